This is an optimization exercise on Yosys and OpenROAD, whose aim is small area, not a production implementation.
In this exercise RTL edits were held to simulation tests only and were not proved equivalent to the original.
Runs are listed by start time; runs that overlapped did not see each other's results, and the first one shown may already differ from the original design.
The series may have gaps, and a smaller design here may also do less where the tests do not look.
The clock port is modelled as an ideal driver; clocking choices that lean on that would not hold on a real chip.
No activity file was given, so power comes from the tool's default toggle rates.

## run.sh

```bash
#!/bin/bash
# synth_recipe.tcl (not shown) runs the flow's synth.tcl, then flattens the netlist and writes it again
# the make line also repeats each setting of config.mk as NAME=value (left out here)
make -C /OpenROAD-flow-scripts/flow DESIGN_CONFIG=/design/flow/config.mk WORK_HOME=/design/flow/orfs CLKGATE_MAP_FILE= SYNTH_SCRIPT=/design/flow/synth_recipe.tcl finish
```

## config.mk

```make
export PLATFORM = sky130hd
export DESIGN_NAME = fpga_storm_iv_demo
export DESIGN_NICKNAME = fpga_storm_iv_demo
export VERILOG_FILES = /design/flow/design.v
export SDC_FILE = /design/flow/constraint.sdc
export NUM_CORES = 4
export LEC_CHECK = 0
export CAP_MARGIN = 20
export CORE_MARGIN = 2
export CORE_UTILIZATION = 40
export SLEW_MARGIN = 20
```

## constraint.sdc

```tcl
create_clock -name core_clock -period 10.0 [get_ports {clk}]
set_input_delay 2.0000 -clock core_clock [delete_from_list [all_inputs] [get_ports {clk}]]
set_output_delay 2.0000 -clock core_clock [all_outputs]
set_load 0.01 [all_outputs]
```

## design.v

```verilog
module fpga_storm_iv_demo(
    input wire clk,            
    input wire rst_n,          
    input wire [3:0] keys,     
    input wire [3:0] dips,     
    output reg [7:0] leds,     
    output reg [3:0] seg_sel,  
    output reg [7:0] seg_data, 
    output reg beep            
);
    parameter ZERO=8'b11000000; parameter ONE=8'b11111001; parameter TWO=8'b10100100;
    parameter THREE=8'b10110000; parameter FOUR=8'b10011001; parameter FIVE=8'b10010010;
    parameter SIX=8'b10000010; parameter SEVEN=8'b11111000; parameter EIGHT=8'b10000000;
    parameter NINE=8'b10010000; parameter OFF=8'b11111111;
    localparam ONE_SEC_LAST = 49_999;   
    localparam DEBOUNCE     = 500;      
    localparam BEEP_LEN     = 5_000;    
    localparam TONE_HALF    = 12;       
    reg [3:0] digit0;  
    reg [3:0] digit1;  
    reg [3:0] digit2;  
    reg [3:0] digit3;  
    reg [15:0] one_sec_timer;
    reg [3:0] last_keys;
    reg [9:0] debounce_timer;
    reg request_beep; 
    always @(posedge clk) begin
        request_beep <= 0;
        if (!rst_n) begin
            digit0 <= 0; digit1 <= 0; digit2 <= 0; digit3 <= 0;
            one_sec_timer <= 0;
        end 
        else if (one_sec_timer == ONE_SEC_LAST) begin
            one_sec_timer <= 0;
            if (dips == 4'b1111) begin
                if (digit0 == 9) begin
                    digit0 <= 0;
                    if (digit1 == 9) begin
                        digit1 <= 0;
                        if (digit2 == 9) begin
                            digit2 <= 0;
                            if (digit3 == 9) digit3 <= 0;
                            else digit3 <= digit3 + 1;
                        end else digit2 <= digit2 + 1;
                    end else digit1 <= digit1 + 1;
                end else digit0 <= digit0 + 1;
            end
            else begin
                if (!dips[0]) digit0 <= (digit0 == 9) ? 0 : digit0 + 1;
                if (!dips[1]) digit1 <= (digit1 == 9) ? 0 : digit1 + 1;
                if (!dips[2]) digit2 <= (digit2 == 9) ? 0 : digit2 + 1;
                if (!dips[3]) digit3 <= (digit3 == 9) ? 0 : digit3 + 1;
            end
        end else begin
            one_sec_timer <= one_sec_timer + 1;
        end
        if (!rst_n) begin
            leds <= 8'b00001111;
            last_keys <= 4'b1111;
            debounce_timer <= 0;
            request_beep <= 0;
        end else if (debounce_timer > 0) begin
            debounce_timer <= debounce_timer - 1;
            last_keys <= keys;
        end else begin
            if (last_keys != keys) begin
                if ((last_keys[0] && !keys[0]) || (last_keys[1] && !keys[1]) || 
                    (last_keys[2] && !keys[2]) || (last_keys[3] && !keys[3])) 
                begin
                    request_beep <= 1;
                    debounce_timer <= DEBOUNCE;
                    if (!keys[0]) leds[0] <= ~leds[0];
                    if (!keys[1]) leds[1] <= ~leds[1];
                    if (!keys[2]) leds[2] <= ~leds[2];
                    if (!keys[3]) leds[3] <= ~leds[3];
                end
            end
            last_keys <= keys;
        end
    end
    reg [2:0] beep_state; 
    reg [14:0] beep_timer;
    reg [7:0] tone_counter;
    always @(posedge clk) begin
        if (!rst_n) begin
            beep_state <= 0;
            beep <= 0;
            beep_timer <= 0;
            tone_counter <= 0;
        end else
        case (beep_state)
            0: begin  
                beep <= 0;
                beep_timer <= 0;
                if (request_beep) beep_state <= 1;
            end
            1: begin  
                beep_timer <= beep_timer + 1;
                tone_counter <= tone_counter + 1;
                if (tone_counter > TONE_HALF) begin  
                    tone_counter <= 0;
                    beep <= ~beep;
                end
                if (beep_timer > BEEP_LEN) begin  
                    beep_state <= 0; 
                    beep <= 0;
                end
            end
        endcase
    end
    reg [1:0] scan_idx;
    reg [7:0] scan_timer;
    reg [3:0] digit_to_show;
    always @(posedge clk) begin
        if (!rst_n) begin
            scan_timer <= 0;
            scan_idx <= 0;
        end else begin
            scan_timer <= scan_timer + 1;
            if (scan_timer == 0) scan_idx <= scan_idx + 1;
        end
    end
    always @(*) begin
        case (scan_idx)
            0: digit_to_show = digit0;
            1: digit_to_show = digit1;
            2: digit_to_show = digit2;
            3: digit_to_show = digit3;
        endcase
        case (scan_idx)
            0: seg_sel = 4'b1110; 
            1: seg_sel = 4'b1101; 
            2: seg_sel = 4'b1011; 
            3: seg_sel = 4'b0111; 
        endcase
        case (digit_to_show)
            0: seg_data = ZERO; 1: seg_data = ONE; 2: seg_data = TWO;
            3: seg_data = THREE; 4: seg_data = FOUR; 5: seg_data = FIVE;
            6: seg_data = SIX; 7: seg_data = SEVEN; 8: seg_data = EIGHT;
            9: seg_data = NINE; default: seg_data = OFF;
        endcase
    end
endmodule
```

==> results.txt, run 1 <==
most crowded layer after global routing met2; clock buffer count from CTS 9; number of buffer and inverter instances along the worst setup path 3; maximum fanout along the worst path 6; power density over the cells 194 nW/µm²; slew at the pin closest to its max-slew limit 961 ps; power share of the clock group roughly a third; final cycle utilization of the critical path between 50% and 60%; cells along the critical path inv_1 -> ha_1 -> a222oi_1 -> mux2i_1 -> inv_1 -> ha_1 -> nor2_1 -> o21ai_0 -> o21a_1 -> clkdlybuf4s50_1; total vias in the final route 3307; total routing usage reported by global routing 14.6%; average detailed-routed wire length per instance 11.8 µm; Resized Gates After CTS 0; routability congestion estimate 0.840; count of synthesis-stage warnings from yosys 1; met1 track utilization from global routing ~18%; number of max-slew violations in the final report 0; XOR/XNOR share of the synthesized area 9.13%; ant diodes 0; signal arrival time at the worst endpoint 3000 ps; total routed wirelength 7700 µm; hold violation count in the final report 0; net count of the finished layout 542; post-placement worst setup slack 5370 ps; FMAX 200 MHz; FFs w/ async S/R, synth 0%; Hold Buf Count CTS 0; multiplexer share of the synthesized area 2.67%; count of different cell masters after synthesis 51; clock root cell sky130_fd_sc_hd__clkbuf_8; width of the die 107 µm; path class of the lowest-slack min-delay path register to register; initial detailed-routing violation count 129; PnR worst setup slack roughly 5000 ps; clock tree from TritonCTS yes; cell with the largest stage delay on the worst path sky130_fd_sc_hd__clkdlybuf4s50_1; layout cells sized above 1 under 10%; initial core utilization roughly 40%; setup repair after global routing missed its margin no; total area of multi-input combinational cells 2310 µm²; portion of total power attributed to sequential cells 43.2%; most used flip-flop cell after synthesis sky130_fd_sc_hd__dfxtp_1; depth of the CTS H-tree 3; fin util around 47%; Max Cap Viol 0; setup TNS after final layout 0 ps; Leakage around 1.8 nW; core region area 10300 µm²; antenna violations before repair 0; post-detailed-route via-to-cell ratio 5.07; die area about 11000 µm²; GR Overflow Total 0; post-synthesis simple-gate area fraction 26.3%; Critical Path End Type output port; maximum clock skew at final layout 7.35 ps; internal cell power 0.000659 W; CP peak stage delay 530 ps; Adder-Cell Fraction of Synth Area 6.22%; post-synthesis sequential area ratio 40.8%; CTS Buffer Depth 2; number of standard cells after synthesis 487; met3 track demand over resource 4.38%; via count of the first global-routing pass 3120; run status timing/DRC/antenna clean; pin count of the biggest net entering global routing 33; Final min period 5000 ps; row count 37; EDFF count, synth 0; switching share of power just under 30%; y dimension of the die ~110 µm; delay-heaviest family, CP buffers and inverters; average instance area after synthesis 8.67 µm²; final setup violation count 0; Combinational Power Share ~24%; final antenna-violating net count 0; Area growth syn-to-layout 14.3%; clock latency at the later pin of the worst-skew pair 360 ps; TritonCTS sink count 86; HPWL after DPL approximately 5400 µm; area occupied by registers 1720 µm²; setup bufs post-CTS 0; share of the synthesized area in compound gates (AO/OA/AOI/OAI) between 10% and 20%; Worst Setup Start Kind register; clock-pin transition on the worst setup and hold timing paths 80 ps; first-pass GRT wire length 13600 µm; Remaining DRCs 0; number of fillers in the final layout around 1000; number of ports placed on the die boundary 31; headroom to the max-slew limit ~36%; register bit count reported by yosys 86; Critical Path RT 8000 ps; dominant combinational cell family by area after synthesis simple AND/OR/NAND/NOR gates; Port Buf Inserts 25; net switching power 0.000276 W; number of iterations in the first detailed-routing pass 6; Cell Area, Synth approximately 4200 µm²; Max rail drop VDD 0.0000871 V; GRT met2 Usage 24.1%; category of the most critical setup path register to output port
-- metal layers --
layer  wire length (µm)  part of all wire (%)
met5                  0                     0
met4                106                   1.4
met3                272                   3.5
met2               3560                    46
met1               3760                    49
-- cell families (layout without fill, tap and decap cells) --
kind of cell | after synthesis | after routing
xor gates and xnor gates | 44 | 44
adders and majority gates | 21 | 21
DFF | 86 | 86
and+or+nand+nor | 214 | 214
AOI/OAI and AO/OA | 63 | 63
buffers and inverters | 46 | 72
muxes | 11 | 11
other | 2 | 5
-- final cells by class --
type	instances	area share, %
inverter	30	2.33
sequential	86	35.7
clock buffer	10	2.85
tap	136	3.52
timing repair buffer	26	5.34
clock inverter	6	2.41
multi-input combinational	358	47.9
-- synthesized netlist by cell type, types with 2 or more instances --
library cell / number / area, µm²
sky130_fd_sc_hd__nand3_1: 26 / 130
sky130_fd_sc_hd__nand3b_1: 5 / 37.5
sky130_fd_sc_hd__conb_1: 2 / 7.51
sky130_fd_sc_hd__nor2_1: 65 / 244
sky130_fd_sc_hd__and3_1: 16 / 100
sky130_fd_sc_hd__o311a_1: 2 / 20.0
sky130_fd_sc_hd__ha_1: 21 / 263
sky130_fd_sc_hd__or3_1: 11 / 68.8
sky130_fd_sc_hd__nor3_1: 15 / 75.1
sky130_fd_sc_hd__nor4b_2: 2 / 30.0
sky130_fd_sc_hd__clkbuf_1: 9 / 33.8
sky130_fd_sc_hd__dfxtp_1: 86 / 1720
sky130_fd_sc_hd__a31o_2: 2 / 17.5
sky130_fd_sc_hd__nor2b_1: 6 / 37.5
sky130_fd_sc_hd__nand4bb_1: 3 / 33.8
sky130_fd_sc_hd__a21oi_1: 21 / 105
sky130_fd_sc_hd__a31oi_1: 5 / 31.3
sky130_fd_sc_hd__xnor2_1: 19 / 166
sky130_fd_sc_hd__and2_1: 4 / 25.0
sky130_fd_sc_hd__mux2_2: 2 / 22.5
sky130_fd_sc_hd__nand2b_1: 3 / 18.8
sky130_fd_sc_hd__a222oi_1: 4 / 40.0
sky130_fd_sc_hd__o21a_1: 4 / 30.0
sky130_fd_sc_hd__buf_4: 5 / 37.5
sky130_fd_sc_hd__mux2i_1: 9 / 90.1
sky130_fd_sc_hd__o21ai_0: 17 / 85.1
sky130_fd_sc_hd__nand2_1: 37 / 139
sky130_fd_sc_hd__nand4_1: 11 / 68.8
sky130_fd_sc_hd__xor2_1: 25 / 219
sky130_fd_sc_hd__inv_1: 29 / 109
-- flip-flops by register name, indices dropped and copies added (netlist names), 8 cells and up --
name	cells
debounce_timer	10
beep_timer	15
one_sec_timer	16
scan_timer	8
tone_counter	8
-- power by group through the flow --
stage | combinational, W | sequential, W | clock (W)
2_1_floorplan | 0.000163 | 0.000406 | 0
3_3_place_gp | 0.000223 | 0.000411 | 0
3_5_place_dp | 0.000229 | 0.000412 | 0
4_1_cts | 0.000230 | 0.000404 | 0.000316
5_1_grt | 0.000258 | 0.000410 | 0.000327
6_report | 0.000228 | 0.000404 | 0.000303
-- per-stage QoR --
step	power, W	cells	hold WS [ps]	instance area (µm²)
global route	0.000995	652	483	4830
global placement	0.000634	636	426	4570
CTS	0.000950	652	451	4830
finish	0.000935	652	448	4830
detailed placement	0.000642	636	435	4570
floorplan	0.000569	490	413	4230
-- placed cells by master (no fill, tap or decap), types with 3 or more instances in the layout --
cell type	synthesis	layout
sky130_fd_sc_hd__o21a_1	4	4
sky130_fd_sc_hd__nor2b_1	6	6
sky130_fd_sc_hd__nand4_1	11	11
sky130_fd_sc_hd__or3_1	11	11
sky130_fd_sc_hd__a21oi_1	21	21
sky130_fd_sc_hd__nor3_1	15	15
sky130_fd_sc_hd__xnor2_1	19	19
sky130_fd_sc_hd__bufinv_16	0	3
sky130_fd_sc_hd__ha_1	21	21
sky130_fd_sc_hd__a31oi_1	5	5
sky130_fd_sc_hd__nor2_1	65	65
sky130_fd_sc_hd__mux2i_1	9	9
sky130_fd_sc_hd__clkbuf_8	0	10
sky130_fd_sc_hd__nand3b_1	5	5
sky130_fd_sc_hd__nand4bb_1	3	3
sky130_fd_sc_hd__a222oi_1	4	4
sky130_fd_sc_hd__and3_1	16	16
sky130_fd_sc_hd__dfxtp_1	86	86
sky130_fd_sc_hd__clkdlybuf4s50_1	0	25
sky130_fd_sc_hd__nand2_1	37	37
sky130_fd_sc_hd__o21ai_0	17	17
sky130_fd_sc_hd__inv_1	29	29
sky130_fd_sc_hd__nand2b_1	3	3
sky130_fd_sc_hd__conb_1	2	5
sky130_fd_sc_hd__xor2_1	25	25
sky130_fd_sc_hd__nand3_1	26	26
sky130_fd_sc_hd__and2_1	4	4
-- path summary, 6_finish.rpt --
| check | from | to | slack, ps | depth (start not counted) |
|---|---|---|---|---|
| setup / recovery | scan_idx[1] | seg_data[3] | 5000 | 10 |
| hold / removal | one_sec_timer[0] | one_sec_timer[0] | 450 | 1 |
| setup reg to reg | one_sec_timer[0] | digit2[2] | 7760 | 6 |
| hold reg to reg | one_sec_timer[0] | one_sec_timer[0] | 450 | 1 |
==> run 2, diff against run 1 <==
==> design.v (replaced) <==
module fpga_storm_iv_demo(
    input wire clk,
    input wire rst_n,
    input wire [3:0] keys,
    input wire [3:0] dips,
    output wire [7:0] leds,
    output wire [3:0] seg_sel,
    output wire [7:0] seg_data,
    output wire beep
);
    localparam [15:0] T_C = 16'h5555;
    localparam [15:0] T_FIRST = 16'h18cb;    
    localparam [15:0] T_LAST = 16'h8c65;     
    localparam [15:0] T_DET = 16'h7fbf;      
    reg  [15:0] t_q;
    wire [15:0] t_s = t_q ^ T_C;
    wire tick = ((t_s & T_DET) == (T_LAST & T_DET));
    wire [15:0] t_n = rst_n ? {t_s[14:0], t_s[2] ^ t_s[15] ^ tick} : T_FIRST;
    always @(posedge clk) t_q <= t_n ^ T_C;
    reg [3:0] digit0, digit1, digit2, digit3;
    wire all_off = &dips;
    wire nine0 = digit0[3] & digit0[0];
    wire nine1 = digit1[3] & digit1[0];
    wire nine2 = digit2[3] & digit2[0];
    wire inc0 = tick & (all_off | ~dips[0]);
    wire inc1 = tick & (all_off ? nine0 : ~dips[1]);
    wire inc2 = tick & (all_off ? (nine0 & nine1) : ~dips[2]);
    wire inc3 = tick & (all_off ? (nine0 & nine1 & nine2) : ~dips[3]);
    function [3:0] bcd_inc(input [3:0] d);    
        bcd_inc = {d[3] ? ~d[0] : (d[2] & d[1] & d[0]),
                   d[2] ^ (d[1] & d[0]),
                   (d[1] ^ d[0]) & ~d[3],
                   ~d[0]};
    endfunction
    always @(posedge clk) begin
        if (!rst_n) begin
            digit0 <= 4'd0; digit1 <= 4'd0; digit2 <= 4'd0; digit3 <= 4'd0;
        end else begin
            if (inc0) digit0 <= bcd_inc(digit0);
            if (inc1) digit1 <= bcd_inc(digit1);
            if (inc2) digit2 <= bcd_inc(digit2);
            if (inc3) digit3 <= bcd_inc(digit3);
        end
    end
    reg  [3:0] last_keys_n;           
    reg  [3:0] led_q;
    reg        request_beep;
    localparam [8:0] D_C = 9'h155;
    localparam [8:0] D_FIRST = 9'h08c;    
    reg  [8:0] d_q;
    wire [8:0] d_s = d_q ^ D_C;
    wire d_z8 = ~|d_s[7:0];
    wire deb_zero = d_z8 & ~d_s[8];
    wire press = |(~last_keys_n & ~keys);
    wire kev = rst_n & deb_zero & press;
    wire [8:0] d_step = {d_s[7:0], (d_s[3] ^ d_s[8]) & ~d_z8};
    wire [8:0] d_n = ({9{rst_n}} & d_step) | ({9{kev}} & D_FIRST);
    always @(posedge clk) begin
        d_q <= d_n ^ D_C;
        last_keys_n <= rst_n ? ~keys : 4'b0000;
        led_q <= rst_n ? (led_q ^ ({4{kev}} & ~keys)) : 4'b1111;
        request_beep <= kev;
    end
    assign leds = {4'b0000, led_q};
    localparam [12:0] B_C = 13'h1555;
    localparam [12:0] B_FIRST = 13'h0710;   
    reg  [12:0] b_q;
    wire [12:0] b_s = b_q ^ B_C;
    wire b_z12 = ~|b_s[11:0];
    wire active = ~(b_z12 & ~b_s[12]);
    wire load = request_beep & ~active;
    wire [12:0] b_step = {b_s[11:0], (b_s[2] ^ b_s[12]) & ~b_z12};
    wire [12:0] b_n = {13{rst_n}} & (b_step | ({13{load}} & B_FIRST));
    reg  [3:0] tone;
    reg        beep_q;
    wire tone_wrap = (tone == 4'd13);
    always @(posedge clk) begin
        b_q <= b_n ^ B_C;
        if (!rst_n) tone <= 4'd0;
        else if (active) tone <= tone_wrap ? 4'd0 : tone + 4'd1;
        beep_q <= rst_n & active & (beep_q ^ tone_wrap);
    end
    assign beep = beep_q & active;
    localparam [7:0] S_C = 8'h55;
    localparam [7:0] S_E = 8'h80;    
    reg  [7:0] s_q;
    wire [7:0] s_s = s_q ^ S_C;
    wire s_z7 = ~|s_s[6:0];
    wire scan_step = s_z7 & (s_s[7] == S_E[7]);
    wire [7:0] s_n = rst_n ? {s_s[6:0], s_s[0] ^ s_s[1] ^ s_s[6] ^ s_s[7] ^ s_z7} : S_E;
    reg  [1:0] scan_idx;
    always @(posedge clk) begin
        s_q <= s_n ^ S_C;
        if (!rst_n) scan_idx <= 2'd0;
        else if (scan_step) scan_idx <= scan_idx + 2'd1;
    end
    assign seg_sel = ~(4'b0001 << scan_idx);
    wire [3:0] dd = scan_idx[1] ? (scan_idx[0] ? digit3 : digit2)
                                : (scan_idx[0] ? digit1 : digit0);
    assign seg_data[7] = 1'b1;
    assign seg_data[0] = (~dd[0] & ~dd[1] & dd[2]) | (dd[0] & ~dd[1] & ~dd[2] & ~dd[3]);
    assign seg_data[1] = (dd[0] & ~dd[1] & dd[2]) | (~dd[0] & dd[1] & dd[2]);
    assign seg_data[2] = (~dd[0] & dd[1] & ~dd[2]);
    assign seg_data[3] = (~dd[0] & ~dd[1] & dd[2]) | (dd[0] & dd[1] & dd[2]) | (dd[0] & ~dd[1] & ~dd[2] & ~dd[3]);
    assign seg_data[4] = (dd[0]) | (~dd[1] & dd[2]);
    assign seg_data[5] = (dd[1] & ~dd[2]) | (dd[0] & dd[1]) | (dd[0] & ~dd[2] & ~dd[3]);
    assign seg_data[6] = (~dd[1] & ~dd[2] & ~dd[3]) | (dd[0] & dd[1] & dd[2]);
endmodule
--- a/config.mk
+++ b/config.mk
@@ -7,2 +7,3 @@
 export LEC_CHECK = 0
+export ABC_AREA = 1
 export CAP_MARGIN = 20
==> results.txt, run 2 <==
run status timing/DRC/antenna clean; clock tree from TritonCTS yes; Final min period 4310 ps; FFs w/ async S/R, synth 0%; library cell appearing most often on the critical path sky130_fd_sc_hd__nand2_1; top area cells in the synthesized netlist sky130_fd_sc_hd__dfxtp_1 45%, sky130_fd_sc_hd__nand2_1 12%, sky130_fd_sc_hd__nor2_1 6.8%; Max rail drop VDD around 0.00010 V; power density over the cells 200 nW/µm²; power share of the clock group 27.7%; CTS Buffer Depth 2; Resized Gates After CTS 0; total routing usage reported by global routing 14.2%; headroom to the max-slew limit 47.4%; die area 9480 µm²; Combinational Power Share 24.8%; count of synthesis-stage warnings from yosys 1; core region area 8590 µm²; setup TNS after final layout 0 ps; most common cell after layout, fill and taps aside sky130_fd_sc_hd__nand2_1; number of max-slew violations in the final report 0; row count 34; cell with the largest stage delay on the worst path sky130_fd_sc_hd__dfxtp_1; clock buffer count from CTS 9; initial detailed-routing violation count 93; Cell Area, Synth between 3000 and 4000 µm²; layout cells sized above 1 7.72%; delay-heaviest family, CP buffers and inverters; ant diodes 0; count of different cell masters after synthesis 35; Worst Setup Start Kind register; GR Overflow Total 0; final antenna-violating net count 0; pin count of the biggest net entering global routing 43; most used flip-flop cell after synthesis sky130_fd_sc_hd__dfxtp_1; setup repair after global routing missed its margin no; Yosys top cell by area sky130_fd_sc_hd__dfxtp_1; maximum clock skew at final layout 10.7 ps; Critical Path RT 8000 ps; hold violation count in the final report 0; Area growth syn-to-layout 14.4%; Max Cap Viol 0; Placed Cells incl. Taps 597; Reg-to-Reg Start t_q[5]; Critical Path End Type output port; destination of the worst hold path t_q[7]; final setup violation count 0; net switching power 0.000271 W; y dimension of the die about 97 µm; category of the most critical setup path register to output port; slew at the pin closest to its max-slew limit 788 ps; width of the die 97.4 µm; number of iterations in the first detailed-routing pass 5; internal cell power 0.000525 W; path class of the lowest-slack min-delay path register to register; average detailed-routed wire length per instance 10.5 µm; average instance area after synthesis 7.34 µm²; initial core utilization roughly two fifths; switching share of power 34.1%; HP Start t_q[6]; post-detailed-route via-to-cell ratio 4.74; final std cells w/o fill 613; top flop regs t_q: 16 flops, b_q: 13 flops, d_q: 9 flops; TritonCTS sink count 78; clock latency at the later pin of the worst-skew pair 350 ps; first-pass GRT wire length 11300 µm; HPWL after DPL 4640 µm; FMAX 232 MHz; cells along the critical path inv_1 -> nand2_1 -> nand3_1 -> nand2_2 -> nand2_1 -> inv_1 -> nand2_1 -> nand3_1 -> clkdlybuf4s50_1; setup bufs post-CTS 0; post-synthesis sequential area ratio 44.8%; register bank with the most flops t_q; portion of total power attributed to sequential cells 47.5%; commonest cells in the netlist 110 x sky130_fd_sc_hd__nand2_1, 78 x sky130_fd_sc_hd__dfxtp_1, 63 x sky130_fd_sc_hd__nor2_1; Hold Buf Count CTS 0; total routed wirelength 6430 µm; clock root cell sky130_fd_sc_hd__clkbuf_8; routability congestion estimate 0.867; number of ports placed on the die boundary 31; most common cell in the netlist sky130_fd_sc_hd__nand2_1; number of standard cells after synthesis 475; Remaining DRCs 0; maximum fanout along the worst path 18; commonest cells after routing, fill and taps aside 110 x sky130_fd_sc_hd__nand2_1, 78 x sky130_fd_sc_hd__dfxtp_1, 63 x sky130_fd_sc_hd__nor2_1; Leakage 1.74 nW; post-placement worst setup slack 6050 ps; antenna violations before repair 0; depth of the CTS H-tree 3; cell depth of the worst flop-to-flop path 7; max FFs per register 16; Port Buf Inserts 25; Synth top area share 44.8%; signal arrival time at the worst endpoint 2310 ps; EDFF count, synth 0; final cycle utilization of the critical path 43.1%; PnR worst setup slack 5690 ps; number of buffer and inverter instances along the worst setup path 3; net count of the finished layout ~520; capture instance of the worst register-to-register path digit0[3]; total vias in the final route 2904; clock-pin transition on the worst setup and hold timing paths about 80 ps; WHS Path Cells 1; via count of the first global-routing pass ~2600; CP peak stage delay 620 ps; register bit count reported by yosys 78; Worst R2R Setup Slack ~8600 ps
-- run 2: how the worst max path moves through the flow --
stage,from,endpoint,slack (ps),cells past startpoint
floorplan,scan_idx[0],seg_data[1],6820,7
global placement,scan_idx[0],seg_data[3],6120,9
detailed placement,scan_idx[0],seg_data[3],6050,9
CTS,scan_idx[0],seg_data[3],5670,9
global route,scan_idx[0],seg_data[3],5450,9
finish,scan_idx[0],seg_data[3],5690,9
-- run 2: metrics by stage --
| stage | hold WS (ps) | area, µm² | util, % | total power, W |
|---|---|---|---|---|
| final | 373 | 3990 | 46.4 | 0.000797 |
| after global routing | 398 | 3990 | 46.4 | 0.000856 |
| after CTS | 376 | 3990 | 46.4 | 0.000810 |
| after detailed placement | 355 | 3800 | 44.3 | 0.000585 |
| after global placement | 354 | 3800 | 44.3 | 0.000582 |
| after floorplan | 352 | 3500 | - | 0.000524 |
-- run 2: cell families (layout without fill, tap and decap cells) --
logic type	Yosys count	after routing	synth area share, %
flip-flops	78	78	44.8
adder cells (fa/ha/maj)	8	8	2.87
buffers and inverters	78	105	9.29
XOR/XNOR	10	10	2.51
AND/OR/NAND/NOR	245	245	31.9
AO/OA/AOI/OAI	54	54	8.47
other	2	5	0.215
-- run 2: routing by layer --
metal / global-route usage (%) / wire length, µm / up-vias
li1: - / - / 1546
met1: 17.6 / 3100 / 1295
met2: 24.2 / 2980 / 49
met3: 2.95 / 233 / 14
met4: 5.66 / 109 / 0
met5: 0 / 0 / -
-- run 2: area by class of cell --
class	count	area, µm²
clock buffer	9	124
inverter	63	236
sequential	78	1560
timing repair buffer	26	258
clock inverter	7	62.6
tap	108	135
multi-input combinational	322	1610
fill	882	4600
-- run 2: power groups by stage --
stage	sequential (W)	clock (W)	combinational, W
final	0.000379	0.000220	0.000197
after floorplan	0.000378	0	0.000146
after CTS	0.000379	0.000231	0.000200
after detailed placement	0.000386	0	0.000199
after global placement	0.000384	0	0.000197
after global routing	0.000385	0.000244	0.000228
==> run 3, diff against run 2 <==
--- a/config.mk
+++ b/config.mk
@@ -7,3 +7,2 @@
 export LEC_CHECK = 0
-export ABC_AREA = 1
 export CAP_MARGIN = 20
==> results.txt, run 3 <==
Hold Buf Count CTS 0; signal arrival time at the worst endpoint 2750 ps; Critical Path RT 8000 ps; count of different cell masters after synthesis 44; ant diodes 0; antenna violations before repair 0; depth of the CTS H-tree 3; max FFs per register 16; most used flip-flop cell after synthesis sky130_fd_sc_hd__dfxtp_1; layout cells sized above 1 6.36%; Leakage 1.45 nW; EDFF count, synth 0; Cell Area, Synth roughly 3100 µm²; clock latency at the later pin of the worst-skew pair approximately 350 ps; maximum fanout along the worst path 7; Remaining DRCs 0; y dimension of the die 91.5 µm; register bit count reported by yosys 78; number of standard cells after synthesis ~320; Yosys top cell by area sky130_fd_sc_hd__dfxtp_1; Port Buf Inserts 25; most common cell after layout, fill and taps aside sky130_fd_sc_hd__dfxtp_1; setup TNS after final layout 0 ps; average detailed-routed wire length per instance around 13 µm; Final min period 4750 ps; initial detailed-routing violation count 89; headroom to the max-slew limit between 50% and 60%; clock-pin transition on the worst setup and hold timing paths 90 ps; number of max-slew violations in the final report 0; CTS Buffer Depth 2; cell with the largest stage delay on the worst path sky130_fd_sc_hd__mux4_2; number of iterations in the first detailed-routing pass 5; maximum clock skew at final layout approximately 13 ps; TritonCTS sink count 78; clock tree from TritonCTS yes; category of the most critical setup path register to output port; Placed Cells incl. Taps between 400 and 500; average instance area after synthesis 9.63 µm²; pin count of the biggest net entering global routing 54; top flop regs t_q: 16 flops, b_q: 13 flops, d_q: 9 flops; post-synthesis sequential area ratio 51.0%; total routing usage reported by global routing 14.9%; clock root cell sky130_fd_sc_hd__clkbuf_8; power density over the cells 207 nW/µm²; net count of the finished layout 359; commonest cells in the netlist 78 x sky130_fd_sc_hd__dfxtp_1, 39 x sky130_fd_sc_hd__nand2_1, 30 x sky130_fd_sc_hd__nor2_1; Critical Path End Type output port; core region area 7330 µm²; initial core utilization 41.8%; Resized Gates After CTS 0; number of buffer and inverter instances along the worst setup path 1; final antenna-violating net count 0; total power about 0.00073 W; GR Overflow Total 0; HPWL after DPL 3860 µm; FMAX 210 MHz; commonest cells after routing, fill and taps aside 78 x sky130_fd_sc_hd__dfxtp_1, 39 x sky130_fd_sc_hd__nand2_1, 30 x sky130_fd_sc_hd__nor2_1; CP peak stage delay 620 ps; run status timing/DRC/antenna clean; Max Cap Viol 0; final cycle utilization of the critical path 47.5%; number of ports placed on the die boundary 31; post-detailed-route via-to-cell ratio 4.99; delay-heaviest family, CP multiplexers; worst slack on hold paths 377 ps; top area cells in the synthesized netlist sky130_fd_sc_hd__dfxtp_1 51%, sky130_fd_sc_hd__nand2_1 4.8%, sky130_fd_sc_hd__mux2i_1 4.2%; final setup violation count 0; Area growth syn-to-layout 15.8%; setup repair after global routing missed its margin no; total routed wirelength approximately 5700 µm; FFs w/ async S/R, synth 0%; Synth top area share 51.0%; die area between 8000 and 9000 µm²; clock buffer count from CTS 9; cells along the critical path mux4_2 -> or3b_1 -> a21oi_2 -> nand2b_1 -> clkdlybuf4s50_1; number of fillers in the final layout 709; register bank with the most flops t_q; slew at the pin closest to its max-slew limit roughly 640 ps; count of synthesis-stage warnings from yosys 1; first-pass GRT wire length 10100 µm; setup bufs post-CTS 0; hold violation count in the final report 0; total vias in the final route 2219; most common cell in the netlist sky130_fd_sc_hd__dfxtp_1; final std cells w/o fill between 400 and 500; width of the die 91.5 µm; routability congestion estimate between 0.8 and 0.9; Max rail drop VDD 0.000115 V; via count of the first global-routing pass ~2200; row count 31; Worst Setup Start Kind register; path class of the lowest-slack min-delay path register to register
## run 3: power by group
group | internal [W] | switching (W)
registers | 0.000350 | 0.0000295
logic | 0.0000697 | 0.0000730
clock network | 0.0000981 | 0.000115
total | 0.000518 | 0.000217
## run 3: final timing paths
| kind | start | endpoint | slack [ps] | cells past startpoint |
|---|---|---|---|---|
| max | scan_idx[0] | seg_data[3] | 5250 | 5 |
| min | t_q[6] | t_q[7] | 380 | 1 |
| max reg2reg | t_q[1] | digit3[2] | 7920 | 4 |
| min reg2reg | t_q[6] | t_q[7] | 380 | 1 |
## run 3: metrics by stage
step,cell area (µm²),setup WS [ps],util [%]
floorplan,3070,6180,-
global placement,3370,5690,45.9
detailed placement,3370,5620,45.9
CTS,3550,5230,48.4
global route,3550,5090,48.4
finish,3550,5250,48.4
## run 3: cell families after synthesis
group	count (synthesis)	synth area share (%)
AND/OR/NAND/NOR	130	22.1
AO/OA/AOI/OAI	41	8.01
flip-flops	78	51.0
other	2	0.245
buffers and inverters	31	4.66
multiplexers	17	7.56
XOR/XNOR	11	3.15
adder cells (fa/ha/maj)	8	3.27
## run 3: per-layer routing
layer	share of wire, %	global-route usage, %
met1	50	19.4
met2	45	23.8
met3	4.2	3.73
met4	1.5	5.30
met5	0	0
## run 3: final cells by class
type / count / area (µm²) / share of cell area [%]
Clock buffer: 10 / 138 / 3.88
Multi-Input combinational cell: 212 / 1370 / 38.6
Tap cell: 99 / 124 / 3.49
Timing Repair Buffer: 26 / 258 / 7.27
Clock inverter: 6 / 43.8 / 1.23
Inverter: 14 / 52.6 / 1.48
Sequential cell: 78 / 1560 / 44.0
==> run 4, diff against run 3 <==
==> flow/run.sh (new file) <==
#!/bin/bash
# Own layout flow: the standard ORFS flow (standard.sh) with these changes:
#  - synthesis: ABC's area-oriented mapping (flow/synth_area.tcl), no adder extraction
#  - port buffers: sky130_fd_sc_hd__buf_1 instead of the default pick
#  - clock tree: larger sink clusters, no dummy loads
# Each tool's full output goes to the ORFS logs (orfs/logs/...) and make's to flow_make.log.
set -euo pipefail
W=$(pwd)
bash standard.sh \
  SYNTH_SCRIPT="$W/flow/synth_area.tcl" \
  ADDER_MAP_FILE= \
  BUFFER_PORTS_ARGS="-buffer_cell sky130_fd_sc_hd__buf_1" \
  CTS_ARGS="-sink_clustering_enable -repair_clock_nets -dont_use_dummy_load -sink_clustering_size 30 -sink_clustering_max_diameter 100" \
  finish > "$W/flow_make.log" 2>&1
==> flow/synth_area.tcl (new file) <==
# Standard synthesis (synth_recipe.tcl, sourced below) with one change: ABC maps the
# logic with its default area-oriented script instead of the delay-driven one with a
# 10 ps target. Registers are mapped before ABC runs, so they are the standard ones.
proc abc {args} {
  set keep {}
  set skip 0
  foreach a $args {
    if {$skip} { incr skip -1; continue }
    if {$a eq "-script" || $a eq "-D" || $a eq "-constr"} { set skip 1; continue }
    lappend keep $a
  }
  yosys abc {*}$keep
}
source [file join [file dirname [file dirname [file normalize [info script]]]] synth_recipe.tcl]
==> standard.sh (new file) <==
#!/bin/bash
# synth_recipe.tcl (not shown) runs the flow's synth.tcl, then flattens the netlist and writes it again
# the make line also repeats each setting of config.mk as NAME=value (left out here)
make -C /OpenROAD-flow-scripts/flow DESIGN_CONFIG=/design/flow/config.mk WORK_HOME=/design/flow/orfs CLKGATE_MAP_FILE= SYNTH_SCRIPT=/design/flow/synth_recipe.tcl "${@:-finish}"
removed: run.sh
==> results.txt, run 4 <==
average instance area after synthesis 9.56 µm²; Remaining DRCs 0; HPWL after DPL 3360 µm; Critical Path RT 8000 ps; run status timing/DRC/antenna clean; clock root cell sky130_fd_sc_hd__clkbuf_8; most common cell in the netlist sky130_fd_sc_hd__dfxtp_1; GR Overflow Total 0; initial detailed-routing violation count roughly 120; delay-heaviest family, CP simple AND/OR/NAND/NOR gates; depth of the CTS H-tree 3; die area 7660 µm²; slew at the pin closest to its max-slew limit between 400 and 500 ps; portion of total power attributed to sequential cells a little under three fifths; cells along the critical path and3b_1 -> or4_1 -> a21o_1 -> a21boi_0 -> nand2b_1 -> buf_1; count of synthesis-stage warnings from yosys 1; top area cells in the synthesized netlist sky130_fd_sc_hd__dfxtp_1 56%, sky130_fd_sc_hd__nand2_1 4.8%, sky130_fd_sc_hd__nor2_1 4.8%; FFs w/ async S/R, synth 0%; Hold Buf Count CTS 0; EDFF count, synth 0; maximum fanout along the worst path 14; Area growth syn-to-layout 12.0%; clock tree from TritonCTS yes; clock-pin transition on the worst setup and hold timing paths 70 ps; antenna violations before repair 0; initial core utilization 41.3%; pin count of the biggest net entering global routing 44; total routing usage reported by global routing between 10% and 20%; number of max-slew violations in the final report 0; headroom to the max-slew limit 66.9%; power share of the clock group 25.7%; Combinational Power Share between 10% and 20%; layout cells sized above 1 4.59%; category of the most critical setup path register to output port; power density over the cells 216 nW/µm²; commonest cells in the netlist 78 x sky130_fd_sc_hd__dfxtp_1, 36 x sky130_fd_sc_hd__nand2_1, 36 x sky130_fd_sc_hd__nor2_1; Final min period 4300 ps; worst slack on hold paths around 360 ps; setup repair after global routing missed its margin no; switching share of power about 29%; total routed wirelength 5010 µm; hold violation count in the final report 0; final cycle utilization of the critical path between 40% and 50%; y dimension of the die 87.5 µm; number of iterations in the first detailed-routing pass 4; CP peak stage delay 590 ps; row count 30; core region area 6760 µm²; clock latency at the later pin of the worst-skew pair ~330 ps; total area of multi-input combinational cells 1180 µm²; post-synthesis sequential area ratio 55.9%; clock buffer count from CTS 9; top flop regs t_q: 16 flops, b_q: 13 flops, d_q: 9 flops; Yosys top cell by area sky130_fd_sc_hd__dfxtp_1; most used flip-flop cell after synthesis sky130_fd_sc_hd__dfxtp_1; final setup violation count 0; setup TNS after final layout 0 ps; area occupied by registers between 1500 and 2000 µm²; CTS Buffer Depth 2; setup bufs post-CTS 0; number of ports placed on the die boundary 31; count of different cell masters after synthesis 42; net count of the finished layout 339; via count of the first global-routing pass 1868; Synth top area share 55.9%; Max Cap Viol 0; Max rail drop VDD 0.000124 V; TritonCTS sink count 78; maximum clock skew at final layout between 10 and 15 ps; number of fillers in the final layout roughly 640; max FFs per register 16; number of buffer and inverter instances along the worst setup path 1; width of the die 87.5 µm; Resized Gates After CTS 0; routability congestion estimate 0.722; Port Buf Inserts 25; number of standard cells after synthesis 292; signal arrival time at the worst endpoint 2300 ps; register bank with the most flops t_q; most common cell after layout, fill and taps aside sky130_fd_sc_hd__dfxtp_1; post-detailed-route via-to-cell ratio 5.15; ant diodes 0; FMAX roughly 230 MHz; average detailed-routed wire length per instance 12.3 µm; total vias in the final route between 2000 and 2500; net switching power 0.000195 W; Cell Area, Synth 2790 µm²; first-pass GRT wire length 8540 µm; path class of the lowest-slack min-delay path register to register; Leakage 1.19 nW; internal cell power 0.000480 W; Critical Path End Type output port; register bit count reported by yosys 78; final antenna-violating net count 0; commonest cells after routing, fill and taps aside 78 x sky130_fd_sc_hd__dfxtp_1, 36 x sky130_fd_sc_hd__nor2_1, 36 x sky130_fd_sc_hd__nand2_1; Worst Setup Start Kind register; cell with the largest stage delay on the worst path sky130_fd_sc_hd__dfxtp_1
-- run 4: power by group through the flow --
| stage | Clock, W | Combinational, W | Sequential (W) |
|---|---|---|---|
| after floorplan | 0 | 0.0000906 | 0.000382 |
| after global placement | 0 | 0.000118 | 0.000388 |
| after detailed placement | 0 | 0.000121 | 0.000388 |
| after CTS | 0.000179 | 0.000121 | 0.000382 |
| after global routing | 0.000194 | 0.000138 | 0.000388 |
| final | 0.000173 | 0.000121 | 0.000382 |
-- run 4: cells by family after synthesis --
logic type,after synthesis,synth area share [%]
and+or+nand+nor,145,27.3
DFF,78,55.9
AOI/OAI and AO/OA,48,10.6
buffers and inverters,10,2.02
xor gates and xnor gates,7,2.20
muxes,2,1.61
other,2,0.269
-- run 4: final cells by class --
class                   count  area share (%)
flip-flops and latches     78            49.9
inverters                   5           0.600
well taps                  80            3.20
clock buffers               9            3.96
multi-input cells         207            37.9
repair buffers             28            4.40
-- run 4: final timing paths --
| check | startpoint | end | slack, ps | cells after the start |
|---|---|---|---|---|
| max | scan_idx[0] | seg_data[3] | 5700 | 6 |
| max reg2reg | t_q[3] | digit0[0] | 8080 | 6 |
| min | t_q[6] | t_q[7] | 360 | 1 |
| min reg2reg | t_q[6] | t_q[7] | 360 | 1 |
-- run 4: worst register-to-register path, cell delays in order (launching register included) --
cell	delay, ps
sky130_fd_sc_hd__dfxtp_1	310
sky130_fd_sc_hd__or4b_1	510
sky130_fd_sc_hd__nor4_1	230
sky130_fd_sc_hd__buf_4	230
sky130_fd_sc_hd__and2_0	240
sky130_fd_sc_hd__nor2_1	60
sky130_fd_sc_hd__a311oi_1	250
-- run 4: routing by layer --
layer | wire (µm) | share of wire (%) | GRT usage, % | vias to the layer above
li1 | - | - | - | 1101
met1 | 2680 | 53 | 19.7 | 950
met2 | 2070 | 41 | 21.2 | 37
met3 | 166 | 3.3 | 3.39 | 10
met4 | 102 | 2.0 | 7.55 | 0
met5 | 0 | 0 | 0 | -
-- run 4: stage by stage --
stage	total power, W	utilization (%)	area, µm²	setup slack (ps)	std cells
after floorplan	0.000472	-	2800	6110	295
after global placement	0.000506	44.0	2980	5910	397
after detailed placement	0.000509	44.0	2980	5890	397
after CTS	0.000682	45.9	3100	5660	406
after global routing	0.000720	46.3	3130	5520	407
final	0.000675	46.3	3130	5700	407
==> run 5, diff against run 4 <==
--- a/flow/run.sh
+++ b/flow/run.sh
@@ -4,3 +4,3 @@
 #  - port buffers: sky130_fd_sc_hd__buf_1 instead of the default pick
-#  - clock tree: larger sink clusters, no dummy loads
+#  - clock tree: clkbuf_4 buffers, no dummy loads
 # Each tool's full output goes to the ORFS logs (orfs/logs/...) and make's to flow_make.log.
@@ -12,3 +12,3 @@
   BUFFER_PORTS_ARGS="-buffer_cell sky130_fd_sc_hd__buf_1" \
-  CTS_ARGS="-sink_clustering_enable -repair_clock_nets -dont_use_dummy_load -sink_clustering_size 30 -sink_clustering_max_diameter 100" \
+  CTS_ARGS="-sink_clustering_enable -repair_clock_nets -dont_use_dummy_load -buf_list sky130_fd_sc_hd__clkbuf_4 -root_buf sky130_fd_sc_hd__clkbuf_4" \
   finish > "$W/flow_make.log" 2>&1
==> flow/abc_area.abc (new file) <==
strash; &get -n; &fraig -x; &put; scorr; dc2; dretime; strash; &get -n; &syn2; &dch -f; &nf -R 1000; &put
==> flow/synth_area.tcl (replaced) <==
# Standard synthesis (synth_recipe.tcl, sourced below) with one change: ABC maps the
# logic with an area-oriented script (flow/abc_area.abc) instead of the delay-driven
# one with a 10 ps target. Registers are mapped before ABC runs, so they are the
# standard ones, with the same names and cells.
proc abc {args} {
  set keep {}
  set skip 0
  foreach a $args {
    if {$skip} { incr skip -1; continue }
    if {$a eq "-script" || $a eq "-D" || $a eq "-constr"} { set skip 1; continue }
    lappend keep $a
  }
  yosys abc {*}$keep -script [file join $::own_flow_dir abc_area.abc]
}
set ::own_flow_dir [file dirname [file normalize [info script]]]
source [file join [file dirname $::own_flow_dir] synth_recipe.tcl]
==> results.txt, run 5 <==
die area around 7300 µm²; routability congestion estimate 0.766; number of iterations in the first detailed-routing pass 4; capture instance of the worst register-to-register path digit3[1]; XOR/XNOR share of the synthesized area 1.97%; number of ports placed on the die boundary 31; most common cell in the netlist sky130_fd_sc_hd__dfxtp_1; signal arrival time at the worst endpoint 2090 ps; delay-heaviest family, CP simple AND/OR/NAND/NOR gates; initial core utilization 41.8%; maximum clock skew at final layout 33.2 ps; count of synthesis-stage warnings from yosys 1; count of different cell masters after synthesis 35; cell with the largest stage delay on the worst path sky130_fd_sc_hd__dfxtp_1; Adder-Cell Fraction of Synth Area 0%; first-pass GRT wire length 8340 µm; top flop regs t_q: 16 flops, b_q: 13 flops, d_q: 9 flops; post-synthesis simple-gate area fraction 21.5%; antenna violations before repair 0; average instance area after synthesis between 9 and 10 µm²; GR Overflow Total 0; Hold Buf Count CTS 0; initial detailed-routing violation count 79; Synth top area share 58.5%; setup repair after global routing missed its margin no; power share of the clock group between 15 and 20%; TritonCTS sink count 78; net switching power 0.000246 W; core region area 6390 µm²; commonest cells in the netlist 78 x sky130_fd_sc_hd__dfxtp_1, 38 x sky130_fd_sc_hd__nor2_1, 31 x sky130_fd_sc_hd__nand2_1; Max rail drop VDD roughly 0.00013 V; FFs w/ async S/R, synth 0%; total routing usage reported by global routing 14.5%; number of standard cells after synthesis 283; HPWL after DPL 3430 µm; multiplexer share of the synthesized area 0.375%; number of buffer and inverter instances along the worst setup path 1; path class of the lowest-slack min-delay path register to register; fin util 45.7%; category of the most critical setup path register to output port; EDFF count, synth 0; dominant combinational cell family by area after synthesis simple AND/OR/NAND/NOR gates; via count of the first global-routing pass 1818; Critical Path End Type output port; most used flip-flop cell after synthesis sky130_fd_sc_hd__dfxtp_1; setup TNS after final layout 0 ps; power density over the cells around 250 nW/µm²; Area growth syn-to-layout 9.23%; hold violation count in the final report 0; run status timing/DRC/antenna clean; total routed wirelength 4880 µm; area occupied by registers between 1500 and 2000 µm²; destination of the worst hold path t_q[7]; pin count of the biggest net entering global routing 37; Leakage 1.08 nW; CP peak stage delay 420 ps; clock latency at the later pin of the worst-skew pair 400 ps; portion of total power attributed to sequential cells roughly 52%; Critical Path RT 8000 ps; Reg-to-Reg Start t_q[0]; total area of multi-input combinational cells 1060 µm²; Remaining DRCs 0; clock buffer count from CTS 9; Final min period 4090 ps; width of the die 85.7 µm; commonest cells after routing, fill and taps aside 78 x sky130_fd_sc_hd__dfxtp_1, 38 x sky130_fd_sc_hd__nor2_1, 31 x sky130_fd_sc_hd__nand2_1; maximum fanout along the worst path 7; ant diodes 0; Max Cap Viol 0; Combinational Power Share just over 30%; clock tree from TritonCTS yes; number of fillers in the final layout 635; HP Start t_q[6]; post-synthesis sequential area ratio ~60%; layout cells sized above 1 3.47%; final std cells w/o fill 394; final cycle utilization of the critical path between 40% and 50%; cell depth of the worst flop-to-flop path 6; switching share of power 34.1%; post-detailed-route via-to-cell ratio 5.22; Yosys top cell by area sky130_fd_sc_hd__dfxtp_1; register bank with the most flops t_q; setup bufs post-CTS 0; internal cell power 0.000475 W; clock root cell sky130_fd_sc_hd__clkbuf_4; depth of the CTS H-tree 3; Placed Cells incl. Taps 385; Port Buf Inserts 25; max FFs per register 16; FMAX 245 MHz; cells along the critical path or2_0 -> o22ai_1 -> nor2_1 -> nand2_1 -> o21ai_0 -> buf_1; final antenna-violating net count 0; average detailed-routed wire length per instance ~12 µm; number of logic stages on the critical path including buffering 6; register bit count reported by yosys a little under 80; most common cell after layout, fill and taps aside sky130_fd_sc_hd__dfxtp_1; Resized Gates After CTS 0; clock-pin transition on the worst setup and hold timing paths 110 ps; Worst R2R Setup Slack 7900 ps; number of max-slew violations in the final report 0; final setup violation count 0; WHS Path Cells 1; total power roughly 0.00072 W; y dimension of the die 85.7 µm; top area cells in the synthesized netlist sky130_fd_sc_hd__dfxtp_1 58%, sky130_fd_sc_hd__nor2_1 5.3%, sky130_fd_sc_hd__nand2_1 4.4%; Cell Area, Synth 2670 µm²; row count 29; net count of the finished layout 329; total vias in the final route 2058; CTS Buffer Depth 2; Worst Setup Start Kind register; share of the synthesized area in compound gates (AO/OA/AOI/OAI) 15.3%
## run 5: cell count changes after synthesis, sizes merged, moves of 4 or more
cell     previous run  this run
o22ai               2         6
and4                7         1
a2111oi             0         4
nor2b               6         0
nor3                7        11
nand2              36        31
a211oi              1         5
xor2                5         1
a21oi              15        20
## run 5: metrics by stage
step | worst slack, ps | hold slack, ps | instance area, µm²
6_report | 5910 | 386 | 2920
3_5_place_dp | 6230 | 365 | 2850
4_1_cts | 5880 | 384 | 2920
5_1_grt | 5580 | 388 | 2920
2_1_floorplan | 6490 | 350 | 2680
3_3_place_gp | 6360 | 359 | 2850
## run 5: worst max-delay path by stage
stage	from	end	slack [ps]
6_report	scan_idx[0]	seg_data[1]	5910
5_1_grt	scan_idx[0]	seg_data[6]	5580
3_5_place_dp	dips[2]	digit3[1]	6230
3_3_place_gp	b_q[5]	beep	6360
4_1_cts	scan_idx[0]	seg_data[3]	5880
2_1_floorplan	scan_idx[0]	seg_data[1]	6490
## run 5: final cells by class
cell class                      count  share of cell area, %
Tap cell                           77                   3.30
Sequential cell                    78                   53.5
Inverter                            5                  0.644
Clock buffer                        9                   2.32
Multi-Input combinational cell    198                   36.5
Timing Repair Buffer               27                   3.73
## run 5: kinds of logic (layout without fill, tap and decap cells)
family | Yosys count | after routing
AND/OR/NAND/NOR | 121 | 121
flip-flops | 78 | 78
AO/OA/AOI/OAI | 65 | 65
buffers and inverters | 10 | 41
XOR/XNOR | 6 | 6
other | 2 | 5
multiplexers | 1 | 1
## run 5: power groups by stage
stage	clock network (W)	logic (W)	registers [W]
finish	0.000126	0.000219	0.000375
global route	0.000145	0.000252	0.000381
global placement	0	0.000220	0.000382
CTS	0.000135	0.000221	0.000376
detailed placement	0	0.000220	0.000382
floorplan	0	0.000164	0.000377
## run 5: per-layer routing
metal  GRT usage [%]  part of all wire [%]
met1            18.9                    51
met3            6.16                   4.3
met2            21.5                    43
met5               0                     0
met4            5.19                  0.90
==> run 6, diff against run 5 <==
--- a/config.mk
+++ b/config.mk
@@ -9,3 +9,3 @@
 export CORE_MARGIN = 2
-export CORE_UTILIZATION = 40
+export CORE_UTILIZATION = 60
 export SLEW_MARGIN = 20
==> results.txt, run 6 <==
top area cells in the synthesized netlist sky130_fd_sc_hd__dfxtp_1 58%, sky130_fd_sc_hd__nor2_1 5.3%, sky130_fd_sc_hd__nand2_1 4.4%; total routing usage reported by global routing between 20% and 30%; via count of the first global-routing pass around 1800; most common cell in the netlist sky130_fd_sc_hd__dfxtp_1; total area of multi-input combinational cells 1060 µm²; number of iterations in the first detailed-routing pass 4; capture instance of the worst register-to-register path tone[3]; post-synthesis sequential area ratio approximately 58%; Worst R2R Setup Slack 7910 ps; average detailed-routed wire length per instance between 10 and 15 µm; most common cell after layout, fill and taps aside sky130_fd_sc_hd__dfxtp_1; max FFs per register 16; setup TNS after final layout 0 ps; CTS Buffer Depth 2; setup repair after global routing missed its margin no; row count 24; routability congestion estimate between 0.7 and 0.8; maximum clock skew at final layout 24.6 ps; most used flip-flop cell after synthesis sky130_fd_sc_hd__dfxtp_1; FFs w/ async S/R, synth 0%; met1 wire length 2490 µm; Critical Path End Type output port; headroom to the max-slew limit 63.0%; Critical Path RT 8000 ps; width of the die ~71 µm; HPWL after DPL 3300 µm; depth of the CTS H-tree 3; final antenna-violating net count 0; initial core utilization 61.7%; total routed wirelength 4790 µm; number of ports placed on the die boundary 31; FMAX between 200 and 250 MHz; crit path launch b_q[5]; ant diodes 0; Area growth syn-to-layout 8.06%; Reg-to-Reg Start b_q[5]; TritonCTS sink count 78; area occupied by registers roughly 1600 µm²; cell depth of the worst flop-to-flop path 6; commonest cells after routing, fill and taps aside 78 x sky130_fd_sc_hd__dfxtp_1, 38 x sky130_fd_sc_hd__nor2_1, 31 x sky130_fd_sc_hd__nand2_1; number of fillers in the final layout 366; count of synthesis-stage warnings from yosys 1; EDFF count, synth 0; antenna violations before repair 0; net count of the finished layout 329; clock-pin transition on the worst setup and hold timing paths 100 ps; capturing instance or port of the critical path beep; post-detailed-route via-to-cell ratio 5.55; routed length on met2 1990 µm; Max Cap Viol 0; Max rail drop VDD roughly 0.00017 V; post-placement worst setup slack 6210 ps; slew at the pin closest to its max-slew limit 552 ps; power density over the cells 252 nW/µm²; count of different cell masters after synthesis 35; commonest cells in the netlist 78 x sky130_fd_sc_hd__dfxtp_1, 38 x sky130_fd_sc_hd__nor2_1, 31 x sky130_fd_sc_hd__nand2_1; layout cells sized above 1 3.47%; max layer used met4; Worst Setup Start Kind register; number of max-slew violations in the final report 0; total vias in the final route 2048; Remaining DRCs 0; maximum fanout along the worst path 4; die area 5000 µm²; Synth top area share 58.5%; average instance area after synthesis 9.43 µm²; signal arrival time at the worst endpoint 2100 ps; category of the most critical setup path register to output port; setup bufs post-CTS 0; initial detailed-routing violation count 197; met3 WL 202 µm; Cell Area, Synth between 2000 and 3000 µm²; run status timing/DRC/antenna clean; Leakage 1.08 nW; path class of the lowest-slack min-delay path register to register; Resized Gates After CTS 0; Yosys top cell by area sky130_fd_sc_hd__dfxtp_1; first-pass GRT wire length 8270 µm; Port Buf Inserts 25; clock root cell sky130_fd_sc_hd__clkbuf_4; clock latency at the later pin of the worst-skew pair around 400 ps; GR Overflow Total 0; core region area 4320 µm²; final setup violation count 0; register bit count reported by yosys 78; pin count of the biggest net entering global routing 37; register bank with the most flops t_q; clock buffer count from CTS 9; hold violation count in the final report 0; Hold Buf Count CTS 0; clock tree from TritonCTS yes; final cycle utilization of the critical path 41.0%; PnR worst setup slack 5900 ps; Final min period between 4000 and 5000 ps; y dimension of the die between 70 and 80 µm; top flop regs t_q: 16 flops, b_q: 13 flops, d_q: 9 flops; number of standard cells after synthesis between 200 and 300
run 6: cell counts in the layout (fill, tap and decap cells not counted):
No cell type changed its count.
run 6: per-layer routing:
layer	global-route usage, %	up-vias
met1	30.4	925
met5	0	-
met2	29.3	36
li1	-	1074
met4	10.7	0
met3	4.42	13
run 6: area by class of cell:
cell class | instances | share of cell area, %
clock buffers | 9 | 2.34
inverters | 5 | 0.650
multi-input cells | 198 | 36.9
flip-flops and latches | 78 | 54.1
well taps | 52 | 2.25
repair buffers | 27 | 3.77
run 6: kinds of logic (layout without fill, tap and decap cells):
kind of cell | after synthesis | in the layout | share of synthesized area, %
compound gates | 65 | 65 | 15.3
xor+xnor | 6 | 6 | 1.97
buf+inv | 10 | 41 | 2.11
flops | 78 | 78 | 58.5
mux | 1 | 1 | 0.375
other cells | 2 | 5 | 0.281
simple gates | 121 | 121 | 21.5
run 6: critical path, stage by stage (launching register included):
cell                      delay (ps)
sky130_fd_sc_hd__dfxtp_1         320
sky130_fd_sc_hd__or4b_1          510
sky130_fd_sc_hd__nor4_1          410
sky130_fd_sc_hd__nand2_1         180
sky130_fd_sc_hd__and2_0          180
sky130_fd_sc_hd__buf_1           120
run 6: where the power goes:
part | internal (W) | total, W | switching (W)
logic | 0.0000836 | 0.000222 | 0.000139
registers | 0.000349 | 0.000375 | 0.0000259
clock network | 0.0000419 | 0.000130 | 0.0000881
run 6: how the worst min path moves through the flow:
stage | cells past startpoint | endpoint | from | slack [ps]
floorplan | 1 | t_q[7] | t_q[6] | 350
global placement | 1 | t_q[7] | t_q[6] | 360
detailed placement | 1 | t_q[7] | t_q[6] | 360
CTS | 1 | t_q[7] | t_q[6] | 390
global route | 1 | t_q[7] | t_q[6] | 400
finish | 1 | t_q[7] | t_q[6] | 380
run 6: stage by stage:
step                instance area [µm²]  instances  hold WS [ps]  total power, W  utilization (%)
global route                       2890        369           396        0.000780             66.7
finish                             2890        369           381        0.000727             66.7
CTS                                2890        369           387        0.000731             66.7
global placement                   2820        360           360        0.000600             65.2
detailed placement                 2820        360           360        0.000603             65.2
floorplan                          2680        286           350        0.000541                -
==> run 7, diff against run 6 <==
--- a/design.v
+++ b/design.v
@@ -10,11 +10,22 @@
 );
-    localparam [15:0] T_C = 16'h5555;
-    localparam [15:0] T_FIRST = 16'h18cb;    
-    localparam [15:0] T_LAST = 16'h8c65;     
-    localparam [15:0] T_DET = 16'h7fbf;      
-    reg  [15:0] t_q;
-    wire [15:0] t_s = t_q ^ T_C;
-    wire tick = ((t_s & T_DET) == (T_LAST & T_DET));
-    wire [15:0] t_n = rst_n ? {t_s[14:0], t_s[2] ^ t_s[15] ^ tick} : T_FIRST;
-    always @(posedge clk) t_q <= t_n ^ T_C;
+    localparam [3:0] A_C = 4'h5;
+    reg  [3:0] a_q;                       
+    wire [3:0] a_s = a_q ^ A_C;
+    wire a_z3 = ~|a_s[2:0];
+    wire a_wrap = a_z3 & ~a_s[3];         
+    wire a_last = a_z3 & a_s[3];          
+    wire [3:0] a_n = {4{rst_n}} & {a_s[2:0], a_s[0] ^ a_s[3] ^ a_z3};
+    localparam [11:0] C_C = 12'h555;
+    localparam [11:0] C_FIRST = 12'h235;    
+    localparam [11:0] C_LAST = 12'h11a;     
+    localparam [11:0] C_DET = 12'hfbf;      
+    reg  [11:0] c_q;
+    wire [11:0] c_s = c_q ^ C_C;
+    wire c_last = ((c_s & C_DET) == (C_LAST & C_DET));
+    wire [11:0] c_n = rst_n ? {c_s[10:0], c_s[0] ^ c_s[11] ^ c_last} : C_FIRST;
+    wire tick = a_last & c_last;          
+    always @(posedge clk) begin
+        a_q <= a_n ^ A_C;
+        c_q <= c_n ^ C_C;
+    end
     reg [3:0] digit0, digit1, digit2, digit3;
@@ -83,14 +94,12 @@
     assign beep = beep_q & active;
-    localparam [7:0] S_C = 8'h55;
-    localparam [7:0] S_E = 8'h80;    
-    reg  [7:0] s_q;
-    wire [7:0] s_s = s_q ^ S_C;
-    wire s_z7 = ~|s_s[6:0];
-    wire scan_step = s_z7 & (s_s[7] == S_E[7]);
-    wire [7:0] s_n = rst_n ? {s_s[6:0], s_s[0] ^ s_s[1] ^ s_s[6] ^ s_s[7] ^ s_z7} : S_E;
+    localparam [3:0] V_C = 4'h5;
+    reg  [3:0] v_q;
+    wire [3:0] v_s = v_q ^ V_C;
+    wire v_z3 = ~|v_s[2:0];
+    wire [3:0] v_n = {4{rst_n}} & (a_wrap ? {v_s[2:0], v_s[0] ^ v_s[3] ^ v_z3} : v_s);
     reg  [1:0] scan_idx;
     always @(posedge clk) begin
-        s_q <= s_n ^ S_C;
+        v_q <= v_n ^ V_C;
         if (!rst_n) scan_idx <= 2'd0;
-        else if (scan_step) scan_idx <= scan_idx + 2'd1;
+        else if (a_wrap & v_z3 & ~v_s[3]) scan_idx <= scan_idx + 2'd1;
     end
--- a/config.mk
+++ b/config.mk
@@ -9,3 +9,3 @@
 export CORE_MARGIN = 2
-export CORE_UTILIZATION = 60
+export CORE_UTILIZATION = 55
 export SLEW_MARGIN = 20
==> results.txt, run 7 <==
run status timing/DRC/antenna clean; commonest cells after routing, fill and taps aside 74 x sky130_fd_sc_hd__dfxtp_1, 46 x sky130_fd_sc_hd__nor2_1, 40 x sky130_fd_sc_hd__nand2_1; total routed wirelength 4790 µm; Remaining DRCs 0; most common cell after layout, fill and taps aside sky130_fd_sc_hd__dfxtp_1; most used flip-flop cell after synthesis sky130_fd_sc_hd__dfxtp_1; layout cells sized above 1 ~3.3%; top flop regs b_q: 13 flops, c_q: 12 flops, d_q: 9 flops; net count of the finished layout 346; path class of the lowest-slack min-delay path register to register; initial core utilization 56.8%; clock latency at the later pin of the worst-skew pair 380 ps; initial detailed-routing violation count 83; commonest cells in the netlist 74 x sky130_fd_sc_hd__dfxtp_1, 46 x sky130_fd_sc_hd__nor2_1, 40 x sky130_fd_sc_hd__nand2_1; most common cell in the netlist sky130_fd_sc_hd__dfxtp_1; depth of the CTS H-tree 3; total power about 0.0006 W; max FFs per register 13; Critical Path RT 8000 ps; number of max-slew violations in the final report 0; total routing usage reported by global routing 20.4%; count of synthesis-stage warnings from yosys 1; power density over the cells approximately 210 nW/µm²; CTS Buffer Depth 2; final setup violation count 0; CP peak stage delay 450 ps; clock tree from TritonCTS yes; number of iterations in the first detailed-routing pass 4; headroom to the max-slew limit 56.2%; Worst Setup Start Kind register; pin count of the biggest net entering global routing 40; setup repair after global routing missed its margin no; delay-heaviest family, CP simple AND/OR/NAND/NOR gates; EDFF count, synth 0; signal arrival time at the worst endpoint 2120 ps; number of standard cells after synthesis 301; final antenna-violating net count 0; average detailed-routed wire length per instance roughly 12 µm; slew at the pin closest to its max-slew limit 657 ps; first-pass GRT wire length 8400 µm; clock-pin transition on the worst setup and hold timing paths 100 ps; cell with the largest stage delay on the worst path sky130_fd_sc_hd__dfxtp_1; row count 25; Synth top area share 55.6%; Max rail drop VDD 0.000141 V; hold violation count in the final report 0; Yosys top cell by area sky130_fd_sc_hd__dfxtp_1; antenna violations before repair 0; number of fillers in the final layout 447; GR Overflow Total 0; Leakage between 1 and 1.5 nW; clock buffer count from CTS 9; maximum fanout along the worst path 8; Resized Gates After CTS 0; width of the die 73.6 µm; total vias in the final route about 2100; Area growth syn-to-layout 7.88%; Port Buf Inserts 25; clock root cell sky130_fd_sc_hd__clkbuf_4; maximum clock skew at final layout 36.4 ps; register bit count reported by yosys 74; Hold Buf Count CTS 0; FMAX 243 MHz; post-synthesis sequential area ratio a little under three fifths; die area ~5400 µm²; category of the most critical setup path register to output port; average instance area after synthesis 8.86 µm²; TritonCTS sink count 74; y dimension of the die 73.6 µm; number of buffer and inverter instances along the worst setup path 1; Critical Path End Type output port; number of ports placed on the die boundary 31; Max Cap Viol 0; HPWL after DPL 3290 µm; setup bufs post-CTS 0; area occupied by registers 1480 µm²; count of different cell masters after synthesis 36; top area cells in the synthesized netlist sky130_fd_sc_hd__dfxtp_1 56%, sky130_fd_sc_hd__nor2_1 6.5%, sky130_fd_sc_hd__nand2_1 5.6%; via count of the first global-routing pass approximately 1900; total area of multi-input combinational cells 1130 µm²; final cycle utilization of the critical path 41.2%; cells along the critical path or2_0 -> o22ai_1 -> nor2_1 -> nand2_1 -> a31oi_1 -> buf_1; FFs w/ async S/R, synth 0%; Cell Area, Synth 2670 µm²; ant diodes 0; setup TNS after final layout 0 ps; routability congestion estimate roughly 0.88; post-detailed-route via-to-cell ratio approximately 5.4; register bank with the most flops b_q; Final min period 4120 ps; core region area 4690 µm²
[run 7: cell count changes after synthesis, sizes merged, moves of 3 or more]
cell | before | now
a2111oi | 4 | 0
dfxtp | 78 | 74
nand2 | 31 | 40
nand2b | 2 | 5
nand4b | 1 | 5
nor2 | 38 | 46
nor4b | 3 | 0
xnor2 | 5 | 1
xor2 | 1 | 4
[run 7: stage by stage]
step | setup slack [ps] | cells | cell area, µm² | hold slack, ps | util, %
final | 5880 | 388 | 2880 | 381 | 61.3
after global placement | 6060 | 379 | 2810 | 366 | 59.9
after floorplan | 6470 | 304 | 2680 | 358 | -
after detailed placement | 5960 | 379 | 2810 | 374 | 59.9
after CTS | 5840 | 388 | 2880 | 385 | 61.3
after global routing | 5630 | 388 | 2880 | 388 | 61.3
[run 7: layout make-up]
class                           instances  area share [%]
Inverter                                7           0.913
Sequential cell                        74            51.5
Timing Repair Buffer                   26            3.52
Tap cell                               54            2.35
Clock buffer                            9            2.35
Multi-Input combinational cell        218            39.4
[run 7: worst reg2reg max path, delay by kind of cell (launching register included)]
kind | cells | cell delay [ps]
AND/OR/NAND/NOR | 7 | 1710
flip-flops | 1 | 330
AO/OA/AOI/OAI | 1 | 210
XOR/XNOR | 1 | 150
[run 7: layer usage]
metal | track usage, % | up-vias | share of wire [%]
met3 | 6.31 | 5 | 2.9
met4 | 8.48 | 0 | 0.94
met1 | 27.2 | 959 | 51
met2 | 30.7 | 29 | 45
met5 | 0 | - | 0
li1 | - | 1115 | -
[run 7: worst paths after layout]
path                       to         from  cells after the start  slack (ps)
setup / recovery  seg_data[3]  scan_idx[0]                      6        5880
hold / removal         c_q[7]       c_q[6]                      1         380
setup reg to reg    digit3[2]       c_q[4]                      9        7490
hold reg to reg        c_q[7]       c_q[6]                      1         380
[run 7: cell families (layout without fill, tap and decap cells)]
family | Yosys count | in the layout | share of synthesized area [%]
AOI/OAI and AO/OA | 59 | 59 | 13.1
xor gates and xnor gates | 5 | 5 | 1.64
buffers and inverters | 12 | 42 | 2.39
DFF | 74 | 74 | 55.6
muxes | 1 | 1 | 0.375
other | 2 | 5 | 0.282
and+or+nand+nor | 148 | 148 | 26.7
[run 7: power breakdown]
group / switching (W) / total, W / internal, W / leakage (nW)
combinational: 0.0000762 / 0.000122 / 0.0000454 / 0.422
sequential: 0.0000211 / 0.000350 / 0.000329 / 0.606
clock: 0.0000811 / 0.000123 / 0.0000419 / 0.0414
==> run 8, diff against run 7 <==
--- a/flow/run.sh
+++ b/flow/run.sh
@@ -2,3 +2,4 @@
 # Own layout flow: the standard ORFS flow (standard.sh) with these changes:
-#  - synthesis: ABC's area-oriented mapping (flow/synth_area.tcl), no adder extraction
+#  - synthesis: area-oriented ABC mapping, best of several scripts (flow/synth_area.tcl),
+#    no adder extraction
 #  - port buffers: sky130_fd_sc_hd__buf_1 instead of the default pick
==> flow/abc_area_s0.abc (new file) <==
strash; &get -n; &fraig -x; &put; scorr; dc2; dretime; strash; &get -n; &dch -f; &nf; &put
==> flow/abc_area_s1.abc (new file) <==
strash; &get -n; &fraig -x; &put; scorr; dc2; dretime; strash; &get -n; &dch -f; &nf -R 1000; &put
==> flow/abc_area_s11.abc (new file) <==
strash; &get -n; &fraig -x; &put; scorr; dc2; dretime; strash; &get -n; &dc2; &dch -f; &nf -R 10000 -p; &put
==> flow/abc_area_s12.abc (new file) <==
strash; &get -n; &fraig -x; &put; scorr; dc2; dretime; strash; &get -n; &dch -f; &nf -R 1000; &put; strash; &get -n; &dch -f; &nf -R 1000; &put
==> flow/abc_area_s13.abc (new file) <==
strash; &get -n; &fraig -x; &put; scorr; dc2; dretime; strash; &get -n; &syn2; &dc2; &dch -f; &nf -R 10000 -p; &put
==> flow/abc_area_s14.abc (new file) <==
strash; &get -n; &fraig -x; &put; scorr; dc2; dretime; strash; &get -n; &synch2; &dch -f; &nf -R 1000; &put
==> flow/abc_area_s15.abc (new file) <==
strash; &get -n; &fraig -x; &put; scorr; dc2; dretime; strash; &get -n; &dc2; &syn2; &dch -f; &nf -R 1000 -p; &put
==> flow/abc_area_s16.abc (new file) <==
strash; dc2; dc2; &get -n; &dch -f; &nf -R 1000 -p; &put
==> flow/abc_area_s17.abc (new file) <==
strash; &get -n; &fraig -x; &put; scorr; dc2; dretime; strash; &get -n; &b; &dch -f; &nf -R 1000 -p; &put
==> flow/abc_area_s3.abc (new file) <==
strash; &get -n; &fraig -x; &put; scorr; dc2; dretime; strash; dch -f; amap; topo
==> flow/abc_area_s8.abc (new file) <==
strash; &get -n; &fraig -x; &put; scorr; dc2; dretime; strash; &get -n; &syn2; &dch -f; &nf -R 1000; &put
==> flow/abc_area_s9.abc (new file) <==
strash; &get -n; &fraig -x; &put; scorr; dc2; dretime; strash; dc2; dc2; &get -n; &dch -f; &nf -R 1000; &put
==> flow/synth_area.tcl (replaced) <==
# Standard synthesis (synth_recipe.tcl, sourced below) with one change in the
# technology mapping: instead of ABC's delay-driven script with a 10 ps target,
# ABC runs each area-oriented script flow/abc_area*.abc on the same logic and the
# smallest result is kept. Registers are mapped before ABC runs, so they are the
# standard ones, with the same names and cells.
set ::own_flow_dir [file dirname [file normalize [info script]]]
proc own_abc_area {} {
  set f [file join $::env(OBJECTS_DIR) own_abc_stat.txt]
  yosys tee -q -o $f stat {*}$::own_lib_args
  set fp [open $f r]; set txt [read $fp]; close $fp
  regexp {Chip area for module [^:]*:\s*([0-9.]+)} $txt -> area
  return $area
}
proc abc {args} {
  set keep {}
  set skip 0
  foreach a $args {
    if {$skip} { incr skip -1; continue }
    if {$a eq "-script" || $a eq "-D" || $a eq "-constr"} { set skip 1; continue }
    lappend keep $a
  }
  set ::own_lib_args {}
  foreach lib $::env(LIB_FILES) { lappend ::own_lib_args -liberty $lib }
  set scripts [lsort [glob [file join $::own_flow_dir abc_area*.abc]]]
  yosys design -save own_pre_abc
  set best ""
  foreach s $scripts {
    yosys design -load own_pre_abc
    yosys abc {*}$keep -script $s
    yosys opt_clean
    set area [own_abc_area]
    puts "own flow: ABC script [file tail $s]: area $area"
    if {$best eq "" || $area < $best_area} { set best $s; set best_area $area }
  }
  yosys design -load own_pre_abc
  yosys abc {*}$keep -script $best
  puts "own flow: kept ABC script [file tail $best] (area $best_area)"
}
source [file join [file dirname $::own_flow_dir] synth_recipe.tcl]
removed: flow/abc_area.abc
==> results.txt, run 8 <==
clock tree from TritonCTS yes; commonest cells after routing, fill and taps aside 74 x sky130_fd_sc_hd__dfxtp_1, 49 x sky130_fd_sc_hd__nor2_1, 43 x sky130_fd_sc_hd__nand2_1; setup TNS after final layout 0 ps; post-detailed-route via-to-cell ratio 5.43; max layer used met4; cell depth of the worst flop-to-flop path 11; antenna violations before repair 0; capture instance of the worst register-to-register path digit2[3]; setup bufs post-CTS 0; FFs w/ async S/R, synth 0%; most common cell in the netlist sky130_fd_sc_hd__dfxtp_1; most used flip-flop cell after synthesis sky130_fd_sc_hd__dfxtp_1; register bit count reported by yosys 74; depth of the CTS H-tree 3; initial core utilization a little under three fifths; Resized Gates After CTS 0; pin count of the biggest net entering global routing 43; Area growth syn-to-layout 7.98%; path class of the lowest-slack min-delay path register to register; CTS Buffer Depth 2; delay-heaviest family, CP simple AND/OR/NAND/NOR gates; average detailed-routed wire length per instance 12.0 µm; final cycle utilization of the critical path 43.1%; Cell Area, Synth about 2600 µm²; final setup violation count 0; Leakage 1.09 nW; layout cells sized above 1 under 10%; TritonCTS sink count 74; register bank with the most flops b_q; ant diodes 0; via count of the first global-routing pass 1837; average instance area after synthesis roughly 9 µm²; maximum clock skew at final layout between 20 and 25 ps; GR Overflow Total 0; commonest cells in the netlist 74 x sky130_fd_sc_hd__dfxtp_1, 49 x sky130_fd_sc_hd__nor2_1, 43 x sky130_fd_sc_hd__nand2_1; signal arrival time at the worst endpoint 2310 ps; Final min period roughly 4300 ps; most common cell after layout, fill and taps aside sky130_fd_sc_hd__dfxtp_1; Worst Setup Start Kind register; number of logic stages on the critical path including buffering 9; total vias in the final route 2105; setup repair after global routing missed its margin no; Max rail drop VDD 0.000131 V; number of ports placed on the die boundary 31; final antenna-violating net count 0; met1 wire length 2360 µm; count of different cell masters after synthesis 33; cells along the critical path or2_0 -> nor2_1 -> nor2_1 -> o21ai_0 -> o21ai_0 -> or2_0 -> a21oi_1 -> nand2b_1 -> buf_1; post-synthesis sequential area ratio 56.2%; run status timing/DRC/antenna clean; Reg-to-Reg Start c_q[4]; Critical Path End Type output port; total routing usage reported by global routing 19.3%; Remaining DRCs 0; cell with the largest stage delay on the worst path sky130_fd_sc_hd__dfxtp_1; max FFs per register 13; number of iterations in the first detailed-routing pass 5; power density over the cells 208 nW/µm²; routability congestion estimate 0.753; Max Cap Viol 0; core region area between 4000 and 5000 µm²; row count 25; die area 5360 µm²; Hold Buf Count CTS 0; met3 WL around 160 µm; number of buffer and inverter instances along the worst setup path 1; top area cells in the synthesized netlist sky130_fd_sc_hd__dfxtp_1 56%, sky130_fd_sc_hd__nor2_1 7.0%, sky130_fd_sc_hd__nand2_1 6.1%; clock buffer count from CTS 9; crit path launch scan_idx[0]; Critical Path RT around 8000 ps; clock root cell sky130_fd_sc_hd__clkbuf_4; routed length on met2 about 2100 µm; Synth top area share 56.2%; top flop regs b_q: 13 flops, c_q: 12 flops, d_q: 9 flops; initial detailed-routing violation count approximately 150; PnR worst setup slack 5690 ps; first-pass GRT wire length 7950 µm; FMAX 232 MHz; width of the die 73.2 µm; number of max-slew violations in the final report 0; category of the most critical setup path register to output port; clock-pin transition on the worst setup and hold timing paths about 100 ps; Port Buf Inserts 25; count of synthesis-stage warnings from yosys 1; net count of the finished layout 346; capturing instance or port of the critical path seg_data[3]; EDFF count, synth 0; CP peak stage delay 350 ps; hold violation count in the final report 0; slew at the pin closest to its max-slew limit between 900 and 1000 ps; HPWL after DPL 3150 µm; total routed wirelength 4660 µm; number of standard cells after synthesis approximately 300; clock latency at the later pin of the worst-skew pair 400 ps; post-placement worst setup slack 6090 ps; Worst R2R Setup Slack 7080 ps; headroom to the max-slew limit between 30 and 40%; maximum fanout along the worst path 7; y dimension of the die 73.2 µm; Yosys top cell by area sky130_fd_sc_hd__dfxtp_1
[run 8: cell count changes after synthesis, sizes merged, moves of 3 or more]
cell / delta
nor3: -8
o21ai: +6
nand4b: -4
a21oi: -3
clkinv: -3
nand2: +3
nand4: +3
nor2: +3
nor4b: +3
or2: +3
[run 8: report_power, final]
part           internal (W)  switching (W)
logic             0.0000431      0.0000730
clock network     0.0000419      0.0000838
registers          0.000329      0.0000219
total              0.000414       0.000179
[run 8: final cells by class]
type / instances / area [µm²]
inverters: 4 / 15.0
multi-input cells: 221 / 1110
clock buffers: 9 / 67.6
flip-flops and latches: 74 / 1480
repair buffers: 26 / 101
fillers: 446 / 1820
well taps: 54 / 67.6
[run 8: worst min path at each step]
stage                      start      to  slack (ps)  cells after the start
after floorplan           a_q[1]  a_q[2]         360                      1
after global placement    a_q[1]  a_q[2]         370                      1
after detailed placement  a_q[1]  a_q[2]         370                      1
after CTS                 c_q[7]  c_q[8]         390                      1
after global routing      c_q[6]  c_q[7]         410                      1
final                     c_q[7]  c_q[8]         380                      1
[run 8: cell families after synthesis]
family                 after synthesis  synth area share, %
flip-flops                          74                 56.2
other                                2                0.285
AO/OA/AOI/OAI                       60                 12.9
AND/OR/NAND/NOR                    152                 27.3
buffers and inverters                9                 2.00
XOR/XNOR                             4                 1.33
[run 8: routing by layer]
| metal | GRT usage [%] | vias to the layer above |
|---|---|---|
| li1 | - | 1105 |
| met1 | 25.3 | 951 |
| met2 | 29.1 | 41 |
| met3 | 5.80 | 8 |
| met4 | 9.26 | 0 |
| met5 | 0 | - |
[run 8: through the flow]
| step | hold WS [ps] | power, W | utilization (%) | std cells | cell area [µm²] |
|---|---|---|---|---|---|
| global route | 413 | 0.000633 | 61.0 | 388 | 2840 |
| detailed placement | 372 | 0.000474 | 59.6 | 379 | 2780 |
| finish | 378 | 0.000593 | 61.0 | 388 | 2840 |
| floorplan | 358 | 0.000440 | - | 304 | 2650 |
| global placement | 370 | 0.000471 | 59.6 | 379 | 2780 |
| CTS | 389 | 0.000598 | 61.0 | 388 | 2840 |
==> run 9, diff against run 8 <==
--- a/design.v
+++ b/design.v
@@ -45,2 +45,5 @@
     endfunction
+    function [3:0] bcd_tog(input [3:0] d);    
+        bcd_tog = {d[0] & (d[3] | (d[1] & d[2])), d[0] & d[1], d[0] & ~d[3], 1'b1};
+    endfunction
     always @(posedge clk) begin
@@ -57,3 +60,2 @@
     reg  [3:0] led_q;
-    reg        request_beep;
     localparam [8:0] D_C = 9'h155;
@@ -63,2 +65,3 @@
     wire d_z8 = ~|d_s[7:0];
+    wire request_beep = (d_s == D_FIRST);    
     wire deb_zero = d_z8 & ~d_s[8];
@@ -72,3 +75,2 @@
         led_q <= rst_n ? (led_q ^ ({4{kev}} & ~keys)) : 4'b1111;
-        request_beep <= kev;
     end
@@ -84,12 +86,18 @@
     wire [12:0] b_n = {13{rst_n}} & (b_step | ({13{load}} & B_FIRST));
-    reg  [3:0] tone;
+    reg  [2:0] tone7;
+    reg        tone2;
     reg        beep_q;
-    wire tone_wrap = (tone == 4'd13);
+    wire tone_wrap = tone2 & (tone7 == 3'b100);
     always @(posedge clk) begin
         b_q <= b_n ^ B_C;
-        if (!rst_n) tone <= 4'd0;
-        else if (active) tone <= tone_wrap ? 4'd0 : tone + 4'd1;
-        beep_q <= rst_n & active & (beep_q ^ tone_wrap);
+        if (!rst_n) begin
+            tone7 <= 3'b001;
+            tone2 <= 1'b0;
+        end else if (active) begin
+            tone7 <= {tone7[1:0], tone7[2] ^ tone7[1]};
+            tone2 <= ~tone2;
+        end
+        beep_q <= rst_n & active & ~(b_z12 & b_s[12]) & (beep_q ^ tone_wrap);    
     end
-    assign beep = beep_q & active;
+    assign beep = beep_q;
     localparam [3:0] V_C = 4'h5;
--- a/flow/run.sh
+++ b/flow/run.sh
@@ -5,3 +5,4 @@
 #  - port buffers: sky130_fd_sc_hd__buf_1 instead of the default pick
-#  - clock tree: clkbuf_4 buffers, no dummy loads
+#  - clock tree: clkbuf_4 buffers, no dummy loads; buffers whose clock pins see
+#    too much slew are swapped for clkbuf_8 (flow/post_cts.tcl)
 # Each tool's full output goes to the ORFS logs (orfs/logs/...) and make's to flow_make.log.
@@ -13,2 +14,3 @@
   BUFFER_PORTS_ARGS="-buffer_cell sky130_fd_sc_hd__buf_1" \
+  POST_CTS_TCL="$W/flow/post_cts.tcl" \
   CTS_ARGS="-sink_clustering_enable -repair_clock_nets -dont_use_dummy_load -buf_list sky130_fd_sc_hd__clkbuf_4 -root_buf sky130_fd_sc_hd__clkbuf_4" \
==> flow/post_cts.tcl (new file) <==
estimate_parasitics -placement
set own_big [[ord::get_db] findMaster sky130_fd_sc_hd__clkbuf_8]
set own_swapped 0
foreach inst [[ord::get_db_block] getInsts] {
  if {[[$inst getMaster] getName] ne "sky130_fd_sc_hd__clkbuf_4"} { continue }
  set out [$inst findITerm X]
  set net [$out getNet]
  if {$net eq "NULL"} { continue }
  set worst 0
  foreach it [$net getITerms] {
    if {![$it isInputSignal]} { continue }
    set pin [get_pins -quiet [[$it getInst] getName]/[[$it getMTerm] getName]]
    if {$pin eq ""} { continue }
    set s [get_property $pin slew_max]
    if {$s > $worst} { set worst $s }
  }
  if {$worst > 0.095} {
    puts "own flow: [$inst getName] clock sink slew $worst ns: clkbuf_8"
    $inst swapMaster $own_big
    incr own_swapped
  }
}
if {$own_swapped} {
  detailed_placement
  estimate_parasitics -placement
}
==> results.txt, run 9 <==
clock tree from TritonCTS yes; FMAX 231 MHz; top flop regs b_q: 13 flops, c_q: 12 flops, d_q: 9 flops; most common cell in the netlist sky130_fd_sc_hd__dfxtp_1; ant diodes 0; CP peak stage delay 530 ps; maximum fanout along the worst path 12; pin count of the biggest net entering global routing 41; Synth top area share 56.5%; Critical Path End Type output port; commonest cells after routing, fill and taps aside 73 x sky130_fd_sc_hd__dfxtp_1, 31 x sky130_fd_sc_hd__o21ai_0, 30 x sky130_fd_sc_hd__nor2_1; cells along the critical path nor2_1 -> a222oi_1 -> nand2_1 -> nor2_1 -> nand2_1 -> a21boi_0 -> nand2b_1 -> buf_1; top area cells in the synthesized netlist sky130_fd_sc_hd__dfxtp_1 56%, sky130_fd_sc_hd__o21ai_0 6.0%, sky130_fd_sc_hd__a21oi_1 5.2%; average instance area after synthesis 9.24 µm²; number of standard cells after synthesis 280; setup repair after global routing missed its margin no; Reg-to-Reg Start c_q[0]; number of iterations in the first detailed-routing pass 5; post-detailed-route via-to-cell ratio 5.70; total routing usage reported by global routing 19.6%; final setup violation count 0; clock-pin transition on the worst setup and hold timing paths 90 ps; register bank with the most flops b_q; Layout Cell Area excl Fill roughly 2800 µm²; number of ports placed on the die boundary 31; cell with the largest stage delay on the worst path sky130_fd_sc_hd__dfxtp_1; count of different cell masters after synthesis 35; WHS Path Cells 1; Max Cap Viol 0; number of max-slew violations in the final report 0; FFs w/ async S/R, synth 0%; run status timing/DRC/antenna clean; Cell Area, Synth 2590 µm²; first-pass GRT wire length 8000 µm; hold violation count in the final report 0; routability congestion estimate 0.813; number of buffer and inverter instances along the worst setup path 1; dpl cell area roughly 2700 µm²; power density over the cells 191 nW/µm²; headroom to the max-slew limit 36.9%; delay-heaviest family, CP simple AND/OR/NAND/NOR gates; worst slack on hold paths about 380 ps; Final min period 4340 ps; total area of multi-input combinational cells 1070 µm²; setup TNS after final layout 0 ps; TritonCTS sink count 73; Worst R2R Setup Slack 7360 ps; Critical Path RT around 8000 ps; most used flip-flop cell after synthesis sky130_fd_sc_hd__dfxtp_1; HP Start a_q[1]; Yosys top cell by area sky130_fd_sc_hd__dfxtp_1; Worst Setup Start Kind register; cell depth of the worst flop-to-flop path 9; layout cells sized above 1 under 10%; EDFF count, synth 0; core region area 4440 µm²; Max rail drop VDD 0.000132 V; total routed wirelength 4690 µm; signal arrival time at the worst endpoint 2340 ps; register bit count reported by yosys 73; capture instance of the worst register-to-register path digit2[3]; fin util 63.5%; width of the die 72.6 µm; area occupied by registers about 1500 µm²; Leakage 1.10 nW; average detailed-routed wire length per instance 12.9 µm; number of fillers in the final layout 413; total vias in the final route 2079; destination of the worst hold path a_q[2]; clock latency at the later pin of the worst-skew pair 340 ps; maximum clock skew at final layout 26.2 ps; count of synthesis-stage warnings from yosys 1; final cycle utilization of the critical path 43.4%; commonest cells in the netlist 73 x sky130_fd_sc_hd__dfxtp_1, 31 x sky130_fd_sc_hd__o21ai_0, 30 x sky130_fd_sc_hd__nor2_1; category of the most critical setup path register to output port; HPWL after DPL 3100 µm; most common cell after layout, fill and taps aside sky130_fd_sc_hd__dfxtp_1; path class of the lowest-slack min-delay path register to register; Port Buf Inserts 25; Remaining DRCs 0; GR Overflow Total 0; net count of the finished layout 325; slew at the pin closest to its max-slew limit between 900 and 1000 ps; row count 24; via count of the first global-routing pass 1810; initial detailed-routing violation count 150; final antenna-violating net count 0; y dimension of the die 72.6 µm; max FFs per register 13; Area growth syn-to-layout 8.99%; post-synthesis sequential area ratio 56.5%; initial core utilization 58.2%; die area around 5300 µm²; antenna violations before repair 0
[run 9: changes by cell type in the layout (fill, tap and decap cells not counted), sizes merged, moves of 4 or more]
cell     delta
a2111oi     +4
nor2       -19
a21oi      +10
nand2      -17
o21ai       +6
nand3       -4
o22ai       -6
clkinv      +5
[run 9: worst max-delay path by stage]
stage / startpoint / endpoint / slack [ps] / cells past startpoint
floorplan: scan_idx[0] / seg_data[3] / 6200 / 7
global placement: rst_n / d_q[0] / 5970 / 4
detailed placement: rst_n / d_q[0] / 5960 / 4
global route: scan_idx[0] / seg_data[3] / 5320 / 8
finish: scan_idx[0] / seg_data[3] / 5660 / 8
[run 9: power by group]
part,total [W],internal (W),switching (W)
logic,0.0000607,0.0000228,0.0000379
registers,0.000333,0.000315,0.0000181
clock network,0.000145,0.0000593,0.0000860
[run 9: cell families (layout without fill, tap and decap cells)]
group / count (synthesis) / in the layout / synth area share [%]
AOI/OAI and AO/OA: 83 / 83 / 19.0
buffers and inverters: 14 / 44 / 2.76
and+or+nand+nor: 104 / 104 / 20.2
xor gates and xnor gates: 4 / 4 / 1.35
DFF: 73 / 73 / 56.5
other: 2 / 5 / 0.290
[run 9: final cells by class]
type / instances / area share (%)
multi-input cells: 196 / 37.8
flip-flops and latches: 73 / 51.8
clock buffers: 9 / 3.28
inverters: 9 / 1.20
well taps: 52 / 2.31
repair buffers: 26 / 3.59
[run 9: per-stage QoR]
| step | cells | setup slack [ps] | total power, W |
|---|---|---|---|
| finish | 365 | 5660 | 0.000539 |
| global route | 365 | 5320 | 0.000569 |
| detailed placement | 356 | 5960 | 0.000400 |
| floorplan | 283 | 6200 | 0.000381 |
| global placement | 356 | 5970 | 0.000399 |
[run 9: per-layer routing]
layer	share of wire [%]	track usage, %	wire length [µm]	vias to the layer above
li1	-	-	-	1068
met1	49	26.4	2310	958
met2	45	28.9	2100	48
met3	4.9	7.46	232	5
met4	1.1	7.41	51	0
met5	0	0	0	-
==> run 10, diff against run 9 <==
--- a/flow/run.sh
+++ b/flow/run.sh
@@ -13,2 +13,4 @@
   ADDER_MAP_FILE= \
+  SYNTH_INSBUF=0 \
+  SKIP_REPAIR_TIE_FANOUT=1 \
   BUFFER_PORTS_ARGS="-buffer_cell sky130_fd_sc_hd__buf_1" \
==> results.txt, run 10 <==
routability congestion estimate 0.759; setup TNS after final layout 0 ps; area occupied by registers between 1000 and 1500 µm²; number of buffer and inverter instances along the worst setup path 2; setup repair after global routing missed its margin no; most used flip-flop cell after synthesis sky130_fd_sc_hd__dfxtp_1; number of standard cells after synthesis 275; delay-heaviest family, CP compound AO/OA/AOI/OAI gates; portion of total power attributed to sequential cells 60.8%; HPWL after DPL 3130 µm; Max rail drop VDD 0.000143 V; Port Buf Inserts 25; row count 24; pin count of the biggest net entering global routing 41; number of fillers in the final layout 416; cells along the critical path nor2_1 -> a222oi_1 -> clkinv_1 -> a31oi_1 -> nand2_1 -> a21boi_0 -> nand2b_1 -> buf_1; clock tree from TritonCTS yes; maximum fanout along the worst path 12; Leakage 1.09 nW; dpl cell area approximately 2700 µm²; Remaining DRCs 0; post-synthesis sequential area ratio 57.3%; top flop regs b_q: 13 flops, c_q: 12 flops, d_q: 9 flops; core region area 4410 µm²; hold violation count in the final report 0; headroom to the max-slew limit 36.5%; layout cells sized above 1 approximately 3.2%; final cycle utilization of the critical path 43.3%; via count of the first global-routing pass 1853; power density over the cells 194 nW/µm²; switching share of power 26.0%; net count of the finished layout 322; Yosys top cell by area sky130_fd_sc_hd__dfxtp_1; average detailed-routed wire length per instance 13.1 µm; width of the die 72.1 µm; die area 5200 µm²; commonest cells in the netlist 73 x sky130_fd_sc_hd__dfxtp_1, 31 x sky130_fd_sc_hd__o21ai_0, 30 x sky130_fd_sc_hd__nor2_1; total area of multi-input combinational cells 1050 µm²; post-detailed-route via-to-cell ratio 5.66; Combinational Power Share 11.0%; number of iterations in the first detailed-routing pass 4; signal arrival time at the worst endpoint 2330 ps; net switching power 0.000143 W; count of synthesis-stage warnings from yosys 1; first-pass GRT wire length slightly above 8000 µm; Max Cap Viol 0; Final min period between 4000 and 5000 ps; CP peak stage delay 510 ps; max FFs per register 13; number of ports placed on the die boundary 31; y dimension of the die 72.1 µm; run status timing/DRC/antenna clean; clock-pin transition on the worst setup and hold timing paths 60 ps; clock latency at the later pin of the worst-skew pair 340 ps; path class of the lowest-slack min-delay path register to register; antenna violations before repair 0; category of the most critical setup path register to output port; TritonCTS sink count between 70 and 80; FFs w/ async S/R, synth 0%; Layout Cell Area excl Fill 2820 µm²; Cell Area, Synth 2550 µm²; GR Overflow Total 0; final antenna-violating net count 0; maximum clock skew at final layout between 20 and 25 ps; slew at the pin closest to its max-slew limit 947 ps; FMAX 231 MHz; top area cells in the synthesized netlist sky130_fd_sc_hd__dfxtp_1 57%, sky130_fd_sc_hd__o21ai_0 6.1%, sky130_fd_sc_hd__a21oi_1 5.3%; number of max-slew violations in the final report 0; Worst Setup Start Kind register; register bit count reported by yosys 73; cell with the largest stage delay on the worst path sky130_fd_sc_hd__dfxtp_1; EDFF count, synth 0; Critical Path End Type output port; most common cell after layout, fill and taps aside sky130_fd_sc_hd__dfxtp_1; count of different cell masters after synthesis 34; most common cell in the netlist sky130_fd_sc_hd__dfxtp_1; average instance area after synthesis 9.27 µm²; initial detailed-routing violation count 98; initial core utilization 57.8%; commonest cells after routing, fill and taps aside 73 x sky130_fd_sc_hd__dfxtp_1, 31 x sky130_fd_sc_hd__o21ai_0, 30 x sky130_fd_sc_hd__nor2_1; total routing usage reported by global routing approximately a fifth; register bank with the most flops b_q; power share of the clock group between 20% and 30%; total routed wirelength approximately 4700 µm; Synth top area share 57.3%; ant diodes 0; Area growth syn-to-layout 10.6%; Critical Path RT 8000 ps; total vias in the final route 2050; internal cell power between 0.0004 and 0.0005 W; final setup violation count 0
==> run 10: path summary, 6_finish.rpt <==
| path | startpoint | endpoint | slack (ps) | cells past startpoint |
|---|---|---|---|---|
| worst max-delay path | scan_idx[0] | seg_data[3] | 5670 | 8 |
| worst min-delay path | a_q[1] | a_q[2] | 380 | 1 |
| worst max register to register | c_q[0] | digit2[3] | 7370 | 9 |
| worst min register to register | a_q[1] | a_q[2] | 380 | 1 |
==> run 10: kinds of logic (layout without fill, tap and decap cells) <==
kind of cell | after synthesis | after routing | share of synthesized area (%)
flops | 73 | 73 | 57.3
other cells | 2 | 2 | 0.295
compound gates | 83 | 83 | 19.2
buf+inv | 9 | 44 | 1.32
xor+xnor | 4 | 4 | 1.37
simple gates | 104 | 104 | 20.5
==> run 10: per-stage QoR <==
step	power [W]	setup slack [ps]	cells	util [%]	hold slack (ps)
after floorplan	0.000379	6200	275	-	353
after global placement	0.000399	5960	353	61.5	363
after detailed placement	0.000401	5930	353	61.5	365
after global routing	0.000581	5320	362	63.9	388
final	0.000548	5670	362	63.9	378
==> run 10: area by class of cell <==
cell class	count	area share (%)
Inverter	9	1.20
Clock buffer	9	3.73
Tap cell	52	2.31
Sequential cell	73	51.8
Timing Repair Buffer	26	3.59
Multi-Input combinational cell	193	37.4
==> run 10: worst register-to-register path, stage by stage, from the launching register on <==
cell and delay (ps):
sky130_fd_sc_hd__dfxtp_1 380, sky130_fd_sc_hd__nor4b_1 270, sky130_fd_sc_hd__nand4_1 170, sky130_fd_sc_hd__nor4b_1 350, sky130_fd_sc_hd__o21ai_0 230, sky130_fd_sc_hd__a211oi_1 500
sky130_fd_sc_hd__and3_1 260, sky130_fd_sc_hd__and2_0 160, sky130_fd_sc_hd__o21ai_0 90, sky130_fd_sc_hd__a31oi_1 150
==> run 10: per-layer routing <==
| layer | up-vias | routed length [µm] | global-route usage [%] |
|---|---|---|---|
| met3 | 5 | 222 | 6.67 |
| li1 | 1065 | - | - |
| met4 | 0 | 44 | 8.81 |
| met1 | 939 | 2350 | 26.1 |
| met2 | 41 | 2120 | 31.5 |
| met5 | - | 0 | 0 |
==> run 10: power by group through the flow <==
stage / Sequential (W) / Clock, W / Combinational [W]
6_report: 0.000333 / 0.000154 / 0.0000606
5_1_grt: 0.000337 / 0.000173 / 0.0000708
3_5_place_dp: 0.000340 / 0 / 0.0000612
3_3_place_gp: 0.000339 / 0 / 0.0000598
2_1_floorplan: 0.000337 / 0 / 0.0000417
==> run 11, diff against run 10 <==
--- a/flow/run.sh
+++ b/flow/run.sh
@@ -3,3 +3,4 @@
 #  - synthesis: area-oriented ABC mapping, best of several scripts (flow/synth_area.tcl),
-#    no adder extraction
+#    no adder extraction, no pass-through buffers; constant outputs share one tie cell
+#    per value (SKIP_REPAIR_TIE_FANOUT)
 #  - port buffers: sky130_fd_sc_hd__buf_1 instead of the default pick
--- a/flow/post_cts.tcl
+++ b/flow/post_cts.tcl
@@ -1,3 +1,11 @@
+set own_big [[ord::get_db] findMaster sky130_fd_sc_hd__clkbuf_8]
+foreach it [[[ord::get_db_block] findNet clk] getITerms] {
+  set inst [$it getInst]
+  if {[[$inst getMaster] getName] eq "sky130_fd_sc_hd__clkbuf_4"} {
+    puts "own flow: root [$inst getName]: clkbuf_8"
+    $inst swapMaster $own_big
+  }
+}
+detailed_placement
 estimate_parasitics -placement
-set own_big [[ord::get_db] findMaster sky130_fd_sc_hd__clkbuf_8]
 set own_swapped 0
@@ -16,3 +24,3 @@
   }
-  if {$worst > 0.095} {
+  if {$worst > 0.100} {
     puts "own flow: [$inst getName] clock sink slew $worst ns: clkbuf_8"
==> results.txt, run 11 <==
Cell Area, Synth between 2000 and 3000 µm²; top flop regs b_q: 13 flops, c_q: 12 flops, d_q: 9 flops; Leakage 1.09 nW; top area cells in the synthesized netlist sky130_fd_sc_hd__dfxtp_1 57%, sky130_fd_sc_hd__o21ai_0 6.1%, sky130_fd_sc_hd__a21oi_1 5.3%; slew at the pin closest to its max-slew limit between 900 and 1000 ps; Yosys top cell by area sky130_fd_sc_hd__dfxtp_1; GR Overflow Total 0; register bit count reported by yosys 73; cells along the critical path nor2_1 -> a222oi_1 -> clkinv_1 -> a31oi_1 -> nand2_1 -> a21boi_0 -> nand2b_1 -> buf_1; clock tree from TritonCTS yes; final setup violation count 0; number of ports placed on the die boundary 31; run status timing/DRC/antenna clean; number of fillers in the final layout 416; most common cell in the netlist sky130_fd_sc_hd__dfxtp_1; average instance area after synthesis between 9 and 10 µm²; setup TNS after final layout 0 ps; setup repair after global routing missed its margin no; register bank with the most flops b_q; HP Start a_q[1]; Max rail drop VDD 0.000143 V; power density over the cells 194 nW/µm²; Max Cap Viol 0; width of the die 72.1 µm; clock-pin transition on the worst setup and hold timing paths about 60 ps; ant diodes 0; cell with the largest stage delay on the worst path sky130_fd_sc_hd__dfxtp_1; number of buffer and inverter instances along the worst setup path 2; Critical Path RT 8000 ps; average detailed-routed wire length per instance roughly 13 µm; crit path launch scan_idx[0]; Area growth syn-to-layout 10.6%; count of different cell masters after synthesis 34; core region area 4410 µm²; FFs w/ async S/R, synth 0%; most used flip-flop cell after synthesis sky130_fd_sc_hd__dfxtp_1; commonest cells in the netlist 73 x sky130_fd_sc_hd__dfxtp_1, 31 x sky130_fd_sc_hd__o21ai_0, 30 x sky130_fd_sc_hd__nor2_1; pin count of the biggest net entering global routing between 40 and 50; Worst Setup Start Kind register; total vias in the final route 2050; row count 24; path class of the lowest-slack min-delay path register to register; number of iterations in the first detailed-routing pass 4; total routing usage reported by global routing between 20 and 25%; initial core utilization between 50% and 60%; total power 0.000548 W; final antenna-violating net count 0; post-synthesis sequential area ratio 57.3%; antenna violations before repair 0; number of standard cells after synthesis 275; net count of the finished layout 322; via count of the first global-routing pass around 1900; number of max-slew violations in the final report 0; routability congestion estimate 0.759; delay-heaviest family, CP compound AO/OA/AOI/OAI gates; layout cells sized above 1 3.23%; post-detailed-route via-to-cell ratio 5.66; EDFF count, synth 0; Synth top area share 57.3%; TritonCTS sink count 73; commonest cells after routing, fill and taps aside 73 x sky130_fd_sc_hd__dfxtp_1, 31 x sky130_fd_sc_hd__o21ai_0, 30 x sky130_fd_sc_hd__nor2_1; headroom to the max-slew limit 36.5%; Reg-to-Reg Start c_q[0]; maximum clock skew at final layout 24.1 ps; Final min period 4330 ps; total routed wirelength 4730 µm; die area 5200 µm²; max FFs per register 13; FMAX 231 MHz; clock latency at the later pin of the worst-skew pair 340 ps; Critical Path End Type output port; hold violation count in the final report 0; first-pass GRT wire length 8220 µm; CP peak stage delay 510 ps; worst slack on hold paths between 300 and 400 ps; signal arrival time at the worst endpoint around 2300 ps; initial detailed-routing violation count 98; Remaining DRCs 0; maximum fanout along the worst path 12; count of synthesis-stage warnings from yosys 1; final cycle utilization of the critical path 43.3%; Port Buf Inserts 25; category of the most critical setup path register to output port; most common cell after layout, fill and taps aside sky130_fd_sc_hd__dfxtp_1; y dimension of the die 72.1 µm; HPWL after DPL 3130 µm
==> run 11: cell counts after synthesis <==
No cell type changed its count.
==> run 11: cell type report <==
type | instances | area (µm²) | area share [%]
sequential | 73 | 1460 | 51.8
multi-input combinational | 193 | 1050 | 37.4
clock buffer | 9 | 105 | 3.73
timing repair buffer | 26 | 101 | 3.59
tap | 52 | 65.1 | 2.31
inverter | 9 | 33.8 | 1.20
==> run 11: worst paths after layout <==
kind	to	slack, ps	depth (start not counted)
min reg2reg	a_q[2]	380	1
max	seg_data[3]	5670	8
min	a_q[2]	380	1
max reg2reg	digit2[3]	7370	9
==> run 11: power by group <==
part           internal [W]  switching (W)  total (W)  leakage (nW)
Sequential         0.000315      0.0000181   0.000333         0.597
Clock             0.0000677      0.0000866   0.000154        0.0569
Combinational     0.0000227      0.0000378  0.0000606         0.440
==> run 11: metrics by stage <==
stage               utilization, %  setup WS [ps]  cell area (µm²)  instances
global placement              61.5           5960             2720        353
floorplan                        -           6200             2550        275
global route                  63.9           5320             2820        362
detailed placement            61.5           5930             2720        353
finish                        63.9           5670             2820        362
==> run 11: logic make-up after synthesis <==
kind of cell / Yosys count / synth area share [%]
xor gates and xnor gates: 4 / 1.37
buffers and inverters: 9 / 1.32
AOI/OAI and AO/OA: 83 / 19.2
and+or+nand+nor: 104 / 20.5
DFF: 73 / 57.3
other: 2 / 0.295
==> run 11: metal layers <==
layer  vias to the layer above  global-route usage, %  share of wire [%]
li1                       1065                      -                  -
met1                       939                   26.1                 50
met2                        41                   31.5                 45
met3                         5                   6.67                4.7
met4                         0                   8.81               0.93
met5                         -                      0                  0
==> run 12, diff against run 11 <==
--- a/flow/post_cts.tcl
+++ b/flow/post_cts.tcl
@@ -24,3 +24,3 @@
   }
-  if {$worst > 0.100} {
+  if {$worst > 0.110} {
     puts "own flow: [$inst getName] clock sink slew $worst ns: clkbuf_8"
==> results.txt, run 12 <==
post-placement worst setup slack 5930 ps; cells along the critical path nor2_1 -> a222oi_1 -> nand2_1 -> nor2_1 -> nand2_1 -> a21boi_0 -> nand2b_1 -> buf_1; maximum clock skew at final layout 36.7 ps; Max Cap Viol 0; number of iterations in the first detailed-routing pass 4; net count of the finished layout around 320; row count 24; path class of the lowest-slack min-delay path register to register; number of max-slew violations in the final report 0; y dimension of the die 72.1 µm; delay-heaviest family, CP simple AND/OR/NAND/NOR gates; Area growth syn-to-layout 9.67%; average instance area after synthesis 9.27 µm²; die area 5200 µm²; PnR worst setup slack 5690 ps; number of standard cells after synthesis 275; initial core utilization 57.8%; width of the die 72.1 µm; HPWL after DPL 3130 µm; Synth top area share about 57%; top flop regs b_q: 13 flops, c_q: 12 flops, d_q: 9 flops; CP peak stage delay 510 ps; EDFF count, synth 0; FFs w/ async S/R, synth 0%; layout cells sized above 1 3.23%; ant diodes 0; hold violation count in the final report 0; max FFs per register 13; slew at the pin closest to its max-slew limit 933 ps; Critical Path End Type output port; Critical Path RT 8000 ps; most common cell after layout, fill and taps aside sky130_fd_sc_hd__dfxtp_1; most common cell in the netlist sky130_fd_sc_hd__dfxtp_1; register bank with the most flops b_q; Port Buf Inserts 25; core region area 4410 µm²; count of different cell masters after synthesis 34; first-pass GRT wire length 8220 µm; power density over the cells between 150 and 200 nW/µm²; final setup violation count 0; post-detailed-route via-to-cell ratio 5.69; clock tree from TritonCTS yes; total power 0.000530 W; Worst Setup Start Kind register; pin count of the biggest net entering global routing 41; register bit count reported by yosys 73; top area cells in the synthesized netlist sky130_fd_sc_hd__dfxtp_1 57%, sky130_fd_sc_hd__o21ai_0 6.1%, sky130_fd_sc_hd__a21oi_1 5.3%; worst slack on hold paths 378 ps; total routed wirelength roughly 4700 µm; signal arrival time at the worst endpoint 2310 ps; setup repair after global routing missed its margin no; Cell Area, Synth about 2500 µm²; Remaining DRCs 0; number of buffer and inverter instances along the worst setup path 1; GR Overflow Total 0; total routing usage reported by global routing 20.5%; clock latency at the later pin of the worst-skew pair 340 ps; via count of the first global-routing pass 1859; final cycle utilization of the critical path 43.1%; commonest cells after routing, fill and taps aside 73 x sky130_fd_sc_hd__dfxtp_1, 31 x sky130_fd_sc_hd__o21ai_0, 30 x sky130_fd_sc_hd__nor2_1; most used flip-flop cell after synthesis sky130_fd_sc_hd__dfxtp_1; routability congestion estimate 0.759; antenna violations before repair 0; FMAX 232 MHz; Leakage 1.08 nW; final antenna-violating net count 0; Max rail drop VDD 0.000139 V; maximum fanout along the worst path 12; commonest cells in the netlist 73 x sky130_fd_sc_hd__dfxtp_1, 31 x sky130_fd_sc_hd__o21ai_0, 30 x sky130_fd_sc_hd__nor2_1; count of synthesis-stage warnings from yosys 1; number of ports placed on the die boundary 31; cell with the largest stage delay on the worst path sky130_fd_sc_hd__dfxtp_1; post-synthesis sequential area ratio 57.3%; initial detailed-routing violation count 85; average detailed-routed wire length per instance 13.0 µm; TritonCTS sink count 73; setup TNS after final layout 0 ps; total vias in the final route 2060; clock-pin transition on the worst setup and hold timing paths 100 ps; Yosys top cell by area sky130_fd_sc_hd__dfxtp_1; Final min period between 4000 and 5000 ps; category of the most critical setup path register to output port; run status timing/DRC/antenna clean; headroom to the max-slew limit 37.4%
[run 12: cell types whose count changed in the layout (fill, tap and decap cells not counted)]
cell,before,now
sky130_fd_sc_hd__clkbuf_4,3,7
sky130_fd_sc_hd__clkbuf_8,6,2
[run 12: worst paths after layout]
check / start / endpoint / slack [ps] / depth (start not counted)
worst max-delay path: scan_idx[0] / seg_data[3] / 5690 / 8
worst max register to register: c_q[0] / digit2[3] / 7400 / 9
worst min-delay path: c_q[8] / c_q[9] / 380 / 1
worst min register to register: c_q[8] / c_q[9] / 380 / 1
[run 12: per-stage QoR]
step	instance area (µm²)	utilization, %	instances
floorplan	2550	-	275
global placement	2720	61.5	353
detailed placement	2720	61.5	353
global route	2800	63.4	362
finish	2800	63.4	362
[run 12: power breakdown]
group          switching, W  internal, W
combinational     0.0000376    0.0000227
sequential        0.0000181     0.000315
clock             0.0000850    0.0000508
[run 12: cell type report]
class | count | area [µm²]
multi-input combinational | 193 | 1050
inverter | 9 | 33.8
clock buffer | 9 | 80.1
timing repair buffer | 26 | 101
fill | 421 | 1620
tap | 52 | 65.1
sequential | 73 | 1460
[run 12: per-layer routing]
metal | vias to the layer above | share of wire, % | track usage (%) | wire length, µm
li1 | 1070 | - | - | -
met1 | 950 | 50 | 26.0 | 2370
met2 | 31 | 44 | 31.7 | 2050
met3 | 9 | 4.1 | 7.08 | 191
met4 | 0 | 1.7 | 8.81 | 82
met5 | - | 0 | 0 | 0
[run 12: cells by family after synthesis]
family / Yosys count / synth area share [%]
other: 2 / 0.295
AND/OR/NAND/NOR: 104 / 20.5
XOR/XNOR: 4 / 1.37
AO/OA/AOI/OAI: 83 / 19.2
buffers and inverters: 9 / 1.32
flip-flops: 73 / 57.3
==> run 13, diff against run 12 <==
==> flow/abc_area_x3.abc (new file) <==
strash; &get -n; &fraig -x; &put; scorr; dc2; dretime; strash; &get -n; &syn3; &dch -f; &nf -R 1000 -p; &put
==> flow/abc_area_x7.abc (new file) <==
strash; &get -n; &fraig -x; &put; scorr; dc2; dretime; strash; &get -n; &dch -f -C 1000; &nf -R 1000 -p -E 1; &put
==> flow/abc_area_x8.abc (new file) <==
strash; &get -n; &fraig -x; &put; scorr; dc2; dretime; strash; &get -n; &syn2; &syn2; &dch -f; &nf -R 1000 -p; &put
==> results.txt, run 13 <==
run status timing/DRC/antenna clean; signal arrival time at the worst endpoint 2290 ps; hold violation count in the final report 0; path class of the lowest-slack min-delay path register to register; Yosys top cell by area sky130_fd_sc_hd__dfxtp_1; average instance area after synthesis 9.27 µm²; initial core utilization 57.8%; total vias in the final route between 2000 and 2500; clock tree from TritonCTS yes; first-pass GRT wire length 8290 µm; Placed Cells incl. Taps between 300 and 400; EDFF count, synth 0; commonest cells after routing, fill and taps aside 73 x sky130_fd_sc_hd__dfxtp_1, 31 x sky130_fd_sc_hd__o21ai_0, 30 x sky130_fd_sc_hd__nor2_1; clock-pin transition on the worst setup and hold timing paths 90 ps; HP Start c_q[6]; crit path launch scan_idx[0]; dpl cell area 2720 µm²; register bit count reported by yosys 73; Critical Path RT about 8000 ps; most common cell in the netlist sky130_fd_sc_hd__dfxtp_1; slew at the pin closest to its max-slew limit ~940 ps; average detailed-routed wire length per instance 12.6 µm; number of iterations in the first detailed-routing pass 5; category of the most critical setup path register to output port; Synth top area share a little under three fifths; Remaining DRCs 0; most used flip-flop cell after synthesis sky130_fd_sc_hd__dfxtp_1; final antenna-violating net count 0; number of max-slew violations in the final report 0; post-detailed-route via-to-cell ratio between 5 and 6; Max Cap Viol 0; FFs w/ async S/R, synth 0%; pin count of the biggest net entering global routing 41; Leakage 1.08 nW; maximum clock skew at final layout ~33 ps; power density over the cells 188 nW/µm²; setup repair after global routing missed its margin no; TritonCTS sink count 73; max FFs per register 13; Port Buf Inserts 25; antenna violations before repair 0; total routing usage reported by global routing 20.7%; layout cells sized above 1 3.23%; row count 24; number of fillers in the final layout 389; via count of the first global-routing pass 1850; FMAX around 230 MHz; Worst Setup Start Kind register; final cycle utilization of the critical path 42.9%; die area slightly above 5000 µm²; Area growth syn-to-layout 9.67%; register bank with the most flops b_q; Cell Area, Synth 2550 µm²; Final min period 4290 ps; final setup violation count 0; count of different cell masters after synthesis 34; Reg-to-Reg Start c_q[0]; fin util 63.4%; Max rail drop VDD 0.000116 V; clock latency at the later pin of the worst-skew pair 340 ps; initial detailed-routing violation count approximately 140; Critical Path End Type output port; core region area 4410 µm²; final std cells w/o fill 362; width of the die 72.1 µm; top flop regs b_q: 13 flops, c_q: 12 flops, d_q: 9 flops; count of synthesis-stage warnings from yosys 1; net count of the finished layout 322; top area cells in the synthesized netlist sky130_fd_sc_hd__dfxtp_1 57%, sky130_fd_sc_hd__o21ai_0 6.1%, sky130_fd_sc_hd__a21oi_1 5.3%; number of standard cells after synthesis 275; total routed wirelength 4570 µm; GR Overflow Total 0; setup TNS after final layout 0 ps; post-synthesis sequential area ratio 57.3%; Layout Cell Area excl Fill around 2800 µm²; HPWL after DPL about 3100 µm; most common cell after layout, fill and taps aside sky130_fd_sc_hd__dfxtp_1; maximum fanout along the worst path 12; headroom to the max-slew limit 36.6%; number of ports placed on the die boundary 31; ant diodes 0; y dimension of the die 72.1 µm; commonest cells in the netlist 73 x sky130_fd_sc_hd__dfxtp_1, 31 x sky130_fd_sc_hd__o21ai_0, 30 x sky130_fd_sc_hd__nor2_1; routability congestion estimate 0.753
-- run 13: worst paths after layout --
kind	cells after the start	end	slack, ps
max	8	seg_data[3]	5710
min	1	c_q[7]	380
max reg2reg	9	digit2[3]	7380
min reg2reg	1	c_q[7]	380
-- run 13: metal layers --
layer / track usage, % / wire length [µm]
met1: 28.4 / 2350
met2: 28.7 / 1950
met3: 7.08 / 181
met4: 10.5 / 92
met5: 0 / 0
-- run 13: kinds of logic (layout without fill, tap and decap cells) --
logic type | count (synthesis) | count (layout) | share of synthesized area [%]
AO/OA/AOI/OAI | 83 | 83 | 19.2
XOR/XNOR | 4 | 4 | 1.37
buffers and inverters | 9 | 44 | 1.32
flip-flops | 73 | 73 | 57.3
other | 2 | 2 | 0.295
AND/OR/NAND/NOR | 104 | 104 | 20.5
-- run 13: area by class of cell --
class                      instances  area [µm²]  share of cell area, %
sequential                        73        1460                   52.3
multi-input combinational        193        1050                   37.7
timing repair buffer              26         101                   3.62
clock buffer                       9        80.1                   2.86
tap                               52        65.1                   2.33
inverter                           9        33.8                   1.21
-- run 13: metrics by stage --
stage | worst slack (ps) | hold WS (ps) | total power, W
final | 5710 | 375 | 0.000527
after global routing | 5330 | 393 | 0.000563
after detailed placement | 5900 | 364 | 0.000400
after global placement | 5950 | 362 | 0.000399
after floorplan | 6200 | 353 | 0.000379
-- run 13: critical path: stages (launching register included) --
cell and delay, ps:
sky130_fd_sc_hd__dfxtp_1 520, sky130_fd_sc_hd__nor2_1 160, sky130_fd_sc_hd__a222oi_1 410, sky130_fd_sc_hd__clkinv_1 120, sky130_fd_sc_hd__a31oi_1 200, sky130_fd_sc_hd__nand2_1 90, sky130_fd_sc_hd__a21boi_0 190, sky130_fd_sc_hd__nand2b_1 130
sky130_fd_sc_hd__buf_1 150
-- run 13: where the power goes --
part / switching, W / total (W) / internal [W]
clock: 0.0000831 / 0.000134 / 0.0000508
sequential: 0.0000179 / 0.000333 / 0.000315
combinational: 0.0000370 / 0.0000597 / 0.0000227
total: 0.000138 / 0.000527 / 0.000389

==> what the ideal ports hide <==
No port has a modelled driver above. Below, the same layouts with a new extraction and two added sets of constraints.
Step 1, drivers: a clkbuf_16 drives clk and a buf_2 each remaining input, both assumed.
Step 2 also shifts input and output timing later by t, the mid clock arrival at the registers, as if the neighbouring blocks saw the same clock.
Three values: ideal, step 1, step 2; two values: the first two.
run | t, ns | setup slack, ns | hold slack, ns | slew at the worst register clock pin (ns) | pins driven straight from the clock port
run 1 | 0.390 | 4.998 / 4.967 / 5.357 | 0.448 / 0.448 / 0.448 | 0.09 / 0.09 | 1
run 2 | 0.379 | 5.691 / 5.661 / 6.040 | 0.373 / 0.373 / 0.373 | 0.09 / 0.09 | 1
run 3 | 0.368 | 5.246 / 5.218 / 5.586 | 0.377 / 0.377 / 0.377 | 0.09 / 0.09 | 1
run 4 | 0.351 | 5.703 / 5.676 / 6.027 | 0.364 / 0.364 / 0.364 | 0.07 / 0.07 | 1
run 5 | 0.410 | 5.910 / 5.885 / 6.247 | 0.386 / 0.386 / 0.386 | 0.12 / 0.12 | 1
run 6 | 0.424 | 5.897 / 5.872 / 6.247 | 0.381 / 0.381 / 0.381 | 0.11 / 0.11 | 1
run 7 | 0.387 | 5.883 / 5.857 / 6.244 | 0.381 / 0.381 / 0.381 | 0.11 / 0.11 | 1
run 8 | 0.411 | 5.694 / 5.670 / 6.082 | 0.378 / 0.378 / 0.378 | 0.11 / 0.11 | 1
run 9 | 0.355 | 5.662 / 5.635 / 5.983 | 0.377 / 0.377 / 0.377 | 0.09 / 0.09 | 1
run 10 | 0.358 | 5.670 / 5.642 / 5.929 | 0.378 / 0.378 / 0.378 | 0.09 / 0.09 | 1
run 11 | 0.358 | 5.670 / 5.642 / 5.929 | 0.378 / 0.378 / 0.378 | 0.09 / 0.09 | 1
run 12 | 0.353 | 5.688 / 5.661 / 5.953 | 0.378 / 0.378 / 0.378 | 0.11 / 0.11 | 1
run 13 | 0.353 | 5.709 / 5.683 / 5.961 | 0.375 / 0.375 / 0.375 | 0.11 / 0.11 | 1
After both steps setup and hold are still met in every run listed.
